This is an optimization exercise on Yosys and OpenROAD, whose aim is small area, not a production implementation.
At most, simulation tests tie the RTL to the original design; equivalence was not proved.
Order is by start time. A run may have started before the one above it ended, and the first run may already hold edits.
Not every run is shown, and edits may drop behaviour that the tests do not exercise.
For run 6, only the layout was checked, not whether the RTL still works.
Power and IR drop assume default switching activity.

### run.sh
#!/bin/bash
# synth_recipe.tcl (not shown) runs the flow's synth.tcl, then flattens the netlist and writes it again
# the make line also repeats each setting of config.mk as NAME=value (left out here)
make -C /OpenROAD-flow-scripts/flow DESIGN_CONFIG=/design/flow/config.mk WORK_HOME=/design/flow/orfs CLKGATE_MAP_FILE= SYNTH_SCRIPT=/design/flow/synth_recipe.tcl finish
### config.mk
export PLATFORM = sky130hd
export DESIGN_NAME = DPRAM_Banked_Arch
export DESIGN_NICKNAME = DPRAM_Banked_Arch
export VERILOG_FILES = /design/flow/design.v
export SDC_FILE = /design/flow/constraint.sdc
export NUM_CORES = 4
export LEC_CHECK = 0
export CAP_MARGIN = 20
export CORE_MARGIN = 2
export CORE_UTILIZATION = 40
export PLACE_DENSITY = 0.6
export SLEW_MARGIN = 20
### constraint.sdc
create_clock -name core_clock -period 5.0 [get_ports {clk}]
set_input_delay 1.0000 -clock core_clock [delete_from_list [all_inputs] [get_ports {clk}]]
set_output_delay 1.0000 -clock core_clock [all_outputs]
set_load 0.01 [all_outputs]
### design.v
module DPRAM_Banked_Arch #(
    parameter DATA_WIDTH = 8,           
    parameter ADDR_WIDTH = 6,           
    parameter NUM_BANKS  = 4            
)(
    input  wire                     clk,
    input  wire                     we_a,
    input  wire [ADDR_WIDTH-1:0]    addr_a,
    input  wire [DATA_WIDTH-1:0]    din_a,
    output reg  [DATA_WIDTH-1:0]    dout_a,
    input  wire                     we_b,
    input  wire [ADDR_WIDTH-1:0]    addr_b,
    input  wire [DATA_WIDTH-1:0]    din_b,
    output reg  [DATA_WIDTH-1:0]    dout_b
);
    localparam BANK_ADDR_WIDTH = ADDR_WIDTH - $clog2(NUM_BANKS);   
    localparam BANK_DEPTH      = 1 << BANK_ADDR_WIDTH;
    reg [DATA_WIDTH-1:0] banks[NUM_BANKS-1:0][0:BANK_DEPTH-1];
    wire [$clog2(NUM_BANKS)-1:0] bank_sel_a = addr_a[ADDR_WIDTH-1:ADDR_WIDTH-$clog2(NUM_BANKS)];
    wire [$clog2(NUM_BANKS)-1:0] bank_sel_b = addr_b[ADDR_WIDTH-1:ADDR_WIDTH-$clog2(NUM_BANKS)];
    wire [BANK_ADDR_WIDTH-1:0]   bank_addr_a = addr_a[BANK_ADDR_WIDTH-1:0];
    wire [BANK_ADDR_WIDTH-1:0]   bank_addr_b = addr_b[BANK_ADDR_WIDTH-1:0];
    integer i;
    always @(posedge clk) begin
        for (i = 0; i < NUM_BANKS; i = i + 1) begin
            if (bank_sel_a == i) begin
                if (we_a)
                    banks[i][bank_addr_a] <= din_a;
                dout_a <= banks[i][bank_addr_a];
            end
            if (bank_sel_b == i) begin
                if (bank_sel_b != bank_sel_a || !we_a) begin
                    if (we_b)
                        banks[i][bank_addr_b] <= din_b;
                end
                dout_b <= banks[i][bank_addr_b];
            end
        end
    end
endmodule
==> results of run 1 <==
==> worst reg2reg max path: stages, from the launching register on <==
cell and delay, ps:
edfxtp_1 410, mux4_2 480, mux4_2 550, o221ai_1 550, o311ai_0 420
==> layout by cell type (no fill, tap or decap), types with 7 or more instances in the layout <==
master	Yosys	final
nand2b_1	14	14
conb_1	1	16
buf_4	7	106
mux2_2	50	50
edfxtp_1	528	528
bufinv_16	0	10
clkbuf_16	0	59
nor2b_1	17	17
a22oi_1	15	15
nand2_1	32	32
nand3_1	17	17
mux2i_1	96	92
nor4_4	0	9
a21oi_1	18	16
clkinv_1	1	12
clkinv_2	0	11
nor4_2	0	39
clkdlybuf4s50_1	0	38
a221oi_1	33	33
mux4_2	240	240
o21ai_0	15	15
nor3_1	11	11
a31oi_1	7	7
nor2_1	38	38
==> kinds of logic after synthesis <==
family          share of synthesized area (%)
simple gates                             4.16
flops                                    61.9
buf+inv                                  2.70
mux                                      27.1
other cells                            0.0147
compound gates                           4.11
==> where the power goes <==
group	leakage [nW]	total (mW)	switching (mW)	internal, mW
Clock	0.944	4.39	1.75	2.64
Sequential	4.77	5.01	0.0316	4.98
Combinational	3.68	1.07	0.652	0.416
==> state kept, by name, summed over array words and instances (netlist names) <==
signal  count
dout_a      8
dout_b      8
banks     512
==> synth_stat cells, drive strengths merged (7+ instances only) <==
| master | count | area [um^2] |
|---|---|---|
| mux2i | 96 | 961 |
| a21oi | 19 | 98.9 |
| clkbuf | 45 | 169 |
| a31oi | 7 | 43.8 |
| mux4 | 240 | 5410 |
| nor2 | 38 | 143 |
| a221oi | 33 | 289 |
| nor4 | 50 | 313 |
| nand3 | 17 | 85.1 |
| buf | 65 | 503 |
| nand2b | 14 | 87.6 |
| edfxtp | 528 | 15900 |
| a22oi | 15 | 113 |
| o21ai | 17 | 85.1 |
| nand2 | 32 | 120 |
| nor3 | 11 | 55.1 |
| mux2 | 50 | 563 |
| nor2b | 17 | 106 |
==> stage by stage <==
step | cells | utilization (%) | setup slack [ps] | power [mW]
2_1_floorplan | 1386 | - | 1400 | 5.74
3_3_place_gp | 2275 | 43.8 | 645 | 6.14
3_5_place_dp | 2275 | 43.8 | 541 | 6.15
4_1_cts | 2376 | 46.9 | 1160 | 10.5
5_1_grt | 2378 | 47.0 | 1130 | 10.7
6_report | 2379 | 47.0 | 1240 | 10.5
==> routing by layer <==
layer  part of all wire, %  GRT usage (%)  vias to the layer above
met4                   3.8           8.66                        2
li1                      -              -                     6170
met2                    47           36.7                      764
met3                   9.0           5.21                      165
met5                  0.16           1.39                        -
met1                    40           31.9                     8108
==> final timing paths <==
check	end	slack (ps)	cells past startpoint
worst max-delay path	banks[17][4]	1240	7
worst min-delay path	dout_a[5]	890	3
worst max register to register	dout_a[0]	2260	4
worst min register to register	dout_a[5]	890	3
==> cell type report <==
type / count / area, um^2 / area share (%)
clock buffer: 64 / 1500 / 5.03
sequential: 528 / 15900 / 53.4
timing repair buffer: 155 / 1330 / 4.46
inverter: 5 / 18.8 / 0.0632
antenna: 1 / 2.50 / 0.00842
tap: 846 / 1060 / 3.56
multi-input combinational: 743 / 9510 / 32.0
clock inverter: 37 / 437 / 1.47
==> summary.md, run 1 <==
| Metric | Value |
|---|---|
| Result of the run | `no timing/DRC/antenna violations` |
| Required time of the worst setup path | `~5300 ps` |
| Number of gates resized after CTS | `0` |
| Crit. End Element | `flip-flop` |
| Top FF cell, synth | `edfxtp_1` |
| Final global-route overflow total | `0` |
| Number of enable-type register cells in the synthesized netlist | `528` |
| Number of pins with negative max-slew slack in the final report | `0` |
| Detail Route Antenna Nets | `0` |
| Avg Vias per Cell | `6.39` |
| Share of cells above drive strength 1 | `36.0%` |
| Vias after detailed routing | `roughly 15000` |
| Routed WL | `between 70000 and 80000 um` |
| WS Path Type | `in2reg` |
| Count of endpoints failing hold in the final timing report | `0` |
| Startpoint of the most critical register-to-register path | `banks[54][0]` |
| Summed area of non-filler cells in the final layout | `29700 um^2` |
| # hold bufs at CTS | `0` |
| Leak pwr | `about 9.4 nW` |
| Period Utilization, post-route | `between 70% and 80%` |
| Fill cell count | `5267` |
| Layout Area Growth over Synthesis | `16.1%` |
| Count of routing violations after the opening detailed-route iteration | `slightly below 2000` |
| Root Buffer Master | `clkbuf_16` |
| Hold WS | `around 890 ps` |
| Final-report setup violation count | `0` |
| Total number of H-tree levels | `2` |
| Area of the core region | `about 63000 um^2` |
| Maximum number of pins on one net before global-route repair | `slightly above 80` |
| Drt drc | `0` |
| Worst Path Buf+Inv | `2` |
| Source of the worst hold timing path | `banks[24][5]` |
| Cts bufs inserted | `57` |
| Delay of the slowest cell on the worst path | `~730 ps` |
| Sequential share of the synthesized area | `slightly above 60%` |
| Source of the critical timing path | `addr_b[5]` |
| Total routing usage reported by global routing | `23.4%` |
| Sort of element at the start of the critical path | `input pin` |
| Async set-or-reset flop fraction in the synthesized netlist | `0%` |
| Post-CTS clock slew at the launch and capture registers of the worst setup and hold paths | `~60 ps` |
| Clock latency reported for the late side of the worst-skew pair | `approximately 630 ps` |
| Global-route wire length before repair | `approximately 110000 um` |
| Slew HR | `between 20% and 30%` |
| List of cells traversed by the critical path | `clkdlybuf4s50_1 > nor2b_1 > nand2_1 > a21oi_2 > mux2_2 > nor4_2 > buf_4` |
| Final critical path time including I/O delays and setup | `3760 ps` |
| Detail Placement HPWL | `52000 um` |
| Min-Delay Path Class | `reg2reg` |
| Initial cell density of the core | `a little over 40%` |
| Via count of the first global-routing pass | `15300` |
| Number of storage elements in the synthesis netlist | `around 530` |
| Die Wd | `257 um` |
| Number of buffers added on ports | `46` |
| # rows | `slightly above 90` |
| Transition time at the pin with the least slew margin | `between 1000 and 1500 ps` |
| Synth unique cells | `55` |
| Crit-path max FO | `8` |
| Setup TNS after final layout | `0 ps` |
| Final Skew | `roughly 25 ps` |
| Worst-path cell with the longest stage delay | `clkdlybuf4s50_1` |
| Post-synthesis area per instance | `about 19 um^2` |
| Die Span Y | `between 200 and 300 um` |
| Number of antenna violations at the first check in global routing | `0` |
| Fmax | `around 270 MHz` |
| CTS tree | `done` |
| Net count of the finished layout | `~1500` |
| YS warnings | `1` |
| Per-cell routed wire length | `~32 um` |
| # Post-CTS Setup Buffers | `0` |
| Max VDD drop | `between 200 and 300 uV` |
| First-pass detailed-route iteration total | `5` |
| Cells after Synth | `1371` |
| Worst endpoint data arrival time | `between 4000 and 5000 ps` |
| Cell type group with the largest total delay on the critical path | `simple AND/OR/NAND/NOR gates` |
| Power Density | `about 350 nW/um^2` |
| Setup repair after global routing missed its margin | `no` |
| Total placed instance area | `about 28000 um^2` |
| Number of buffers between clock root and the deepest sink | `3` |
| Placer congestion estimate | `slightly above 0.9` |
| Num Clock Sinks | `around 530` |
| Area of the die | `between 60000 and 70000 um^2` |
| Combined area of all synthesized cells | `approximately 26000 um^2` |
| Number of top-level design ports | `47` |
| Number of max-cap violations | `0` |
==> run 2, diff against run 1 <==
==> design.v (replaced) <==
module DPRAM_Banked_Arch #(
    parameter DATA_WIDTH = 8,
    parameter ADDR_WIDTH = 6,
    parameter NUM_BANKS  = 4
)(
    input  wire                     clk,
    input  wire                     we_a,
    input  wire [ADDR_WIDTH-1:0]    addr_a,
    input  wire [DATA_WIDTH-1:0]    din_a,
    output reg  [DATA_WIDTH-1:0]    dout_a,
    input  wire                     we_b,
    input  wire [ADDR_WIDTH-1:0]    addr_b,
    input  wire [DATA_WIDTH-1:0]    din_b,
    output reg  [DATA_WIDTH-1:0]    dout_b
);
    localparam DW    = DATA_WIDTH;
    localparam WORDS = 1 << ADDR_WIDTH;
    localparam BW    = $clog2(NUM_BANKS);
    localparam WPB   = WORDS / NUM_BANKS;
    reg  [DW*WORDS-1:0] store;
    wire [DW*WORDS-1:0] store_nxt;
    wire [DW-1:0]       rd_a, rd_b;
    always @(posedge clk) begin
        store  <= store_nxt;
        dout_a <= rd_a;
        dout_b <= rd_b;
    end
    wire [WORDS-1:0] sel_a, sel_b;
    dpram_dec6 u_dec_a (.addr(addr_a), .sel(sel_a));
    dpram_dec6 u_dec_b (.addr(addr_b), .sel(sel_b));
    wire [DW*NUM_BANKS-1:0] wd;
    wire wb_ok;
    dpram_ctrl u_ctrl (
        .we_a(we_a), .we_b(we_b),
        .bank_a(addr_a[ADDR_WIDTH-1:ADDR_WIDTH-BW]),
        .bank_b(addr_b[ADDR_WIDTH-1:ADDR_WIDTH-BW]),
        .din_a(din_a), .din_b(din_b),
        .wd(wd), .wb_ok(wb_ok)
    );
    genvar w, j;
    generate
        for (w = 0; w < WORDS; w = w + 1) begin : g_word
            wire wen, wen_n;
            dpram_a22o  u_wen (.a1(sel_a[w]), .a2(we_a),
                               .b1(sel_b[w]), .b2(wb_ok), .y(wen));
            dpram_inv   u_wenn (.a(wen), .y(wen_n));
            for (j = 0; j < DW; j = j + 1) begin : g_bit
                dpram_a22o u_hold (
                    .a1(store[w*DW+j]), .a2(wen_n),
                    .b1(wd[(w/WPB)*DW+j]), .b2(wen),
                    .y(store_nxt[w*DW+j]));
            end
        end
        for (j = 0; j < DW; j = j + 1) begin : g_rd
            wire [WORDS-1:0] col;
            for (w = 0; w < WORDS; w = w + 1) begin : g_col
                assign col[w] = store[w*DW+j];
            end
            dpram_rd64 u_rd_a (.d(col), .sel(sel_a), .y(rd_a[j]));
            dpram_rd64 u_rd_b (.d(col), .sel(sel_b), .y(rd_b[j]));
        end
    endgenerate
endmodule
module dpram_rd64 (
    input  wire [63:0] d,
    input  wire [63:0] sel,
    output wire        y
);
    wire [21:0] p;    
    wire [5:0]  q;    
    wire [1:0]  r;
    genvar i;
    generate
        for (i = 0; i < 21; i = i + 1) begin : g_p
            dpram_a222oi u (.a1(d[3*i]), .a2(sel[3*i]),
                            .b1(d[3*i+1]), .b2(sel[3*i+1]),
                            .c1(d[3*i+2]), .c2(sel[3*i+2]), .y(p[i]));
        end
        for (i = 0; i < 5; i = i + 1) begin : g_q
            dpram_nand4 u (.a(p[4*i]), .b(p[4*i+1]), .c(p[4*i+2]), .d(p[4*i+3]), .y(q[i]));
        end
    endgenerate
    dpram_nand2 u_p21 (.a(d[63]), .b(sel[63]), .y(p[21]));
    dpram_nand2 u_q5  (.a(p[20]), .b(p[21]), .y(q[5]));
    dpram_or3   u_r0  (.a(q[0]), .b(q[1]), .c(q[2]), .y(r[0]));
    dpram_or3   u_r1  (.a(q[3]), .b(q[4]), .c(q[5]), .y(r[1]));
    dpram_or2   u_y   (.a(r[0]), .b(r[1]), .y(y));
endmodule
module dpram_dec6 (
    input  wire [5:0]  addr,
    output wire [63:0] sel
);
    wire [7:0] hi_n, lo_n;
    dpram_dec3n u_hi (.a(addr[5:3]), .y_n(hi_n));
    dpram_dec3n u_lo (.a(addr[2:0]), .y_n(lo_n));
    genvar h, l;
    generate
        for (h = 0; h < 8; h = h + 1) begin : g_h
            for (l = 0; l < 8; l = l + 1) begin : g_l
                dpram_nor2 u (.a(hi_n[h]), .b(lo_n[l]), .y(sel[h*8+l]));
            end
        end
    endgenerate
endmodule
module dpram_dec3n (
    input  wire [2:0] a,
    output wire [7:0] y_n
);
    genvar i;
    generate
        for (i = 0; i < 8; i = i + 1) begin : g
            assign y_n[i] = ~(a == i);
        end
    endgenerate
endmodule
module dpram_ctrl (
    input  wire       we_a,
    input  wire       we_b,
    input  wire [1:0] bank_a,
    input  wire [1:0] bank_b,
    input  wire [7:0] din_a,
    input  wire [7:0] din_b,
    output wire [31:0] wd,
    output wire       wb_ok
);
    assign wb_ok = we_b & ~(we_a & (bank_a == bank_b));
    genvar k;
    generate
        for (k = 0; k < 4; k = k + 1) begin : g_bank
            assign wd[k*8 +: 8] = (we_a && bank_a == k) ? din_a : din_b;
        end
    endgenerate
endmodule
module dpram_a22o (input wire a1, a2, b1, b2, output wire y);
    assign y = (a1 & a2) | (b1 & b2);
endmodule
module dpram_a222oi (input wire a1, a2, b1, b2, c1, c2, output wire y);
    assign y = ~((a1 & a2) | (b1 & b2) | (c1 & c2));
endmodule
module dpram_or3 (input wire a, b, c, output wire y);
    assign y = a | b | c;
endmodule
module dpram_or2 (input wire a, b, output wire y);
    assign y = a | b;
endmodule
module dpram_nand4 (input wire a, b, c, d, output wire y);
    assign y = ~(a & b & c & d);
endmodule
module dpram_nor2 (input wire a, b, output wire y);
    assign y = ~(a | b);
endmodule
module dpram_nand2 (input wire a, b, output wire y);
    assign y = ~(a & b);
endmodule
module dpram_inv (input wire a, output wire y);
    assign y = ~a;
endmodule
--- a/config.mk
+++ b/config.mk
@@ -11,2 +11,3 @@
 export PLACE_DENSITY = 0.6
 export SLEW_MARGIN = 20
+export SYNTH_HIERARCHICAL = 1
==> summary.md, run 2 <==
| Metric | Value |
|---|---|
| Number of max-cap violations | `0 (unchanged)` |
| Via count of the first global-routing pass | `18900 (+23%)` |
| Post-synthesis mux area share | `1.69% (-25 points)` |
| Power Density | `495 nW/um^2 (+41%)` |
| Root Buffer Master | `clkbuf_16` |
| Placer congestion estimate | `1.02 (+12%)` |
| Comb pwr share | `13.2% (+3.0 points)` |
| Period Utilization, post-route | `78.6% (+3.4 points)` |
| Detail Placement HPWL | `61400 um (+18%)` |
| Transition time at the pin with the least slew margin | `1080 ps (-108 ps)` |
| Cts bufs inserted | `54 (-5.3%)` |
| Area of the die | `55100 um^2 (-17%)` |
| Post-synthesis area per instance | `11.4 um^2 (-39%)` |
| Slew HR | `27.8% (+7.2 points)` |
| Number of antenna diodes | `0 (-1)` |
| Maximum number of pins on one net before global-route repair | `37 (-54%)` |
| Total number of H-tree levels | `2 (unchanged)` |
| Number of storage elements in the synthesis netlist | `528 (unchanged)` |
| Avg Vias per Cell | `7.67 (+20%)` |
| Number of enable-type register cells in the synthesized netlist | `0 (-100%)` |
| Die Span Y | `235 um (-8.6%)` |
| Initial cell density of the core | `40.5% (about the same)` |
| Total routing usage reported by global routing | `30.2% (+6.8 points)` |
| Setup TNS after final layout | `0 ps (unchanged)` |
| Top FF cell, synth | `dfxtp_1` |
| WS Path Type | `in2reg` |
| Clock latency reported for the late side of the worst-skew pair | `620 ps (about the same)` |
| First-pass detailed-route iteration total | `17 (+12)` |
| Synth Area in Compound Gates | `39.5% (+35 points)` |
| Flip-flop count of the largest register, all copies and words added | `512 (unchanged)` |
| Setup repair after global routing missed its margin | `no` |
| Post-synth top area cell | `dfxtp_1` |
| Delay of the slowest cell on the worst path | `740 ps (about the same)` |
| Number of top-level design ports | `47 (unchanged)` |
| Async set-or-reset flop fraction in the synthesized netlist | `0% (unchanged)` |
| Min-Delay Path Class | `reg2reg` |
| Layout Area Growth over Synthesis | `16.0%` |
| Ranking of synthesized cells by area | `dfxtp_1 (50%), a22o_1 (24%), a222oi_1 (16%)` |
| Count of routing violations after the opening detailed-route iteration | `4754 (+150%)` |
| Sort of element at the start of the critical path | `input pin` |
| CTS tree | `done` |
| Vias after detailed routing | `20800 (+37%)` |
| Detail Route Antenna Nets | `0 (unchanged)` |
| Design internal power | `8.84 mW (+10%)` |
| Proportion of power drawn by flip-flops and latches | `51.0% (+3.1 points)` |
| Main combinational cell family by area after synthesis | `compound AO/OA/AOI/OAI gates` |
| Hold WS | `514 ps (-373 ps)` |
| Crit-path max FO | `9 (+1)` |
| Most frequent cells in the layout | `a22o_1 (576), dfxtp_1 (528), a222oi_1 (336)` |
| Per-cell routed wire length | `32.5 um (about the same)` |
| Final-report setup violation count | `0 (unchanged)` |
| Net count of the finished layout | `2017 (+33%)` |
| Share of synthesized cell area in full adder, half adder and majority cells | `0% (unchanged)` |
| # rows | `84 (-8.7%)` |
| Fraction of post-synthesis cell area in the top cell type by area | `49.6% (-12 points)` |
| Combined area of all synthesized cells | `21300 um^2 (-17%)` |
| Most flop-heavy register | `store` |
| Number of buffers added on ports | `46 (unchanged)` |
| Synth unique cells | `17 (-69%)` |
| Most common library cell in the layout ignoring fill and taps | `a22o_1` |
| YS warnings | `7 (+6)` |
| Cells after Synth | `1866 (+36%)` |
| Final critical path time including I/O delays and setup | `3930 ps (+171 ps)` |
| Fmax | `254 MHz (-4.4%)` |
| # hold bufs at CTS | `0 (unchanged)` |
| Share of cells above drive strength 1 | `6.96% (-29 points)` |
| Switching share of power | `27.7% (+4.5 points)` |
| Area fraction in and, or, nand and nor cells after synthesis | `7.89% (+3.7 points)` |
| Crit. End Element | `flip-flop` |
| Switch Pwr | `3.39 mW (+39%)` |
| Worst-path cell with the longest stage delay | `nand3b_1` |
| Count of endpoints failing hold in the final timing report | `0 (unchanged)` |
| Drt drc | `0 (unchanged)` |
| Required time of the worst setup path | `5480 ps (+160 ps)` |
| Final global-route overflow total | `0 (unchanged)` |
| Most repeated cell in the gate-level netlist after synthesis | `a22o_1` |
| Result of the run | `no timing/DRC/antenna violations` |
| Max VDD drop | `236 uV (-7.0%)` |
| Routed WL | `88200 um (+14%)` |
| Global-route wire length before repair | `128000 um (+16%)` |
| Xor/xnor share of the synthesized area | `0.0823% (+0.082 points)` |
| Post-CTS clock slew at the launch and capture registers of the worst setup and hold paths | `60 ps (about the same)` |
| List of cells traversed by the critical path | `clkdlybuf4s50_1 > nand3b_1 > nor2_1 > a222oi_1 > nand4_1 > or3_1 > or2_1` |
| Number of antenna violations at the first check in global routing | `6 (+6)` |
| # Post-CTS Setup Buffers | `0 (unchanged)` |
| Clock share of power | `35.9% (-6.0 points)` |
| Final Skew | `23.9 ps (-1.35 ps)` |
| Die Wd | `235 um (-8.6%)` |
| Worst endpoint data arrival time | `4410 ps (+330 ps)` |
| Area of the core region | `52600 um^2 (-17%)` |
| Most instantiated cells after synthesis | `a22o_1 (576), dfxtp_1 (528), a222oi_1 (336)` |
| Number of buffers between clock root and the deepest sink | `3 (unchanged)` |
| Number of pins with negative max-slew slack in the final report | `0 (unchanged)` |
| Leak pwr | `9.04 nW (-3.8%)` |
| Sequential share of the synthesized area | `49.6% (-12 points)` |
| Largest registers in the final layout | `store x512, dout_a x8, dout_b x8` |
| Num Clock Sinks | `528 (unchanged)` |
| Number of gates resized after CTS | `0 (unchanged)` |
run 2: cell types whose count changed after synthesis, sizes merged, moves of 45 or more:
cell,change
edfxtp,-528
clkbuf,-45
buf,-63
mux2i,-96
a22o,+574
nor2,+90
a222oi,+334
mux4,-240
nor4,-50
dfxtp,+528
inv,+61
nand4,+80
run 2: routing by layer:
layer	vias to the layer above	share of wire, %	track usage, %
li1	8643	-	-
met2	1664	42	45.1
met1	10200	41	41.7
met3	271	13	7.77
met5	-	0.068	0
met4	8	4.1	11.5
run 2: cells by family after synthesis:
family | Yosys count
buffers and inverters | 67
xor gates and xnor gates | 2
and+or+nand+nor | 324
muxes | 32
AOI/OAI and AO/OA | 913
DFF | 528
run 2: through the flow:
step	std cells	power, mW	area, um^2	util (%)	worst slack (ps)
CTS	2715	12.2	24700	47.0	1290
detailed placement	2618	7.83	22800	43.3	666
finish	2715	12.2	24700	47.0	1070
global placement	2618	7.78	22800	43.3	672
global route	2715	12.6	24700	47.0	1150
floorplan	1866	6.98	21300	-	104
run 2: power by group through the flow:
| stage | clock network [mW] | logic (mW) | registers [mW] |
|---|---|---|---|
| 2_1_floorplan | 0 | 1.12 | 5.86 |
| 3_3_place_gp | 0 | 1.53 | 6.24 |
| 3_5_place_dp | 0 | 1.58 | 6.25 |
| 4_1_cts | 4.44 | 1.58 | 6.18 |
| 5_1_grt | 4.62 | 1.70 | 6.31 |
| 6_report | 4.39 | 1.61 | 6.24 |
run 2: per-module statistics from Yosys (local to each module, per instance), excerpt:
| module | cell area (um^2) | flops+latches | copies in the design | cells inside |
|---|---|---|---|---|
| DPRAM_Banked_Arch | 10600 | 528 | 1 | 528 |
| dpram_ctrl | 437 | 0 | 1 | 42 |
| dpram_dec3n | 60.1 | 0 | 4 | 8 |
| dpram_a222oi | 10.0 | 0 | 336 | 1 |
| dpram_a22o | 8.76 | 0 | 576 | 1 |
| dpram_nand4 | 6.26 | 0 | 80 | 1 |
| dpram_or2 | 6.26 | 0 | 16 | 1 |
| dpram_or3 | 6.26 | 0 | 32 | 1 |
| dpram_inv | 3.75 | 0 | 64 | 1 |
| dpram_nand2 | 3.75 | 0 | 32 | 1 |
| dpram_nor2 | 3.75 | 0 | 128 | 1 |
run 2: area by class of cell:
| class | count | area [um^2] |
|---|---|---|
| Timing Repair Buffer | 66 | 606 |
| Sequential cell | 528 | 10600 |
| Multi-Input combinational cell | 1271 | 10500 |
| Tap cell | 688 | 861 |
| Fill cell | 4829 | 27900 |
| Clock inverter | 19 | 320 |
| Inverter | 65 | 244 |
| Clock buffer | 78 | 1610 |
run 2: critical path, delay by kind of cell:
| family | cells | cell delay (ps) |
|---|---|---|
| compound gates | 1 | 660 |
| buf+inv | 1 | 590 |
| simple gates | 5 | 2160 |
run 2: final timing paths:
check	slack (ps)	depth (start not counted)	start	endpoint
worst min register to register	510	1	store[155]	store[155]
worst min-delay path	510	1	store[155]	store[155]
worst max-delay path	1070	7	addr_a[2]	dout_a[6]
worst max register to register	2870	4	store[413]	dout_b[5]
==> run 3, diff against run 2 <==
==> flow/run.sh (new file) <==
#!/bin/bash
# The standard ORFS layout, with three changes that only affect cell area:
# port buffers are buf_1 (resized later where timing needs it), CTS inserts
# no dummy loads, and cells off the critical paths are downsized after
# global routing (RECOVER_POWER).
set -euo pipefail
CTS="-sink_clustering_enable -repair_clock_nets -dont_use_dummy_load"
CTS="$CTS -sink_clustering_size 20 -sink_clustering_max_diameter 60"
CTS="$CTS -buf_list {sky130_fd_sc_hd__clkbuf_4 sky130_fd_sc_hd__clkbuf_8}"
bash standard.sh \
  "BUFFER_PORTS_ARGS=-buffer_cell sky130_fd_sc_hd__buf_1" \
  "CTS_ARGS=$CTS" \
  RECOVER_POWER=100 \
  finish > standard_flow.log 2>&1
==> standard.sh (new file) <==
#!/bin/bash
# synth_recipe.tcl (not shown) runs the flow's synth.tcl, then flattens the netlist and writes it again
# the make line also repeats each setting of config.mk as NAME=value (left out here)
make -C /OpenROAD-flow-scripts/flow DESIGN_CONFIG=/design/flow/config.mk WORK_HOME=/design/flow/orfs CLKGATE_MAP_FILE= SYNTH_SCRIPT=/design/flow/synth_recipe.tcl "${@:-finish}"
--- a/config.mk
+++ b/config.mk
@@ -9,4 +9,8 @@
 export CORE_MARGIN = 2
 export CORE_UTILIZATION = 40
+export CTS_BUF_LIST = sky130_fd_sc_hd__clkbuf_4 sky130_fd_sc_hd__clkbuf_8
+export CTS_CLUSTER_DIAMETER = 60
+export CTS_CLUSTER_SIZE = 20
+export GPL_TIMING_DRIVEN = 0
 export PLACE_DENSITY = 0.6
 export SLEW_MARGIN = 20
removed: run.sh
==> summary.md, run 3 <==
| Metric | Value |
|---|---|
| Result of the run | `failed layout checks` |
| Reasons for failing layout checks | `max-capacitance violations, max-slew violations` |
| Total routing usage reported by global routing | `28.9% (-1.3 points)` |
| Number of buffers between clock root and the deepest sink | `3 (unchanged)` |
| Reg2reg end | `dout_b[7]` |
| Num Clock Sinks | `528 (unchanged)` |
| Post-CTS clock slew at the launch and capture registers of the worst setup and hold paths | `80 ps (+20 ps)` |
| Most common library cell in the layout ignoring fill and taps | `a22o_1` |
| Area of the die | `55100 um^2 (unchanged)` |
| First-pass detailed-route iteration total | `13 (-4)` |
| Top FF cell, synth | `dfxtp_1` |
| Leak pwr | `8.22 nW (-9.1%)` |
| Number of enable-type register cells in the synthesized netlist | `0 (unchanged)` |
| Vias after detailed routing | `20400 (-2.2%)` |
| Comb pwr share | `16.2% (+3.0 points)` |
| Drt drc | `0 (unchanged)` |
| Total number of H-tree levels | `2 (unchanged)` |
| Sequential share of the synthesized area | `49.6% (unchanged)` |
| Most repeated cell in the gate-level netlist after synthesis | `a22o_1` |
| Largest registers in the final layout | `store x512, dout_a x8, dout_b x8` |
| # rows | `84 (unchanged)` |
| Root Buffer Master | `clkbuf_8` |
| Switching share of power | `30.1% (+2.4 points)` |
| # Post-CTS Setup Buffers | `0 (unchanged)` |
| Min-Delay Path Class | `reg2reg` |
| Number of pins with negative max-slew slack in the final report | `7 (+7)` |
| Period Utilization, post-route | `82.8% (+4.2 points)` |
| Async set-or-reset flop fraction in the synthesized netlist | `0% (unchanged)` |
| Crit. End Element | `flip-flop` |
| CTS tree | `done` |
| Required time of the worst setup path | `5550 ps (+70 ps)` |
| Number of storage elements in the synthesis netlist | `528 (unchanged)` |
| Startpoint of the most critical register-to-register path | `store[223]` |
| Post-synthesis area per instance | `11.4 um^2 (unchanged)` |
| Most flop-heavy register | `store` |
| Initial cell density of the core | `40.5% (unchanged)` |
| Capture point of the worst path | `store[184]` |
| Cts bufs inserted | `41 (-24%)` |
| Total placed instance area | `22500 um^2 (-1.2%)` |
| Design internal power | `6.84 mW (-23%)` |
| Final Skew | `58.8 ps (+34.9 ps)` |
| Most instantiated cells after synthesis | `a22o_1 (576), dfxtp_1 (528), a222oi_1 (336)` |
| Share of cells above drive strength 1 | `4.19% (-2.8 points)` |
| Area of the core region | `52600 um^2 (unchanged)` |
| Transition time at the pin with the least slew margin | `1910 ps (+832 ps)` |
| Crit-path max FO | `15 (+6)` |
| Least setup slack across all paths after layout | `862 ps (-208 ps)` |
| Cells after Synth | `1866 (unchanged)` |
| Slew HR | `-28.2% (-56 points)` |
| Final global-route overflow total | `0 (unchanged)` |
| YS warnings | `7 (unchanged)` |
| Setup TNS after final layout | `0 ps (unchanged)` |
| Proportion of power drawn by flip-flops and latches | `62.3% (+11 points)` |
| Combined area of all synthesized cells | `21300 um^2 (unchanged)` |
| Most frequent cells in the layout | `a22o_1 (576), dfxtp_1 (528), a222oi_1 (336)` |
| Flip-flop count of the largest register, all copies and words added | `512 (unchanged)` |
| Path depth of the worst reg2reg path | `4 (unchanged)` |
| Via count of the first global-routing pass | `18600 (-1.1%)` |
| Flop-to-flop setup slack | `2690 ps (-180 ps)` |
| # hold bufs at CTS | `0 (unchanged)` |
| Worst setup timing slack at the placement stage | `911 ps (+246 ps)` |
| Switch Pwr | `2.95 mW (-13%)` |
| Fill cell count | `4947 (+2.4%)` |
| Power, Total | `9.78 mW (-20%)` |
| Synth unique cells | `17 (unchanged)` |
| Placer congestion estimate | `0.983 (-3.8%)` |
| Count of endpoints failing hold in the final timing report | `0 (unchanged)` |
| Number of buffers added on ports | `46 (unchanged)` |
| Detail Placement HPWL | `57900 um (-5.7%)` |
| Post-synth top area cell | `dfxtp_1` |
| Count of routing violations after the opening detailed-route iteration | `4599 (-3.3%)` |
| Fmax | `242 MHz (-5.0%)` |
| Net count of the finished layout | `1992 (-1.2%)` |
| Detail Route Antenna Nets | `0 (unchanged)` |
| WS Path Type | `in2reg` |
| Final critical path time including I/O delays and setup | `4140 ps (+208 ps)` |
| Routed WL | `84700 um (-4.0%)` |
| Clock share of power | `21.5% (-14 points)` |
| Avg Vias per Cell | `7.69 (+0.20%)` |
| Number of gates resized after CTS | `0 (unchanged)` |
| Worst endpoint data arrival time | `4680 ps (+270 ps)` |
| Per-cell routed wire length | `32.0 um (-1.7%)` |
| Number of max-cap violations | `1 (+1)` |
| Max VDD drop | `175 uV (-26%)` |
| Die Span Y | `235 um (unchanged)` |
| Maximum number of pins on one net before global-route repair | `34 (-8.1%)` |
| Die Wd | `235 um (unchanged)` |
| Power Density | `425 nW/um^2 (-14%)` |
| Number of antenna violations at the first check in global routing | `12 (+6)` |
| Number of top-level design ports | `47 (unchanged)` |
| Summed area of non-filler cells in the final layout | `23000 um^2 (-6.7%)` |
| Final-report setup violation count | `0 (unchanged)` |
| Clock latency reported for the late side of the worst-skew pair | `690 ps (+70 ps)` |
| Fraction of post-synthesis cell area in the top cell type by area | `49.6% (unchanged)` |
| Layout Area Growth over Synthesis | `8.20%` |
| Setup repair after global routing missed its margin | `no` |
| Share of the core filled with cells in the final layout | `43.8% (-3.1 points)` |
| Sort of element at the start of the critical path | `input pin` |
| Ranking of synthesized cells by area | `dfxtp_1 (50%), a22o_1 (24%), a222oi_1 (16%)` |
| Global-route wire length before repair | `123000 um (-4.0%)` |
| Source of the critical timing path | `addr_a[4]` |
## run 3: cell counts after synthesis
No cell type changed its count.
## run 3: per-stage QoR
stage | hold WS, ps | std cells
2_1_floorplan | 477 | 1866
3_3_place_gp | 487 | 2600
3_5_place_dp | 494 | 2606
4_1_cts | 514 | 2647
5_1_grt | 533 | 2648
6_report | 516 | 2651
## run 3: metal layers
metal	wire (um)	global-route usage, %	part of all wire [%]
met2	35400	42.3	42
met1	34100	39.9	40
met5	100	0	0.12
met4	3700	11.0	4.4
met3	11400	8.55	13
## run 3: cell type report
class / instances / area, um^2 / area share (%)
Multi-Input combinational cell: 1271 / 10500 / 45.4
Inverter: 65 / 244 / 1.06
Tap cell: 688 / 861 / 3.74
Timing Repair Buffer: 52 / 312 / 1.35
Antenna cell: 4 / 10.0 / 0.0434
Clock buffer: 41 / 564 / 2.45
Sequential cell: 528 / 10600 / 45.9
Buffer: 2 / 8.76 / 0.0380
## run 3: how the worst min path moves through the flow
| stage | startpoint | to | slack [ps] | cells after the start |
|---|---|---|---|---|
| detailed placement | store[343] | store[343] | 490 | 1 |
| floorplan | store[0] | store[0] | 480 | 1 |
| global route | store[68] | store[68] | 530 | 1 |
| CTS | store[231] | store[231] | 510 | 1 |
| global placement | store[196] | store[196] | 490 | 1 |
| finish | store[10] | store[10] | 520 | 1 |
## run 3: cells by family (layout without fill, tap and decap cells)
family                    Yosys count  after routing  share of synthesized area (%)
AOI/OAI and AO/OA                 913            913                           39.5
DFF                               528            528                           49.6
and+or+nand+nor                   324            324                           7.89
buffers and inverters              67            160                           1.19
muxes                              32             32                           1.69
xor gates and xnor gates            2              2                         0.0823
other                               0              4                              0
## run 3: power by group through the flow
stage	logic [mW]	registers [mW]	clock network, mW
finish	1.59	6.09	2.10
detailed placement	1.55	6.13	0
global placement	1.49	6.10	0
floorplan	1.12	5.86	0
CTS	1.55	6.05	2.14
global route	1.68	6.19	2.28
## run 3: critical path, cell delays in order
cell and delay [ps]:
clkbuf_1 410, clkbuf_1 310, xnor2_1 110, a31oi_1 1480
buf_16 240, buf_8 180, a22o_1 390, inv_1 270
a22o_1 270
## run 3: Yosys stat by module (local to each module, per instance), excerpt
module,flops+latches,area [um^2]
dpram_or3,0,6.26
dpram_nand2,0,3.75
dpram_or2,0,6.26
dpram_a22o,0,8.76
dpram_ctrl,0,437
dpram_nor2,0,3.75
dpram_dec3n,0,60.1
dpram_nand4,0,6.26
DPRAM_Banked_Arch,528,10600
dpram_inv,0,3.75
dpram_a222oi,0,10.0
==> run 4, diff against run 3 <==
--- a/design.v
+++ b/design.v
@@ -30,5 +30,5 @@
     dpram_dec6 u_dec_b (.addr(addr_b), .sel(sel_b));
     wire [DW*NUM_BANKS-1:0] wd;
-    wire wb_ok;
+    wire [NUM_BANKS-1:0]    wa_bank, wb_bank;
     dpram_ctrl u_ctrl (
         .we_a(we_a), .we_b(we_b),
@@ -36,5 +36,5 @@
         .bank_b(addr_b[ADDR_WIDTH-1:ADDR_WIDTH-BW]),
         .din_a(din_a), .din_b(din_b),
-        .wd(wd), .wb_ok(wb_ok)
+        .wd(wd), .wa_bank(wa_bank), .wb_bank(wb_bank)
     );
     genvar w, j;
@@ -42,6 +42,6 @@
         for (w = 0; w < WORDS; w = w + 1) begin : g_word
             wire wen, wen_n;
-            dpram_a22o  u_wen (.a1(sel_a[w]), .a2(we_a),
-                               .b1(sel_b[w]), .b2(wb_ok), .y(wen));
+            dpram_a22o  u_wen (.a1(sel_a[w]), .a2(wa_bank[w/WPB]),
+                               .b1(sel_b[w]), .b2(wb_bank[w/WPB]), .y(wen));
             dpram_inv   u_wenn (.a(wen), .y(wen_n));
             for (j = 0; j < DW; j = j + 1) begin : g_bit
@@ -122,11 +122,13 @@
     input  wire [7:0] din_b,
     output wire [31:0] wd,
-    output wire       wb_ok
+    output wire [3:0] wa_bank,
+    output wire [3:0] wb_bank
 );
-    assign wb_ok = we_b & ~(we_a & (bank_a == bank_b));
     genvar k;
     generate
         for (k = 0; k < 4; k = k + 1) begin : g_bank
-            assign wd[k*8 +: 8] = (we_a && bank_a == k) ? din_a : din_b;
+            assign wa_bank[k] = we_a && bank_a == k;
+            assign wb_bank[k] = we_b && bank_b == k && !wa_bank[k];
+            assign wd[k*8 +: 8] = wa_bank[k] ? din_a : din_b;
         end
     endgenerate
==> flow/run.sh (replaced) <==
#!/bin/bash
# The standard ORFS layout (bash standard.sh), with two changes that only
# affect cell area: port buffers are buf_1 (the repair steps resize them where
# needed), and the clock tree uses clkbuf_8 leaf clusters of at most 14 sinks
# and no dummy loads.
set -euo pipefail
CTS="-sink_clustering_enable -repair_clock_nets -dont_use_dummy_load"
CTS="$CTS -sink_clustering_size 14 -sink_clustering_max_diameter 50"
CTS="$CTS -buf_list {sky130_fd_sc_hd__clkbuf_8}"
bash standard.sh \
  "BUFFER_PORTS_ARGS=-buffer_cell sky130_fd_sc_hd__buf_1" \
  "CTS_ARGS=$CTS" \
  finish > standard_flow.log 2>&1
--- a/config.mk
+++ b/config.mk
@@ -9,7 +9,4 @@
 export CORE_MARGIN = 2
 export CORE_UTILIZATION = 40
-export CTS_BUF_LIST = sky130_fd_sc_hd__clkbuf_4 sky130_fd_sc_hd__clkbuf_8
-export CTS_CLUSTER_DIAMETER = 60
-export CTS_CLUSTER_SIZE = 20
 export GPL_TIMING_DRIVEN = 0
 export PLACE_DENSITY = 0.6
==> summary.md, run 4 <==
| Metric | Value |
|---|---|
| Post-synthesis area per instance | `11.4 um^2 (+0.28%)` |
| Filler-free cell count of the finished design | `2662 (+0.41%)` |
| Placer congestion estimate | `1.01 (+2.6%)` |
| Via count of the first global-routing pass | `18700 (+0.097%)` |
| # hold bufs at CTS | `0 (unchanged)` |
| Largest registers in the final layout | `store x512, dout_a x8, dout_b x8` |
| Worst endpoint data arrival time | `4430 ps (-250 ps)` |
| Per-cell routed wire length | `33.0 um (+3.3%)` |
| # rows | `84 (unchanged)` |
| Max VDD drop | `163 uV (-6.7%)` |
| Cts bufs inserted | `54 (+32%)` |
| Power Density | `354 nW/um^2 (-17%)` |
| Number of buffers between clock root and the deepest sink | `3 (unchanged)` |
| Most flop-heavy register | `store` |
| Required time of the worst setup path | `5510 ps (-40 ps)` |
| Summed area of non-filler cells in the final layout | `23200 um^2 (+0.68%)` |
| Top FF cell, synth | `dfxtp_1` |
| DP Cell Count | `2606 (unchanged)` |
| Ranking of synthesized cells by area | `dfxtp_1 (49%), a22o_1 (24%), a222oi_1 (16%)` |
| Most frequent cells in the layout | `a22o_1 (576), dfxtp_1 (528), a222oi_1 (336)` |
| Global-route wire length before repair | `127000 um (+3.0%)` |
| Min-Delay Path Class | `reg2reg` |
| Num Clock Sinks | `528 (unchanged)` |
| Setup repair after global routing missed its margin | `no` |
| Area of the die | `55400 um^2 (+0.49%)` |
| WS Path Type | `in2reg` |
| Fraction of post-synthesis cell area in the top cell type by area | `49.4% (-0.24 points)` |
| Async set-or-reset flop fraction in the synthesized netlist | `0% (unchanged)` |
| Number of enable-type register cells in the synthesized netlist | `0 (unchanged)` |
| Initial cell density of the core | `40.6% (about the same)` |
| Final Skew | `54.8 ps (-3.97 ps)` |
| Total placed instance area | `22500 um^2 (-0.14%)` |
| Die Wd | `235 um (+0.24%)` |
| Sort of element at the start of the critical path | `input pin` |
| Clock latency reported for the late side of the worst-skew pair | `690 ps (about the same)` |
| Post-synth top area cell | `dfxtp_1` |
| Count of routing violations after the opening detailed-route iteration | `4477 (-2.7%)` |
| YS warnings | `7 (unchanged)` |
| Total routing usage reported by global routing | `30.1% (+1.2 points)` |
| Leak pwr | `8.24 nW (+0.22%)` |
| Detail Route Antenna Nets | `0 (unchanged)` |
| Detail Placement HPWL | `59600 um (+2.8%)` |
| Clock share of power | `29.0% (+7.5 points)` |
| Post-CTS clock slew at the launch and capture registers of the worst setup and hold paths | `80 ps (about the same)` |
| Maximum number of pins on one net before global-route repair | `26 (-24%)` |
| Switch Pwr | `2.26 mW (-23%)` |
| Number of top-level design ports | `47 (unchanged)` |
| Sequential share of the synthesized area | `49.4% (-0.24 points)` |
| Layout Area Growth over Synthesis | `8.40%` |
| Final-report setup violation count | `0 (unchanged)` |
| Path depth of the worst reg2reg path | `4 (unchanged)` |
| Number of max-cap violations | `0 (-1)` |
| Root Buffer Master | `clkbuf_8` |
| CTS tree | `done` |
| Number of storage elements in the synthesis netlist | `528 (unchanged)` |
| Number of gates resized after CTS | `0 (unchanged)` |
| Vias after detailed routing | `20600 (+1.1%)` |
| Final critical path time including I/O delays and setup | `3920 ps (-218 ps)` |
| Net count of the finished layout | `2005 (+0.65%)` |
| Period Utilization, post-route | `78.4% (-4.4 points)` |
| Most common library cell in the layout ignoring fill and taps | `a22o_1` |
| Routed WL | `87900 um (+3.8%)` |
| Number of pins with negative max-slew slack in the final report | `0 (-7)` |
| Hold WS | `518 ps (+1.15 ps)` |
| Transition time at the pin with the least slew margin | `1310 ps (-600 ps)` |
| Number of buffers added on ports | `46 (unchanged)` |
| Proportion of power drawn by flip-flops and latches | `60.6% (-1.7 points)` |
| Share of the core filled with cells in the final layout | `44.0% (+0.12 points)` |
| Share of cells above drive strength 1 | `4.82% (+0.63 points)` |
| Design internal power | `5.96 mW (-13%)` |
| Result of the run | `no timing/DRC/antenna violations` |
| Comb pwr share | `10.4% (-5.8 points)` |
| First-pass detailed-route iteration total | `17 (+4)` |
| Final global-route overflow total | `0 (unchanged)` |
| Drt drc | `0 (unchanged)` |
| Crit-path max FO | `9 (-6)` |
| Cells after Synth | `1870 (+0.21%)` |
| Number of antenna violations at the first check in global routing | `11 (-1)` |
| Slew HR | `12.1% (+40 points)` |
| Total number of H-tree levels | `2 (unchanged)` |
| Power, Total | `8.22 mW (-16%)` |
| Area of the core region | `52800 um^2 (+0.40%)` |
| Crit. End Element | `flip-flop` |
| Count of endpoints failing hold in the final timing report | `0 (unchanged)` |
| Most repeated cell in the gate-level netlist after synthesis | `a22o_1` |
| Synth unique cells | `21 (+4)` |
| # Post-CTS Setup Buffers | `0 (unchanged)` |
| Flip-flop count of the largest register, all copies and words added | `512 (unchanged)` |
| Avg Vias per Cell | `7.74 (+0.69%)` |
| Die Span Y | `235 um (+0.24%)` |
| Switching share of power | `27.5% (-2.6 points)` |
| Hold Path Depth | `1 (unchanged)` |
| Combined area of all synthesized cells | `21400 um^2 (+0.49%)` |
| Most instantiated cells after synthesis | `a22o_1 (576), dfxtp_1 (528), a222oi_1 (336)` |
| Fmax | `255 MHz (+5.6%)` |
==> run 4: logic make-up after synthesis <==
logic type / count (synthesis) / synth area share, %
AO/OA/AOI/OAI: 912 / 39.3
AND/OR/NAND/NOR: 328 / 8.03
flip-flops: 528 / 49.4
buffers and inverters: 70 / 1.33
multiplexers: 32 / 1.96
==> run 4: per-layer routing <==
layer | vias up | global-route usage (%) | part of all wire, %
li1 | 8572 | - | -
met1 | 10100 | 42.5 | 40
met2 | 1679 | 42.7 | 41
met3 | 297 | 7.68 | 14
met4 | 4 | 14.2 | 5.5
met5 | - | 0 | 0.030
==> run 4: modules after synthesis, one instance, submodules excluded, a selection <==
| module | flip-flops and latches | cells | times used |
|---|---|---|---|
| dpram_or3 | 0 | 1 | 32 |
| dpram_dec3n | 0 | 8 | 4 |
| dpram_a222oi | 0 | 1 | 336 |
| dpram_a22o | 0 | 1 | 576 |
| dpram_or2 | 0 | 1 | 16 |
| DPRAM_Banked_Arch | 528 | 528 | 1 |
| dpram_nand2 | 0 | 1 | 32 |
| dpram_nor2 | 0 | 1 | 128 |
| dpram_inv | 0 | 1 | 64 |
| dpram_nand4 | 0 | 1 | 80 |
| dpram_ctrl | 0 | 46 | 1 |
==> run 4: through the flow <==
stage,setup TNS [ps],worst slack (ps)
floorplan,0,1460
global route,0,1290
finish,0,1080
CTS,0,1510
detailed placement,0,793
global placement,-112300,-989
==> run 4: area by class of cell <==
class / instances / area [um^2]
Sequential cell: 528 / 10600
Fill cell: 4954 / 29600
Tap cell: 688 / 861
Multi-Input combinational cell: 1272 / 10600
Buffer: 3 / 33.8
Timing Repair Buffer: 48 / 183
Antenna cell: 2 / 5.00
Inverter: 67 / 251
Clock buffer: 54 / 743
==> run 4: power by group through the flow <==
stage / logic, mW / clock network (mW) / registers [mW]
4_1_cts: 0.828 / 2.43 / 4.96
6_report: 0.856 / 2.38 / 4.98
3_3_place_gp: 0.807 / 0 / 5.04
5_1_grt: 0.883 / 2.57 / 5.02
2_1_floorplan: 0.543 / 0 / 4.94
3_5_place_dp: 0.827 / 0 / 5.05
==> run 4: critical path, cell delays in order <==
cell and delay, ps:
buf_1 210, nand3b_1 960, nor2_1 450, a222oi_1 660, nand4_1 340, or3_1 490, or2_1 330
==> run 4: final timing paths <==
kind              startpoint          to  slack (ps)
setup reg to reg  store[412]   dout_a[4]        2730
hold / removal    store[132]  store[132]         520
setup / recovery   addr_a[2]   dout_a[4]        1080
hold reg to reg   store[132]  store[132]         520
==> run 5, diff against run 4 <==
==> run.sh (new file) <==
#!/bin/bash
# synth_recipe.tcl (not shown) runs the flow's synth.tcl, then flattens the netlist and writes it again
# the make line also repeats each setting of config.mk as NAME=value (left out here)
make -C /OpenROAD-flow-scripts/flow DESIGN_CONFIG=/design/flow/config.mk WORK_HOME=/design/flow/orfs CLKGATE_MAP_FILE= SYNTH_SCRIPT=/design/flow/synth_recipe.tcl finish
--- a/config.mk
+++ b/config.mk
@@ -9,4 +9,7 @@
 export CORE_MARGIN = 2
 export CORE_UTILIZATION = 40
+export CTS_BUF_LIST = sky130_fd_sc_hd__clkbuf_8
+export CTS_CLUSTER_DIAMETER = 50
+export CTS_CLUSTER_SIZE = 14
 export GPL_TIMING_DRIVEN = 0
 export PLACE_DENSITY = 0.6
removed: flow/run.sh
removed: standard.sh
==> summary.md, run 5 <==
| Metric | Value |
|---|---|
| Flop-to-flop setup slack | `2700 ps (-30 ps)` |
| Detail Route Antenna Nets | `0 (unchanged)` |
| Final-report setup violation count | `0 (unchanged)` |
| Most instantiated cells after synthesis | `a22o_1 (576), dfxtp_1 (528), a222oi_1 (336)` |
| Layout Area Growth over Synthesis | `12.1%` |
| CTS tree | `done` |
| # rows | `84 (unchanged)` |
| Die Span Y | `235 um (unchanged)` |
| Number of buffers between clock root and the deepest sink | `3 (unchanged)` |
| Number of antenna violations at the first check in global routing | `8 (-3)` |
| Total number of H-tree levels | `2 (unchanged)` |
| Via count of the first global-routing pass | `18500 (-0.92%)` |
| Maximum number of pins on one net before global-route repair | `26 (unchanged)` |
| Number of max-cap violations | `0 (unchanged)` |
| # Post-CTS Setup Buffers | `0 (unchanged)` |
| Count of routing violations after the opening detailed-route iteration | `4898 (+9.4%)` |
| Global-route wire length before repair | `127000 um (+0.21%)` |
| Number of gates resized after CTS | `0 (unchanged)` |
| Count of endpoints failing hold in the final timing report | `0 (unchanged)` |
| Sequential share of the synthesized area | `49.4% (unchanged)` |
| Async set-or-reset flop fraction in the synthesized netlist | `0% (unchanged)` |
| Reg2reg end | `dout_a[2]` |
| Root Buffer Master | `clkbuf_8` |
| # hold bufs at CTS | `0 (unchanged)` |
| Capture point of the worst path | `dout_a[2]` |
| Largest registers in the final layout | `store x512, dout_a x8, dout_b x8` |
| Startpoint of the most critical register-to-register path | `store[26]` |
| Post-synth top area cell | `dfxtp_1` |
| Power, Total | `9.04 mW (+9.9%)` |
| Leak pwr | `8.61 nW (+4.5%)` |
| Post-CTS clock slew at the launch and capture registers of the worst setup and hold paths | `80 ps (about the same)` |
| Combined area of all synthesized cells | `21400 um^2 (unchanged)` |
| Transition time at the pin with the least slew margin | `1160 ps (-151 ps)` |
| Top FF cell, synth | `dfxtp_1` |
| Detail Placement HPWL | `59200 um (-0.60%)` |
| Cts bufs inserted | `56 (+3.7%)` |
| Number of enable-type register cells in the synthesized netlist | `0 (unchanged)` |
| Post-synthesis area per instance | `11.4 um^2 (unchanged)` |
| Routed WL | `88800 um (+1.0%)` |
| Fmax | `241 MHz (-5.5%)` |
| WS Path Type | `in2reg` |
| Die Wd | `235 um (unchanged)` |
| First-pass detailed-route iteration total | `14 (-3)` |
| Avg Vias per Cell | `7.70 (-0.48%)` |
| Delay of the slowest cell on the worst path | `840 ps (-120 ps)` |
| Worst-path cell with the longest stage delay | `nand3b_1` |
| Required time of the worst setup path | `5540 ps (+30 ps)` |
| Vias after detailed routing | `20800 (+1.1%)` |
| Crit-path max FO | `9 (unchanged)` |
| Share of cells above drive strength 1 | `6.51% (+1.7 points)` |
| Total routing usage reported by global routing | `30.3% (+0.17 points)` |
| Crit. End Element | `flip-flop` |
| Setup repair after global routing missed its margin | `no` |
| YS warnings | `7 (unchanged)` |
| Path depth of the worst reg2reg path | `4 (unchanged)` |
| Min-Delay Path Class | `reg2reg` |
| Period Utilization, post-route | `83.0% (+4.6 points)` |
| Fill cell count | `4991 (+0.75%)` |
| Fraction of post-synthesis cell area in the top cell type by area | `49.4% (unchanged)` |
| Most common library cell in the layout ignoring fill and taps | `a22o_1` |
| Flip-flop count of the largest register, all copies and words added | `512 (unchanged)` |
| Hold WS | `518 ps (+0.600 ps)` |
| Source of the worst hold timing path | `store[201]` |
| Final Skew | `60.4 ps (+5.64 ps)` |
| Number of buffers added on ports | `46 (unchanged)` |
| Net count of the finished layout | `2007 (+0.10%)` |
| Most repeated cell in the gate-level netlist after synthesis | `a22o_1` |
| Ranking of synthesized cells by area | `dfxtp_1 (49%), a22o_1 (24%), a222oi_1 (16%)` |
| Num Clock Sinks | `528 (unchanged)` |
| Drt drc | `0 (unchanged)` |
| Sort of element at the start of the critical path | `input pin` |
| Slew HR | `22.2% (+10 points)` |
| Power Density | `377 nW/um^2 (+6.4%)` |
| Synth unique cells | `21 (unchanged)` |
| Source of the critical timing path | `addr_a[2]` |
| Number of top-level design ports | `47 (unchanged)` |
| List of cells traversed by the critical path | `clkdlybuf4s50_1 > nand3b_1 > nor2_1 > a222oi_1 > nand4_1 > or3_1 > or2_1` |
| Number of storage elements in the synthesis netlist | `528 (unchanged)` |
| Worst endpoint data arrival time | `4680 ps (+250 ps)` |
| Max VDD drop | `193 uV (+18%)` |
| Clock latency reported for the late side of the worst-skew pair | `720 ps (+30 ps)` |
| Final global-route overflow total | `0 (unchanged)` |
| Final critical path time including I/O delays and setup | `4150 ps (+228 ps)` |
| Initial cell density of the core | `40.6% (unchanged)` |
| Most frequent cells in the layout | `a22o_1 (576), dfxtp_1 (528), a222oi_1 (336)` |
| Cells after Synth | `1870 (unchanged)` |
| Most flop-heavy register | `store` |
| Placer congestion estimate | `0.982 (-2.6%)` |
| Area of the core region | `52800 um^2 (unchanged)` |
| Area of the die | `55400 um^2 (unchanged)` |
| Per-cell routed wire length | `32.8 um (-0.53%)` |
| Hold Path Depth | `1 (unchanged)` |
| Result of the run | `no timing/DRC/antenna violations` |
| Number of pins with negative max-slew slack in the final report | `0 (unchanged)` |
-- run 5: layout make-up --
| cell class | count | area [um^2] | share of cell area (%) |
|---|---|---|---|
| Antenna cell | 3 | 7.51 | 0.0313 |
| Buffer | 3 | 33.8 | 0.141 |
| Clock buffer | 60 | 826 | 3.44 |
| Clock inverter | 34 | 408 | 1.70 |
| Inverter | 67 | 251 | 1.05 |
| Multi-Input combinational cell | 1272 | 10600 | 44.0 |
| Sequential cell | 528 | 10600 | 44.1 |
| Tap cell | 688 | 861 | 3.59 |
| Timing Repair Buffer | 48 | 473 | 1.97 |
-- run 5: how the worst min path moves through the flow --
stage | to | slack [ps]
3_5_place_dp | store[504] | 490
5_1_grt | store[428] | 540
2_1_floorplan | store[0] | 480
4_1_cts | store[52] | 520
3_3_place_gp | store[168] | 490
6_report | store[201] | 520
-- run 5: layer usage --
layer / up-vias / GRT usage [%] / share of wire [%]
li1: 8630 / - / -
met4: 2 / 14.1 / 5.1
met1: 10200 / 42.6 / 41
met2: 1666 / 42.4 / 40
met3: 289 / 8.68 / 14
met5: - / 0 / 0.012
-- run 5: kinds of logic after synthesis --
| logic type | after synthesis | synth area share (%) |
|---|---|---|
| compound gates | 912 | 39.3 |
| buf+inv | 70 | 1.33 |
| flops | 528 | 49.4 |
| mux | 32 | 1.96 |
| simple gates | 328 | 8.03 |
-- run 5: Yosys stat by module, one instance, submodules excluded, a selection --
module             copies in the design  flops+latches  cells inside  area (um^2)
DPRAM_Banked_Arch                     1            528           528        10600
dpram_a222oi                        336              0             1         10.0
dpram_a22o                          576              0             1         8.76
dpram_ctrl                            1              0            46          542
dpram_dec3n                           4              0             8         60.1
dpram_inv                            64              0             1         3.75
dpram_nand2                          32              0             1         3.75
dpram_nand4                          80              0             1         6.26
dpram_nor2                          128              0             1         3.75
dpram_or2                            16              0             1         6.26
dpram_or3                            32              0             1         6.26
-- run 5: report_power, final --
part	total (mW)	switching [mW]	internal, mW	leakage (nW)
registers	4.99	0.372	4.61	4.31
clock network	3.16	1.69	1.48	0.641
logic	0.893	0.464	0.429	3.66
-- run 5: critical path: cells and delay by family --
| family | cells | cell delay [ps] |
|---|---|---|
| AO/OA/AOI/OAI | 1 | 660 |
| AND/OR/NAND/NOR | 5 | 2420 |
| buffers and inverters | 1 | 580 |
-- run 5: metrics by stage --
| step | cell area (um^2) | setup TNS (ps) | std cells | util (%) | worst slack [ps] |
|---|---|---|---|---|---|
| final | 24000 | 0 | 2703 | 45.5 | 852 |
| after CTS | 24000 | 0 | 2700 | 45.4 | 1180 |
| after global placement | 22700 | -141240 | 2604 | 43.1 | -1170 |
| after global routing | 24000 | 0 | 2701 | 45.4 | 957 |
| after detailed placement | 22700 | 0 | 2606 | 43.1 | 443 |
| after floorplan | 21400 | 0 | 1870 | - | 1460 |
==> run 6, diff against run 5 <==
--- a/design.v
+++ b/design.v
@@ -30,14 +30,20 @@
     dpram_dec6 u_dec_b (.addr(addr_b), .sel(sel_b));
     wire [DW*NUM_BANKS-1:0] wd;
-    wire [NUM_BANKS-1:0]    wa_bank, wb_bank;
+    wire [NUM_BANKS-1:0]    wa_bank, wa_bank_n, wb_bank;
     dpram_ctrl u_ctrl (
         .we_a(we_a), .we_b(we_b),
         .bank_a(addr_a[ADDR_WIDTH-1:ADDR_WIDTH-BW]),
         .bank_b(addr_b[ADDR_WIDTH-1:ADDR_WIDTH-BW]),
-        .din_a(din_a), .din_b(din_b),
-        .wd(wd), .wa_bank(wa_bank), .wb_bank(wb_bank)
+        .wa_bank(wa_bank), .wa_bank_n(wa_bank_n), .wb_bank(wb_bank)
     );
-    genvar w, j;
+    genvar w, j, k;
     generate
+        for (k = 0; k < NUM_BANKS; k = k + 1) begin : g_wd
+            for (j = 0; j < DW; j = j + 1) begin : g_bit
+                dpram_a22o u_wd (.a1(din_a[j]), .a2(wa_bank[k]),
+                                 .b1(din_b[j]), .b2(wa_bank_n[k]),
+                                 .y(wd[k*DW+j]));
+            end
+        end
         for (w = 0; w < WORDS; w = w + 1) begin : g_word
             wire wen, wen_n;
@@ -107,8 +113,14 @@
     output wire [7:0] y_n
 );
+    wire [2:0] an;
+    dpram_inv u_i0 (.a(a[0]), .y(an[0]));
+    dpram_inv u_i1 (.a(a[1]), .y(an[1]));
+    dpram_inv u_i2 (.a(a[2]), .y(an[2]));
     genvar i;
     generate
         for (i = 0; i < 8; i = i + 1) begin : g
-            assign y_n[i] = ~(a == i);
+            dpram_nand3 u (.a(i & 1 ? a[0] : an[0]),
+                           .b(i & 2 ? a[1] : an[1]),
+                           .c(i & 4 ? a[2] : an[2]), .y(y_n[i]));
         end
     endgenerate
@@ -119,8 +131,6 @@
     input  wire [1:0] bank_a,
     input  wire [1:0] bank_b,
-    input  wire [7:0] din_a,
-    input  wire [7:0] din_b,
-    output wire [31:0] wd,
     output wire [3:0] wa_bank,
+    output wire [3:0] wa_bank_n,
     output wire [3:0] wb_bank
 );
@@ -128,7 +138,7 @@
     generate
         for (k = 0; k < 4; k = k + 1) begin : g_bank
-            assign wa_bank[k] = we_a && bank_a == k;
-            assign wb_bank[k] = we_b && bank_b == k && !wa_bank[k];
-            assign wd[k*8 +: 8] = wa_bank[k] ? din_a : din_b;
+            assign wa_bank[k]   = we_a && bank_a == k;
+            assign wa_bank_n[k] = !(we_a && bank_a == k);
+            assign wb_bank[k]   = we_b && bank_b == k && !wa_bank[k];
         end
     endgenerate
@@ -152,4 +162,7 @@
     assign y = ~(a | b);
 endmodule
+module dpram_nand3 (input wire a, b, c, output wire y);
+    assign y = ~(a & b & c);
+endmodule
 module dpram_nand2 (input wire a, b, output wire y);
     assign y = ~(a & b);
==> flow/run.sh (new file) <==
#!/bin/bash
# The standard ORFS layout (bash standard.sh), with two changes that only
# affect cell area: port buffers are buf_1 (the repair steps resize them where
# needed), and the clock tree uses clkbuf_8 leaf clusters of at most 15 sinks
# and no dummy loads.
set -euo pipefail
CTS="-sink_clustering_enable -repair_clock_nets -dont_use_dummy_load"
CTS="$CTS -sink_clustering_size 15 -sink_clustering_max_diameter 100"
CTS="$CTS -buf_list {sky130_fd_sc_hd__clkbuf_8}"
bash standard.sh \
  "BUFFER_PORTS_ARGS=-buffer_cell sky130_fd_sc_hd__buf_1" \
  "CTS_ARGS=$CTS" \
  finish > standard_flow.log 2>&1
==> standard.sh (new file) <==
#!/bin/bash
# synth_recipe.tcl (not shown) runs the flow's synth.tcl, then flattens the netlist and writes it again
# the make line also repeats each setting of config.mk as NAME=value (left out here)
make -C /OpenROAD-flow-scripts/flow DESIGN_CONFIG=/design/flow/config.mk WORK_HOME=/design/flow/orfs CLKGATE_MAP_FILE= SYNTH_SCRIPT=/design/flow/synth_recipe.tcl "${@:-finish}"
--- a/config.mk
+++ b/config.mk
@@ -9,7 +9,4 @@
 export CORE_MARGIN = 2
 export CORE_UTILIZATION = 40
-export CTS_BUF_LIST = sky130_fd_sc_hd__clkbuf_8
-export CTS_CLUSTER_DIAMETER = 50
-export CTS_CLUSTER_SIZE = 14
 export GPL_TIMING_DRIVEN = 0
 export PLACE_DENSITY = 0.6
removed: run.sh
==> summary.md, run 6 <==
| Metric | Value |
|---|---|
| Number of pins with negative max-slew slack in the final report | `0 (unchanged)` |
| Fraction of post-synthesis cell area in the top cell type by area | `49.9% (+0.47 points)` |
| Root Buffer Master | `clkbuf_8` |
| Flip-flop count of the largest register, all copies and words added | `512 (unchanged)` |
| Share of synthesized cell area in full adder, half adder and majority cells | `0% (unchanged)` |
| Initial cell density of the core | `40.4% (-0.14 points)` |
| Max VDD drop | `136 uV (-30%)` |
| Number of max-cap violations | `0 (unchanged)` |
| Number of storage elements in the synthesis netlist | `528 (unchanged)` |
| Combined area of all synthesized cells | `21200 um^2 (-0.95%)` |
| Via count of the first global-routing pass | `18700 (+1.3%)` |
| Most repeated cell in the gate-level netlist after synthesis | `a22o_1` |
| Most instantiated cells after synthesis | `a22o_1 (608), dfxtp_1 (528), a222oi_1 (336)` |
| Path depth of the worst reg2reg path | `4 (unchanged)` |
| Placer congestion estimate | `0.981 (-0.18%)` |
| Xor/xnor share of the synthesized area | `0% (unchanged)` |
| Final-report setup violation count | `0 (unchanged)` |
| # hold bufs at CTS | `0 (unchanged)` |
| Die Span Y | `234 um (-0.47%)` |
| Final Skew | `46.0 ps (-14.5 ps)` |
| Number of enable-type register cells in the synthesized netlist | `0 (unchanged)` |
| Count of routing violations after the opening detailed-route iteration | `4828 (-1.4%)` |
| Crit. End Element | `flip-flop` |
| Net count of the finished layout | `2005 (-0.10%)` |
| WS Path Type | `in2reg` |
| Avg Vias per Cell | `7.78 (+1.0%)` |
| Count of endpoints failing hold in the final timing report | `0 (unchanged)` |
| Filler-free cell count of the finished design | `2662 (-1.5%)` |
| Die Wd | `234 um (-0.47%)` |
| Sequential share of the synthesized area | `49.9% (+0.47 points)` |
| Hold Path Depth | `1 (unchanged)` |
| Top FF cell, synth | `dfxtp_1` |
| Min-Delay Path Class | `reg2reg` |
| Number of top-level design ports | `47 (unchanged)` |
| DP Cell Count | `2619 (+0.50%)` |
| Most frequent cells in the layout | `a22o_1 (608), dfxtp_1 (528), a222oi_1 (336)` |
| Transition time at the pin with the least slew margin | `1170 ps (+5.43 ps)` |
| Post-synth top area cell | `dfxtp_1` |
| Share of cells above drive strength 1 | `2.59% (-3.9 points)` |
| Routed WL | `86500 um (-2.6%)` |
| Power Density | `345 nW/um^2 (-8.5%)` |
| Total routing usage reported by global routing | `30.3% (about the same)` |
| Leak pwr | `8.13 nW (-5.5%)` |
| First-pass detailed-route iteration total | `17 (+3)` |
| Layout Area Growth over Synthesis | `7.86%` |
| Async set-or-reset flop fraction in the synthesized netlist | `0% (unchanged)` |
| Drt drc | `0 (unchanged)` |
| # rows | `84 (unchanged)` |
| Required time of the worst setup path | `5530 ps (about the same)` |
| Number of buffers added on ports | `46 (unchanged)` |
| Largest registers in the final layout | `store x512, dout_a x8, dout_b x8` |
| Per-cell routed wire length | `32.5 um (-1.1%)` |
| Cts bufs inserted | `41 (-27%)` |
| Area of the core region | `52400 um^2 (-0.60%)` |
| Detail Route Antenna Nets | `0 (unchanged)` |
| CTS tree | `done` |
| Slew HR | `22.1% (-0.13 points)` |
| Area fraction in and, or, nand and nor cells after synthesis | `7.74% (-0.29 points)` |
| Synth Area in Compound Gates | `41.0% (+1.7 points)` |
| Result of the run | `no timing/DRC/antenna violations` |
| YS warnings | `7 (unchanged)` |
| Fmax | `265 MHz (+9.9%)` |
| Cells after Synth | `1881 (+0.59%)` |
| Maximum number of pins on one net before global-route repair | `26 (unchanged)` |
| Final global-route overflow total | `0 (unchanged)` |
| Synth unique cells | `17 (-19%)` |
| Global-route wire length before repair | `125000 um (-1.5%)` |
| Detail Placement HPWL | `59200 um (about the same)` |
| Main combinational cell family by area after synthesis | `compound AO/OA/AOI/OAI gates` |
| Vias after detailed routing | `20700 (-0.49%)` |
| # Post-CTS Setup Buffers | `0 (unchanged)` |
| Hold WS | `524 ps (+5.46 ps)` |
| Clock latency reported for the late side of the worst-skew pair | `660 ps (-60 ps)` |
| Number of gates resized after CTS | `0 (unchanged)` |
| Most flop-heavy register | `store` |
| Share of the core filled with cells in the final layout | `43.6% (-1.9 points)` |
| Post-CTS clock slew at the launch and capture registers of the worst setup and hold paths | `90 ps (about the same)` |
| Num Clock Sinks | `528 (unchanged)` |
| Number of antenna violations at the first check in global routing | `14 (+6)` |
| Sort of element at the start of the critical path | `input pin` |
| Total number of H-tree levels | `2 (unchanged)` |
| Ranking of synthesized cells by area | `dfxtp_1 (50%), a22o_1 (25%), a222oi_1 (16%)` |
| Final critical path time including I/O delays and setup | `3780 ps (-373 ps)` |
| Area of the die | `54900 um^2 (-0.93%)` |
| Crit-path max FO | `9 (unchanged)` |
| Post-synthesis mux area share | `0% (-2.0 points)` |
| Most common library cell in the layout ignoring fill and taps | `a22o_1` |
| Setup repair after global routing missed its margin | `no` |
| Number of buffers between clock root and the deepest sink | `3 (unchanged)` |
| Post-synthesis area per instance | `11.3 um^2 (-1.5%)` |
| Period Utilization, post-route | `75.5% (-7.5 points)` |
| Worst endpoint data arrival time | `4300 ps (-380 ps)` |
## run 6: routing by layer
metal  part of all wire, %  track usage (%)
met1                    40             42.0
met2                    42             44.2
met3                    13             8.41
met4                   4.7             12.1
met5                  0.12                0
## run 6: final timing paths
check,from,end,slack (ps)
setup / recovery,addr_a[0],dout_a[4],1220
hold / removal,store[88],store[88],520
setup reg to reg,store[271],dout_a[7],2810
hold reg to reg,store[88],store[88],520
## run 6: metrics by stage
step	setup TNS [ps]	instance area (um^2)	power (mW)	worst slack (ps)
6_report	0	22900	7.89	1220
5_1_grt	0	22900	8.13	1310
4_1_cts	0	22900	7.88	1500
3_5_place_dp	0	22300	5.83	792
3_3_place_gp	-239	22200	5.79	-31.3
2_1_floorplan	0	21200	5.44	1700
## run 6: kinds of logic after synthesis
group           Yosys count
compound gates          944
buf+inv                  80
flops                   528
simple gates            329
## run 6: layout make-up
cell class	instances	area [um^2]
Timing Repair Buffer	50	210
Multi-Input combinational cell	1273	10400
Antenna cell	2	5.00
Sequential cell	528	10600
Inverter	80	300
Tap cell	688	861
Clock buffer	41	564
Fill cell	4924	29600
## run 6: report_power, final
part           internal (mW)  switching (mW)
Sequential              4.60           0.364
Combinational          0.368           0.452
Clock                  0.737            1.37
## run 6: critical path, stage by stage
cell	delay, ps
buf_1	170
inv_1	120
nand3_1	820
nor2_1	400
a222oi_1	650
nand4_1	290
or3_1	530
or2_1	310
## run 6: per-module statistics from Yosys (local to each module, per instance), a selection
module / flip-flops and latches / times used / cells / area (um^2)
dpram_or2: 0 / 16 / 1 / 6.26
dpram_nand3: 0 / 32 / 1 / 5.00
dpram_ctrl: 0 / 1 / 13 / 93.8
dpram_a22o: 0 / 608 / 1 / 8.76
dpram_or3: 0 / 32 / 1 / 6.26
dpram_nand2: 0 / 32 / 1 / 3.75
dpram_nor2: 0 / 128 / 1 / 3.75
==> run 7, diff against run 6 <==
--- a/design.v
+++ b/design.v
@@ -75,5 +75,5 @@
     wire [21:0] p;    
     wire [5:0]  q;    
-    wire [1:0]  r;
+    wire        r;
     genvar i;
     generate
@@ -89,7 +89,6 @@
     dpram_nand2 u_p21 (.a(d[63]), .b(sel[63]), .y(p[21]));
     dpram_nand2 u_q5  (.a(p[20]), .b(p[21]), .y(q[5]));
-    dpram_or3   u_r0  (.a(q[0]), .b(q[1]), .c(q[2]), .y(r[0]));
-    dpram_or3   u_r1  (.a(q[3]), .b(q[4]), .c(q[5]), .y(r[1]));
-    dpram_or2   u_y   (.a(r[0]), .b(r[1]), .y(y));
+    dpram_or4   u_r   (.a(q[0]), .b(q[1]), .c(q[2]), .d(q[3]), .y(r));
+    dpram_or3   u_y   (.a(r), .b(q[4]), .c(q[5]), .y(y));
 endmodule
 module dpram_dec6 (
@@ -153,6 +152,6 @@
     assign y = a | b | c;
 endmodule
-module dpram_or2 (input wire a, b, output wire y);
-    assign y = a | b;
+module dpram_or4 (input wire a, b, c, d, output wire y);
+    assign y = a | b | c | d;
 endmodule
 module dpram_nand4 (input wire a, b, c, d, output wire y);
==> summary.md, run 7 <==
| Metric | Value |
|---|---|
| Result of the run | `no timing/DRC/antenna violations` |
| Fmax | `240 MHz (-9.5%)` |
| Global-route wire length before repair | `124000 um (-0.37%)` |
| Cell type group with the largest total delay on the critical path | `simple AND/OR/NAND/NOR gates` |
| Per-cell routed wire length | `32.2 um (-0.76%)` |
| Most flop-heavy register | `store` |
| # Post-CTS Setup Buffers | `0 (unchanged)` |
| YS warnings | `7 (unchanged)` |
| Detail Route Antenna Nets | `0 (unchanged)` |
| Combined area of all synthesized cells | `21100 um^2 (-0.38%)` |
| Leak pwr | `8.07 nW (-0.79%)` |
| Number of gates resized after CTS | `0 (unchanged)` |
| Summed area of non-filler cells in the final layout | `22800 um^2 (-0.20%)` |
| Total routing usage reported by global routing | `30.2% (-0.091 points)` |
| Min-Delay Path Class | `reg2reg` |
| Area fraction in and, or, nand and nor cells after synthesis | `7.39% (-0.35 points)` |
| Xor/xnor share of the synthesized area | `0% (unchanged)` |
| Most common library cell in the layout ignoring fill and taps | `a22o_1` |
| Placer congestion estimate | `1.02 (+3.7%)` |
| Count of endpoints failing hold in the final timing report | `0 (unchanged)` |
| Number of storage elements in the synthesis netlist | `528 (unchanged)` |
| Least setup slack across all paths after layout | `829 ps (-395 ps)` |
| Routed WL | `85500 um (-1.1%)` |
| Number of buffers between clock root and the deepest sink | `3 (unchanged)` |
| Ranking of synthesized cells by area | `dfxtp_1 (50%), a22o_1 (25%), a222oi_1 (16%)` |
| Number of antenna violations at the first check in global routing | `13 (-1)` |
| Final critical path time including I/O delays and setup | `4170 ps (+395 ps)` |
| Detail Placement HPWL | `59100 um (-0.12%)` |
| Via count of the first global-routing pass | `18600 (-0.51%)` |
| Worst Path Buf+Inv | `2 (unchanged)` |
| Global Route met2 Usage | `44.3% (about the same)` |
| Power Density | `347 nW/um^2 (+0.44%)` |
| Comb pwr share | `10.4% (about the same)` |
| Number of pins with negative max-slew slack in the final report | `0 (unchanged)` |
| Hold WS | `514 ps (-9.48 ps)` |
| Final-report setup violation count | `0 (unchanged)` |
| Sort of element at the start of the critical path | `input pin` |
| Crit-path max FO | `9 (unchanged)` |
| Share of cells above drive strength 1 | `2.66% (+0.071 points)` |
| Flip-flop count of the largest register, all copies and words added | `512 (unchanged)` |
| Cells after Synth | `1865 (-0.85%)` |
| List of cells traversed by the critical path | `buf_1 > inv_1 > nand3_1 > nor2_1 > a222oi_1 > nand4_1 > or4_1 > or3_1` |
| CTS tree | `done` |
| Delay of the slowest cell on the worst path | `720 ps (-100 ps)` |
| Total number of H-tree levels | `2 (unchanged)` |
| Clock share of power | `27.0% (+0.3 points)` |
| Async set-or-reset flop fraction in the synthesized netlist | `0% (unchanged)` |
| Post-synthesis area per instance | `11.3 um^2 (+0.48%)` |
| # hold bufs at CTS | `0 (unchanged)` |
| Period Utilization, post-route | `83.4% (+7.9 points)` |
| Area of the core region | `52300 um^2 (-0.20%)` |
| Most frequent cells in the layout | `a22o_1 (608), dfxtp_1 (528), a222oi_1 (336)` |
| Die Wd | `234 um (-0.19%)` |
| Worst setup timing slack at the placement stage | `434 ps (-358 ps)` |
| Synth unique cells | `17 (unchanged)` |
| WS Path Type | `in2reg` |
| Maximum number of pins on one net before global-route repair | `26 (unchanged)` |
| Root Buffer Master | `clkbuf_8` |
| Met1 global-route usage | `41.5% (-0.53 points)` |
| Crit. End Element | `flip-flop` |
| Most instantiated cells after synthesis | `a22o_1 (608), dfxtp_1 (528), a222oi_1 (336)` |
| Max VDD drop | `166 uV (+22%)` |
| Number of buffers added on ports | `46 (unchanged)` |
| # rows | `84 (unchanged)` |
| Drt drc | `0 (unchanged)` |
| Final Skew | `40.7 ps (-5.26 ps)` |
| Layout Area Growth over Synthesis | `8.06%` |
| Post-CTS clock slew at the launch and capture registers of the worst setup and hold paths | `100 ps (about the same)` |
| Clock latency reported for the late side of the worst-skew pair | `640 ps (-20 ps)` |
| Synth Area in Compound Gates | `41.1% (+0.16 points)` |
| Post-synthesis mux area share | `0% (unchanged)` |
| Vias after detailed routing | `20700 (-0.15%)` |
| Number of enable-type register cells in the synthesized netlist | `0 (unchanged)` |
| Layer with the highest usage after global routing | `met2` |
| Sequential share of the synthesized area | `50.1% (+0.19 points)` |
| Switching share of power | `27.9% (+0.16 points)` |
| Largest registers in the final layout | `store x512, dout_a x8, dout_b x8` |
| Final global-route overflow total | `0 (unchanged)` |
| Main combinational cell family by area after synthesis | `compound AO/OA/AOI/OAI gates` |
| Avg Vias per Cell | `7.80 (+0.23%)` |
| Fill cell count | `4920 (-0.081%)` |
| Setup repair after global routing missed its margin | `no` |
| Worst-path cell with the longest stage delay | `nand3_1` |
| Cts bufs inserted | `41 (unchanged)` |
| Required time of the worst setup path | `5520 ps (about the same)` |
| Count of routing violations after the opening detailed-route iteration | `5297 (+9.7%)` |
| Initial cell density of the core | `40.3% (-0.072 points)` |
| Transition time at the pin with the least slew margin | `1070 ps (-94.1 ps)` |
| Top FF cell, synth | `dfxtp_1` |
| Post-synth top area cell | `dfxtp_1` |
| Switch Pwr | `2.20 mW (+0.84%)` |
| First-pass detailed-route iteration total | `14 (-3)` |
| Proportion of power drawn by flip-flops and latches | `62.6% (-0.3 points)` |
| Most repeated cell in the gate-level netlist after synthesis | `a22o_1` |
| Net count of the finished layout | `1990 (-0.75%)` |
| Num Clock Sinks | `528 (unchanged)` |
| Total placed instance area | `22200 um^2 (-0.26%)` |
| Number of max-cap violations | `0 (unchanged)` |
| Slew HR | `28.2% (+6.1 points)` |
| Fraction of post-synthesis cell area in the top cell type by area | `50.1% (+0.19 points)` |
| Met3 demand-to-capacity share in global routing | `8.35% (-0.061 points)` |
| Number of top-level design ports | `47 (unchanged)` |
| Share of synthesized cell area in full adder, half adder and majority cells | `0% (unchanged)` |
| Die Span Y | `234 um (-0.19%)` |
| Worst endpoint data arrival time | `4690 ps (+390 ps)` |
| Design internal power | `5.70 mW (about the same)` |
| Area of the die | `54700 um^2 (-0.37%)` |
## run 7: cell count changes after synthesis
cell   previous run  this run
or4_1             0        16
or3_1            32        16
or2_1            16         0
## run 7: path summary, 6_finish.rpt
kind / cells past startpoint / start / slack (ps) / to
max: 8 / addr_b[2] / 830 / dout_b[4]
min: 1 / store[336] / 510 / store[336]
max reg2reg: 4 / store[124] / 2320 / dout_a[4]
min reg2reg: 1 / store[336] / 510 / store[336]
## run 7: stage by stage
step / setup TNS (ps) / cells / util [%] / power [mW]
6_report: 0 / 2652 / 43.6 / 7.91
5_1_grt: 0 / 2647 / 43.6 / 8.14
4_1_cts: 0 / 2645 / 43.6 / 7.90
3_5_place_dp: 0 / 2604 / 42.5 / 5.82
3_3_place_gp: -188 / 2599 / 42.3 / 5.78
2_1_floorplan: 0 / 1865 / - / 5.44
## run 7: cell type report
| type | count | area [um^2] | share of cell area, % |
|---|---|---|---|
| diodes | 7 | 17.5 | 0.0768 |
| clock buffers | 41 | 564 | 2.47 |
| inverters | 80 | 300 | 1.32 |
| multi-input cells | 1257 | 10300 | 45.0 |
| flip-flops and latches | 528 | 10600 | 46.3 |
| well taps | 688 | 861 | 3.77 |
| repair buffers | 51 | 233 | 1.02 |
## run 7: logic make-up (layout without fill, tap and decap cells)
kind of cell           after synthesis  count (layout)
AO/OA/AOI/OAI                      944             944
buffers and inverters               80             172
flip-flops                         528             528
other                                0               7
AND/OR/NAND/NOR                    313             313
## run 7: Yosys stat by module, one instance, submodules excluded, a selection
module,flip-flops and latches,times used
DPRAM_Banked_Arch,528,1
dpram_ctrl,0,1
dpram_a222oi,0,336
dpram_a22o,0,608
dpram_or4,0,16
dpram_nand4,0,80
dpram_or3,0,16
dpram_nand3,0,32
dpram_inv,0,76
dpram_nand2,0,32
dpram_nor2,0,128
## run 7: per-layer routing
metal,share of wire (%),routed length (um)
met5,0.063,54
met4,5.1,4330
met3,14,11900
met2,41,35400
met1,40,33800
## run 7: power by group through the flow
stage | combinational, mW | sequential [mW] | clock, mW
floorplan | 0.521 | 4.92 | 0
global placement | 0.771 | 5.01 | 0
detailed placement | 0.800 | 5.02 | 0
CTS | 0.801 | 4.93 | 2.17
global route | 0.858 | 4.99 | 2.29
finish | 0.826 | 4.95 | 2.13
==> run 8, diff against run 7 <==
--- a/config.mk
+++ b/config.mk
@@ -8,7 +8,7 @@
 export CAP_MARGIN = 20
 export CORE_MARGIN = 2
-export CORE_UTILIZATION = 40
+export CORE_UTILIZATION = 55
 export GPL_TIMING_DRIVEN = 0
-export PLACE_DENSITY = 0.6
+export PLACE_DENSITY = 0.7
 export SLEW_MARGIN = 20
 export SYNTH_HIERARCHICAL = 1
==> summary.md, run 8 <==
| Metric | Value |
|---|---|
| Result of the run | `no timing/DRC/antenna violations` |
| Period Utilization, post-route | `84.9% (+1.5 points)` |
| Die Span Y | `200 um (-14%)` |
| Number of gates resized after CTS | `0 (unchanged)` |
| Most common library cell in the layout ignoring fill and taps | `a22o_1` |
| Via count of the first global-routing pass | `18300 (-1.8%)` |
| Detail Placement HPWL | `56300 um (-4.9%)` |
| Fmax | `236 MHz (-1.8%)` |
| Number of top-level design ports | `47 (unchanged)` |
| Source of the critical timing path | `addr_b[0]` |
| Number of enable-type register cells in the synthesized netlist | `0 (unchanged)` |
| Filler-free cell count of the finished design | `2470 (-6.9%)` |
| DP Cell Count | `2425 (-6.9%)` |
| Cells after Synth | `1865 (unchanged)` |
| Sequential share of the synthesized area | `50.1% (unchanged)` |
| Final-report setup violation count | `0 (unchanged)` |
| Largest registers in the final layout | `store x512, dout_a x8, dout_b x8` |
| First-pass detailed-route iteration total | `15 (+1)` |
| Final critical path time including I/O delays and setup | `4250 ps (+75.3 ps)` |
| Combined area of all synthesized cells | `21100 um^2 (unchanged)` |
| Flip-flop count of the largest register, all copies and words added | `512 (unchanged)` |
| Count of endpoints failing hold in the final timing report | `0 (unchanged)` |
| Number of storage elements in the synthesis netlist | `528 (unchanged)` |
| Total number of H-tree levels | `2 (unchanged)` |
| Post-synthesis area per instance | `11.3 um^2 (unchanged)` |
| Slew HR | `29.7% (+1.5 points)` |
| Ranking of synthesized cells by area | `dfxtp_1 (50%), a22o_1 (25%), a222oi_1 (16%)` |
| Async set-or-reset flop fraction in the synthesized netlist | `0% (unchanged)` |
| Source of the worst hold timing path | `store[117]` |
| Synth unique cells | `17 (unchanged)` |
| Final global-route overflow total | `0 (unchanged)` |
| Share of cells above drive strength 1 | `2.56% (-0.10 points)` |
| Most repeated cell in the gate-level netlist after synthesis | `a22o_1` |
| Summed area of non-filler cells in the final layout | `22600 um^2 (-1.1%)` |
| Number of pins with negative max-slew slack in the final report | `0 (unchanged)` |
| Transition time at the pin with the least slew margin | `1060 ps (-19.7 ps)` |
| Leak pwr | `8.05 nW (-0.17%)` |
| Fill cell count | `3204 (-35%)` |
| Min-Delay Path Class | `reg2reg` |
| Vias after detailed routing | `20700 (+0.14%)` |
| Setup repair after global routing missed its margin | `no` |
| Per-cell routed wire length | `33.5 um (+3.8%)` |
| # hold bufs at CTS | `0 (unchanged)` |
| Required time of the worst setup path | `5480 ps (-40 ps)` |
| Most flop-heavy register | `store` |
| Layout Area Growth over Synthesis | `6.85%` |
| Placer congestion estimate | `1.01 (-1.1%)` |
| Total placed instance area | `22000 um^2 (-1.1%)` |
| Post-synth top area cell | `dfxtp_1` |
| Count of routing violations after the opening detailed-route iteration | `4495 (-15%)` |
| # Post-CTS Setup Buffers | `0 (unchanged)` |
| Number of buffers added on ports | `46 (unchanged)` |
| YS warnings | `7 (unchanged)` |
| Power Density | `349 nW/um^2 (+0.65%)` |
| Die Wd | `200 um (-14%)` |
| Number of buffers between clock root and the deepest sink | `3 (unchanged)` |
| Maximum number of pins on one net before global-route repair | `26 (unchanged)` |
| Crit. End Element | `flip-flop` |
| Drt drc | `0 (unchanged)` |
| Root Buffer Master | `clkbuf_8` |
| Cts bufs inserted | `41 (unchanged)` |
| Sort of element at the start of the critical path | `input pin` |
| Most frequent cells in the layout | `a22o_1 (608), dfxtp_1 (528), a222oi_1 (336)` |
| Final Skew | `63.2 ps (+22.5 ps)` |
| Number of antenna violations at the first check in global routing | `4 (-9)` |
| Clock latency reported for the late side of the worst-skew pair | `680 ps (+40 ps)` |
| Setup TNS after final layout | `0 ps (unchanged)` |
| Most instantiated cells after synthesis | `a22o_1 (608), dfxtp_1 (528), a222oi_1 (336)` |
| Avg Vias per Cell | `8.39 (+7.5%)` |
| Top FF cell, synth | `dfxtp_1` |
| Initial cell density of the core | `55.9% (+16 points)` |
| Post-CTS clock slew at the launch and capture registers of the worst setup and hold paths | `90 ps (about the same)` |
| Startpoint of the most critical register-to-register path | `store[52]` |
| Worst endpoint data arrival time | `4730 ps (+40 ps)` |
| Net count of the finished layout | `1988 (-0.10%)` |
| Max VDD drop | `291 uV (+75%)` |
| Routed WL | `82600 um (-3.3%)` |
| Num Clock Sinks | `528 (unchanged)` |
| # rows | `71 (-15%)` |
| CTS tree | `done` |
| Area of the die | `40000 um^2 (-27%)` |
| Total routing usage reported by global routing | `40.1% (+9.9 points)` |
| Detail Route Antenna Nets | `0 (unchanged)` |
| WS Path Type | `in2reg` |
| Fraction of post-synthesis cell area in the top cell type by area | `50.1% (unchanged)` |
| Global-route wire length before repair | `120000 um (-3.5%)` |
| Crit-path max FO | `9 (unchanged)` |
| Number of max-cap violations | `0 (unchanged)` |
| Area of the core region | `37800 um^2 (-28%)` |
run 8: metal layers:
metal / wire, um / track usage, %
met5: 0 / 0
met4: 4460 / 16.8
met3: 12100 / 11.8
met2: 34100 / 58.6
met1: 32000 / 55.3
run 8: cell families after synthesis:
kind of cell	count (synthesis)	share of synthesized area, %
flops	528	50.1
buf+inv	80	1.42
simple gates	313	7.39
compound gates	944	41.1
run 8: cell type report:
class / instances / area [um^2] / share of cell area (%)
well taps: 511 / 639 / 2.83
clock buffers: 41 / 564 / 2.50
multi-input cells: 1257 / 10300 / 45.5
inverters: 80 / 300 / 1.33
flip-flops and latches: 528 / 10600 / 46.8
repair buffers: 49 / 206 / 0.915
diodes: 4 / 10.0 / 0.0444
run 8: path summary, 6_finish.rpt:
check | end | slack (ps) | depth (start not counted)
min reg2reg | store[117] | 520 | 1
max | dout_b[4] | 750 | 8
max reg2reg | dout_b[4] | 2300 | 4
min | store[117] | 520 | 1
run 8: critical path: stages:
cell and delay, ps:
buf_1 210, inv_1 130, nand3_1 750, nor2_1 360, a222oi_1 760, nand4_1 390, or4_1 650, or3_1 460
run 8: metrics by stage:
step                      setup slack [ps]  util [%]  power, mW  hold WS (ps)
after global placement                 186      58.1       5.76           487
final                                  754      59.8       7.87           519
after global routing                   842      59.8       8.10           538
after detailed placement               564      58.2       5.80           493
after CTS                             1220      59.7       7.82           520
after floorplan                       1700         -       5.44           477
run 8: Yosys stat by module (local to each module, per instance), excerpt:
module | copies in the design | area (um^2) | flops+latches
DPRAM_Banked_Arch | 1 | 10600 | 528
dpram_a222oi | 336 | 10.0 | 0
dpram_nand3 | 32 | 5.00 | 0
dpram_a22o | 608 | 8.76 | 0
dpram_inv | 76 | 3.75 | 0
dpram_ctrl | 1 | 93.8 | 0
dpram_nand4 | 80 | 6.26 | 0
dpram_or3 | 16 | 6.26 | 0
dpram_nor2 | 128 | 3.75 | 0
dpram_nand2 | 32 | 3.75 | 0
dpram_or4 | 16 | 7.51 | 0
run 8: report_power, final:
part	internal (mW)	leakage [nW]	switching, mW	total (mW)
registers	4.60	4.31	0.345	4.94
clock network	0.737	0.295	1.38	2.12
logic	0.367	3.45	0.445	0.812
total	5.70	8.05	2.17	7.87

[separate check: timing with driven ports]
No port has a modelled driver above. Below, the same layouts with a new extraction and two added sets of constraints. Step 1 assumes that a clkbuf_16 drives the clock port and a buf_2 every other input. Step 2 also shifts input and output timing later by t, the mid clock arrival at the registers, as if the neighbouring blocks saw the same clock. a / b / c = ideal ports / drivers / drivers and shift; a / b = the first two.
run	t, ns	setup slack, ns	worst register clock-pin slew, ns
run 1	0.678	1.242 / 1.277 / 0.599	0.06 / 0.06
run 2	0.657	1.071 / 1.096 / 0.439	0.07 / 0.07
run 3	0.699	0.862 / 0.830 / 0.131	0.12 / 0.12
run 4	0.719	1.080 / 1.061 / 0.342	0.09 / 0.09
run 5	0.746	0.852 / 0.858 / 0.113	0.10 / 0.10
run 6	0.696	1.224 / 1.212 / 0.516	0.10 / 0.10
run 7	0.699	0.829 / 0.865 / 0.166	0.11 / 0.11
run 8	0.707	0.754 / 0.785 / 0.078	0.12 / 0.12
The setup slack of run 5, which loses most, moves by +0.006 ns with the drivers and by -0.739 ns with both steps.
